What follows belongs to an exercise in optimizing a design on an open flow for small area; a production flow would make more cautious choices. At most, simulation tests tie the RTL to the original design; equivalence was not proved. Runs are listed by start time; runs that overlapped did not see each other's results, and the first one shown may already differ from the original design. Some runs may be left out. An edit can pass the tests and still lose a function that they never use. No functional check of the RTL was part of run 2.

==> design/flow/design.v <==
`timescale 1ns / 1ps
module ALU(
        input [31:0] A,
        input [31:0] B,
        input [2:0] ALU_op,
        output reg [31:0] res,
        output wire zero
    );
    always @ (*) begin
        case(ALU_op)
            3'b000: res = A & B;
            3'b001: res = A | B;
            3'b010: res = A + B;
            3'b011: res = A ^ B;
            3'b100: res = ~(A | B);
            3'b101: res = A >> B;
            3'b110: res = A - B;
            3'b111: res = {31'b0, A < B};
        endcase
    end
    assign zero = (res == 0);
endmodule
module Pipeline_EX(
    input [31:0] rs1_data,
    input [31:0] rs2_data,
    input [31:0] Imm_data,
    input ALUSrc_B,
    input [2:0] ALU_Control,
    output [31:0] ALU_res
);
wire [31:0] alu_b_data = ALUSrc_B ? Imm_data : rs2_data;
ALU alu(
    .A(rs1_data),
    .B(alu_b_data),
    .ALU_op(ALU_Control),
    .res(ALU_res),
    .zero()
);
endmodule
module Pipeline_ID(
    input clk,
    input rst,
    input [31:0] inst,
    output [4:0] rs1_addr,
    output [4:0] rs2_addr,
    output [4:0] rd_addr,
    output [31:0] Imm_data,
    output reg ALUSrc_B,
    output reg [1:0] MemtoReg,
    output reg Branch,
    output reg Jump,
    output reg RegWrite,
    output reg MemRW,
    output reg [2:0] ALU_Control
);
    reg [1:0] ALU_op;
    wire [4:0] OPcode = inst[6:2];
    wire [2:0] Fun3 = inst[14:12];
    wire Fun7 = inst[30];
    reg [1:0] ImmSel;
    always @(*) begin
        case(OPcode)
            5'b01100: begin  
                ImmSel = 2'b00;
                ALUSrc_B = 0;
                MemtoReg = 0;
                Jump = 0;
                Branch = 0;
                RegWrite = 1;
                MemRW = 0;
                ALU_op = 2'b10;    
            end
            5'b00100: begin  
                ImmSel = 2'b00;
                ALUSrc_B = 1;
                MemtoReg = 0;
                Jump = 0;
                Branch = 0;
                RegWrite = 1;
                MemRW = 0;
                ALU_op = 2'b10; 
            end
            5'b00000: begin  
                ImmSel = 2'b00;
                ALUSrc_B = 1;
                MemtoReg = 1;
                Jump = 0;
                Branch = 0;
                RegWrite = 1;
                MemRW = 0;
                ALU_op = 2'b00;
            end
            5'b01000: begin  
                ImmSel = 2'b01;
                ALUSrc_B = 1;
                MemtoReg = 2'b00;
                Jump = 0;
                Branch = 0;
                RegWrite = 0;
                MemRW = 1;
                ALU_op = 2'b00; 
            end
            5'b11000: begin  
                ImmSel = 2'b10;
                ALUSrc_B = 0;
                MemtoReg = 2'b00;
                Jump = 0;
                Branch = 1;
                RegWrite = 0;
                MemRW = 0;
                ALU_op = 2'b01;
            end
            5'b11011: begin  
                ImmSel = 2'b11;
                ALUSrc_B = 1'b0;
                MemtoReg = 2'b10;
                Jump = 1;
                Branch = 0;
                RegWrite = 1;
                MemRW = 0;
                ALU_op = 2'b00;
            end
            default: begin
                ImmSel = 2'b00;
                ALUSrc_B = 1'b0;
                MemtoReg = 2'b00;
                Jump = 1'b0;
                Branch = 1'b0;
                RegWrite = 1'b0;
                MemRW = 1'b0;
                ALU_op = 2'b00;
            end
        endcase
    end 
    always @(*) begin
        case(ALU_op)
            2'b00: begin  
                ALU_Control = 3'b010;
            end
            2'b01: begin  
                ALU_Control = 3'b110;
            end
            default: begin  
                case(Fun3) 
                    3'b000: begin  
                        ALU_Control = {Fun7, 2'b10};
                    end
                    3'b010: begin
                        ALU_Control = 3'b111;
                    end
                    3'b100: begin
                        ALU_Control = 3'b011;
                    end
                    3'b101: begin
                        ALU_Control = 3'b101;
                    end
                    3'b110: begin
                        ALU_Control = 3'b001;
                    end
                    3'b111: begin
                        ALU_Control = 3'b000;
                    end
                    default: begin
                        ALU_Control = 3'b010;
                    end
                endcase 
            end
        endcase
    end
    assign Imm_data = ImmSel[1] ? (
        ImmSel[0] ? 
            {{12{inst[31]}}, inst[19:12], inst[20], inst[30:21], 1'b0} : 
            {{20{inst[31]}}, inst[7], inst[30:25], inst[11:8], 1'b0}
    ) : (
        ImmSel[0] ? {{21{inst[31]}}, inst[30:25], inst[11:7]} :
        {{21{inst[31]}}, inst[30:20]}
    );
    assign rs1_addr = inst[19:15];
    assign rs2_addr = inst[24:20];
    assign rd_addr = inst[11:7];
endmodule
module Pipeline_WB(
    input [31:0] ALU_res,
    input [31:0] Mem_res,
    input [31:0] PC,
    input [1:0] MemtoReg,
    output reg [31:0] wb_data
);
    always @ (*) begin
        case(MemtoReg)
        2'b00: begin
            wb_data = ALU_res;
        end
        2'b01: begin
            wb_data = Mem_res;
        end
        2'b10: begin
            wb_data = PC + 4;
        end
        2'b11: begin
            wb_data = PC + 4;
        end
        endcase
    end
endmodule
`timescale 1ns / 1ps
module regs(
    input clk, rst, RegWrite,
    input [4:0] Rs1_addr, Rs2_addr, Wt_addr,
    input [31:0] Wt_data,
    output [31:0] Rs1_data, Rs2_data
    );
    reg[31:0] register[1:31];
    integer i;
    wire Wt_en = (Wt_addr != 0) && (RegWrite == 1);
    assign Rs1_data = (Rs1_addr == 0) ? 0 : (Wt_en && Wt_addr == Rs1_addr) ? Wt_data : register[Rs1_addr];
    assign Rs2_data = (Rs2_addr == 0) ? 0 : (Wt_en && Wt_addr == Rs2_addr) ? Wt_data : register[Rs2_addr];
    always @ (posedge clk or posedge rst) begin
        if(rst == 1) 
            for(i = 1; i < 32; i=i+1) 
                register[i] <= 0;
        else if(Wt_en) 
            register[Wt_addr] <= Wt_data;
    end
endmodule
`timescale 1ns / 1ps
module Pipeline_CPU(
        input clk,
        input rst,
        input [31:0] Data_in,
        input [31:0] inst_in,
        output wire MemRW,
        output reg [31:0] PC_out,
        output [31:0] Addr_out,
        output [31:0] Data_out,
        output [31:0] PC_IF_debug,
        output [31:0] PC_ID_debug,
        output [31:0] PC_EX_debug,
        output [31:0] PC_MEM_debug,
        output [31:0] inst_IF_debug,
        output [31:0] inst_ID_debug,
        output MemRW_EX_debug,
        output MemRW_MEM_debug,
        output [31:0] wb_data_debug
    );
    reg [31:0] inst_IFID;
    reg [31:0] PC_IFID;
    reg [31:0] inst_IF;
    always @ (posedge clk or posedge rst) begin
        if(rst) begin
            PC_out <= 0; 
            inst_IF <= 0;
        end else begin
            PC_out <= PC_out + 4; 
            inst_IF <= inst_in;
        end
    end
    always @ (posedge clk or posedge rst) begin
        if(rst) begin
            inst_IFID <= 0;
            PC_IFID <= 0;
        end
        else begin
            inst_IFID <= inst_in;
            PC_IFID <= PC_out;
        end
    end
    reg [31:0] rs1_data_IDEX;
    reg [31:0] rs2_data_IDEX;
    reg [4:0] rd_addr_IDEX;
    reg [31:0] Imm_data_IDEX;
    reg ALUSrc_B_IDEX;
    reg [1:0] MemtoReg_IDEX;
    reg RegWrite_IDEX;
    reg MemRW_IDEX;
    reg [2:0] ALU_Control_IDEX;
    reg [31:0] PC_IDEX;
    wire [4:0] rs1_addr_IDEX_wire;
    wire [31:0] rs1_data_IDEX_wire;
    wire [4:0] rs2_addr_IDEX_wire;
    wire [31:0] rs2_data_IDEX_wire;
    wire [4:0] rd_addr_IDEX_wire;
    wire [31:0] Imm_data_IDEX_wire;
    wire ALUSrc_B_IDEX_wire;
    wire [1:0] MemtoReg_IDEX_wire;
    wire Branch_IDEX_wire;
    wire Jump_IDEX_wire;
    wire RegWrite_IDEX_wire;
    wire MemRW_IDEX_wire;
    wire [2:0] ALU_Control_IDEX_wire;
    Pipeline_ID ID(
        .clk(clk),
        .rst(rst),
        .inst(inst_IFID),
        .rs1_addr(rs1_addr_IDEX_wire),
        .rs2_addr(rs2_addr_IDEX_wire),
        .rd_addr(rd_addr_IDEX_wire),
        .Imm_data(Imm_data_IDEX_wire),
        .ALUSrc_B(ALUSrc_B_IDEX_wire),
        .MemtoReg(MemtoReg_IDEX_wire),
        .Branch(Branch_IDEX_wire),
        .Jump(Jump_IDEX_wire),
        .RegWrite(RegWrite_IDEX_wire),
        .MemRW(MemRW_IDEX_wire),
        .ALU_Control(ALU_Control_IDEX_wire)
    );
    always @ (posedge clk or posedge rst) begin
        if(rst) begin
            rs1_data_IDEX <= 0;
            rs2_data_IDEX <= 0;
            rd_addr_IDEX <= 0;
            Imm_data_IDEX <= 0;
            ALUSrc_B_IDEX <= 0;
            MemtoReg_IDEX <= 0;
            RegWrite_IDEX <= 0;
            MemRW_IDEX <= 0;
            ALU_Control_IDEX <= 0;
            PC_IDEX <= 0;
        end else begin
            rs1_data_IDEX <= rs1_data_IDEX_wire;
            rs2_data_IDEX <= rs2_data_IDEX_wire;
            rd_addr_IDEX <= rd_addr_IDEX_wire;
            Imm_data_IDEX <= Imm_data_IDEX_wire;
            ALUSrc_B_IDEX <= ALUSrc_B_IDEX_wire;
            MemtoReg_IDEX <= MemtoReg_IDEX_wire;
            RegWrite_IDEX <= RegWrite_IDEX_wire;
            MemRW_IDEX <= MemRW_IDEX_wire;
            ALU_Control_IDEX <= ALU_Control_IDEX_wire;
            PC_IDEX <= PC_IFID;
        end
    end
    reg [4:0] rd_addr_EXMEM;
    reg [1:0] MemtoReg_EXMEM;
    reg RegWrite_EXMEM;
    reg MemRW_EXMEM;
    reg [31:0] PC_EXMEM;
    reg [31:0] ALU_res_EXMEM;
    reg [31:0] rs2_data_EXMEM;
    wire [31:0] ALU_res_EXMEM_wire;
    Pipeline_EX EX(
        .rs1_data(rs1_data_IDEX),
        .rs2_data(rs2_data_IDEX),
        .Imm_data(Imm_data_IDEX),
        .ALUSrc_B(ALUSrc_B_IDEX),
        .ALU_Control(ALU_Control_IDEX),
        .ALU_res(ALU_res_EXMEM_wire)
    );
    always @ (posedge clk or posedge rst) begin
        if(rst) begin
            rd_addr_EXMEM <= 0;
            MemtoReg_EXMEM <= 0;
            RegWrite_EXMEM <= 0;
            MemRW_EXMEM <= 0;
            PC_EXMEM <= 0;
            ALU_res_EXMEM <= 0;
            rs2_data_EXMEM <= 0;
        end
        else begin
            rd_addr_EXMEM <= rd_addr_IDEX;
            MemtoReg_EXMEM <= MemtoReg_IDEX;
            RegWrite_EXMEM <= RegWrite_IDEX;
            MemRW_EXMEM <= MemRW_IDEX;
            PC_EXMEM <= PC_IDEX;
            ALU_res_EXMEM <= ALU_res_EXMEM_wire;
            rs2_data_EXMEM <= rs2_data_IDEX;
        end
    end
    assign Addr_out = ALU_res_EXMEM;
    assign Data_out = rs2_data_EXMEM;
    assign MemRW = MemRW_EXMEM;
    reg [4:0] rd_addr_MEMWB;
    reg [1:0] MemtoReg_MEMWB;
    reg RegWrite_MEMWB;
    reg [31:0] PC_MEMWB;
    reg [31:0] ALU_res_MEMWB;
    reg [31:0] Mem_res_MEMWB;
    always @ (posedge clk or posedge rst) begin
        if(rst) begin
            rd_addr_MEMWB <= 0;
            MemtoReg_MEMWB <= 0;
            RegWrite_MEMWB <= 0;
            PC_MEMWB <= 0;
            ALU_res_MEMWB <= 0;
            Mem_res_MEMWB <= 0;
        end
        else begin
            rd_addr_MEMWB <= rd_addr_EXMEM;
            MemtoReg_MEMWB <= MemtoReg_EXMEM;
            RegWrite_MEMWB <= RegWrite_EXMEM;
            PC_MEMWB <= PC_EXMEM;
            ALU_res_MEMWB <= ALU_res_EXMEM;
            Mem_res_MEMWB <= Data_in;
        end
    end
    wire [31:0] wb_data;
    Pipeline_WB WB(
        .ALU_res(ALU_res_MEMWB),
        .Mem_res(Mem_res_MEMWB),
        .PC(PC_MEMWB),
        .MemtoReg(MemtoReg_MEMWB),
        .wb_data(wb_data)
    );
    regs regfile(
        .clk(clk),
        .rst(rst),
        .RegWrite(RegWrite_MEMWB),
        .Rs1_addr(rs1_addr_IDEX_wire),
        .Rs2_addr(rs2_addr_IDEX_wire),
        .Wt_addr(rd_addr_MEMWB),
        .Wt_data(wb_data),
        .Rs1_data(rs1_data_IDEX_wire),
        .Rs2_data(rs2_data_IDEX_wire)
    );
    assign PC_IF_debug = PC_out;
    assign PC_ID_debug = PC_IFID;
    assign PC_EX_debug = PC_IDEX;
    assign PC_MEM_debug = PC_EXMEM;
    assign inst_IF_debug = inst_in;
    assign inst_ID_debug = inst_IFID;
    assign MemRW_EX_debug = MemRW_IDEX;
    assign MemRW_MEM_debug = MemRW_EXMEM;
    assign wb_data_debug = wb_data;
endmodule
==> design/flow/run.sh <==
#!/bin/bash
# synth_recipe.tcl (not shown) runs the flow's synth.tcl, then flattens the netlist and writes it again
# the make line also repeats each setting of config.mk as NAME=value (left out here)
make -C /OpenROAD-flow-scripts/flow DESIGN_CONFIG=/design/flow/config.mk WORK_HOME=/design/flow/orfs CLKGATE_MAP_FILE= SYNTH_SCRIPT=/design/flow/synth_recipe.tcl finish
==> design/flow/config.mk <==
export PLATFORM = sky130hd
export DESIGN_NAME = Pipeline_CPU
export DESIGN_NICKNAME = Pipeline_CPU
export VERILOG_FILES = /design/flow/design.v
export SDC_FILE = /design/flow/constraint.sdc
export NUM_CORES = 4
export LEC_CHECK = 0
export CAP_MARGIN = 20
export CORE_MARGIN = 2
export CORE_UTILIZATION = 25
export PLACE_DENSITY = 0.32
export SLEW_MARGIN = 20
==> design/flow/constraint.sdc <==
create_clock -name core_clock -period 8.0 [get_ports {clk}]
set_input_delay 1.6000 -clock core_clock [delete_from_list [all_inputs] [get_ports {clk}]]
set_output_delay 1.6000 -clock core_clock [all_outputs]
set_load 0.01 [all_outputs]
==> results of run 1 <==
==> worst paths after layout <==
kind	endpoint	slack, ns	cells after the start
worst max-delay path	wb_data_debug[26]	2.36	11
worst min-delay path	PC_IDEX[4]$_DFF_PP0_	0.33	0
worst max register to register	ALU_res_EXMEM[30]$_DFF_PP0_	3.03	12
worst min register to register	PC_IDEX[4]$_DFF_PP0_	0.33	0
max in group asynchronous	inst_IFID[15]$_DFF_PP0_	4.90	4
min in group asynchronous	regfile.register[16][14]$_DFFE_PP0P_	1.24	2
==> stage by stage <==
step | instances | area [um^2] | worst slack (ns)
finish | 10800 | 81700 | 2.36
global route | 10800 | 81700 | 2.04
CTS | 10800 | 81500 | 1.97
detailed placement | 10500 | 75500 | 2.93
global placement | 10500 | 75500 | 2.87
floorplan | 6985 | 67200 | -13.21
==> flip-flops by register name, summed over array words and instances (netlist names), 32 cells and up <==
| name | cells |
|---|---|
| regfile.register | 992 |
| inst_IFID | 32 |
| Mem_res_MEMWB | 32 |
| ALU_res_MEMWB | 32 |
| rs2_data_IDEX | 32 |
| rs1_data_IDEX | 32 |
| ALU_res_EXMEM | 32 |
| rs2_data_EXMEM | 32 |
==> cell type report <==
class | instances | area [um^2] | area share [%]
well taps | 3552 | 4440 | 5.44
multi-input cells | 4732 | 29100 | 35.6
diodes | 39 | 97.6 | 0.119
inverters | 141 | 533 | 0.653
repair buffers | 631 | 6000 | 7.34
clock inverters | 50 | 563 | 0.689
clock buffers | 271 | 5490 | 6.73
flip-flops and latches | 1417 | 35500 | 43.4
==> worst reg2reg max path: stages, from the launching register on <==
cell	delay, ns
dfrtp_2	0.52
mux2i_4	0.26
buf_4	0.41
clkinv_1	0.59
ha_1	0.46
o2111ai_1	0.46
a31o_2	0.25
a31oi_1	0.14
o31ai_2	0.69
o21ai_1	0.29
a31o_2	0.32
o311a_1	0.32
a31oi_1	0.18
==> Yosys cell counts (37+ instances only) <==
cell      number  area (um^2)
a22o_1       270         2360
clkbuf_1     495         1860
buf_2         89          445
o22ai_1       49          307
inv_1        133          499
xnor2_1       57          499
nand3_1       92          460
a222oi_1      65          651
a22oi_1      284         2130
a211oi_1      40          300
o21ai_0     1093         5470
nor2_1       263          987
a21oi_1      207         1040
ha_1          98         1230
buf_4         85          638
nand2_1     1181         4430
xor2_1        37          324
a221oi_1     322         2820
dfrtp_1     1417        35500
nor3_1        52          260
nand4_1      146          913
mux2i_1      107         1070
==> layer usage <==
layer / global-route usage, % / vias up / share of wire [%]
li1: - / 25700 / -
met1: 41.0 / 32400 / 42
met2: 48.8 / 3437 / 44
met3: 6.66 / 947 / 7.6
met4: 15.7 / 8 / 5.9
met5: 0 / - / 0.013
==> cell families after synthesis <==
group                      synth area share (%)
muxes                                      1.86
buffers and inverters                      5.37
AOI/OAI and AO/OA                          24.7
other                                   0.00558
xor gates and xnor gates                   1.23
and+or+nand+nor                            12.2
adders and majority gates                  1.89
DFF                                        52.8
==> results by group, run 1 <==
Status
  – Status: finished clean

Drt
  – DRT Pass-1 Iters: 11
  – DRT iter0 DRCs: 8282
  – Wire per inst: just over 40 um
  – DRC: 0
  – Vias per inst: 5.77
  – Final WL: 439000 um
  – DR vias: 62500
  – Antenna Violating Nets Remaining: 0

Place
  – Hpwl dp: 280000 um
  – GPL Wtd Cong: 0.940
  – PortBufs: about 380

Clock tree
  – Setup Fix Bufs, Post-CTS: 0
  – # hold bufs at CTS: 0
  – Later-pin clock latency in the skew report: roughly 0.9 ns
  – Clock buffer count from CTS: 186
  – CTS tree: done
  – Max Buffers Root-to-Sink: 4
  – Clock-pin slew on the worst setup and hold paths: 0.06 ns
  – Resize count post-CTS: 0
  – Htree depth: 4
  – CTS sink count: ~1400
  – Root Driver: clkbuf_16

Worst setup path
  – CP most frequent cell: nand2_1
  – Reg2reg start: ALUSrc_B_IDEX$_DFF_PP0_
  – Crit path max fanout: 34
  – Max stage delay cell, worst path: clkdlybuf4s50_1
  – WP buf/inv: 3
  – Critical Path Max Stage Delay: 0.49 ns
  – Critical Path Source: PC_MEMWB[2]$_DFF_PP0_
  – CP Capture Type: output port
  – CP required: 6.40 ns
  – Crit-path leading delay family: buffers and inverters
  – CP arrival: 4.04 ns
  – Crit path cell chain: ha_1 > and3_1 > and2_1 > nand2_1 > nor2_1 > nand2_1 > xor2_1 > a21o_1 > buf_4 > inv_1 > clkdlybuf4s50_1
  – Crit path kind: reg2out
  – Startpoint Class: flip-flop

Timing
  – Worst-margin pin slew: 1.33 ns
  – Fin. Hold Viols: 0
  – Post-layout minimum cycle time: 5.64 ns
  – Final Hold Slack: 0.326 ns
  – Final setup fails: 0
  – Final Skew: 0.0563 ns
  – Final Cycle Share: 70.5%
  – Slew Limit Fails: 0
  – Top achievable clock speed: 177 MHz
  – Unrepaired setup endpoints after global routing: no
  – Worst rel slew slack: 11.4%
  – Setup TNS: 0 ns

Cells and area
  – Layout cells sized above 1: 9.87%
  – Area delta synth->final: 21.6%
  – Most common cell after layout, fill and taps aside: dfrtp_1
  – Nets@finish: 7275
  – Layout Utilization: 30.5%
  – Fillers: 28000
  – Commonest cells after routing, fill and taps aside: dfrtp_1 (1411), nand2_1 (1160), o21ai_0 (1088)

Synthesis
  – Fraction of registers with async set/reset: between 90% and 100%
  – Ys Warns: 6
  – Post-synth EDFFs: 0
  – Register area share after synthesis: 52.8%
  – Synthesized instance count: between 6000 and 7000
  – Ys flop type: dfrtp_1
  – Register bit total from synthesis: 1417
  – Mapped Area: 0.0672 mm^2
  – Post-synth cell types: slightly above 90
  – Mean Syn Cell Area: 9.63 um^2

Floorplan
  – DIE WIDTH: 522 um
  – I/O pins: 389
  – Core ar.: 0.268 mm^2
  – Die height: 522 um
  – Row count: 190
  – Overall die area: 0.273 mm^2
  – Initial core utilization: between 20% and 30%

GRT
  – First-pass GRT wire length: slightly below 600000 um
  – Grt ovf: 0
  – Vias in the first global route: 60000
  – Pin count of the biggest net entering global routing: about 150
  – Initial antenna violation count: 45
  – GRT Total Usage: 31.3%

Min path
  – Hold crit path type: reg2reg
  – Hold path startpoint: PC_IFID[4]$_DFF_PP0_

Run
  – Max Cap Viol: 0
Power of run 1 is not shown: the default activity estimate is doubtful for this run.
==> run 2, diff against run 1 <==
==> design/flow/design.v (replaced) <==
module ALU(
        input [31:0] A,
        input [31:0] B,
        input [2:0] ALU_op,
        output [31:0] res
    );
    wire sub = (ALU_op == 3'b001) | (ALU_op == 3'b010);
    wire is_arith = (ALU_op == 3'b000) | (ALU_op == 3'b001) | (ALU_op == 3'b011);
    wire is_sltu = (ALU_op == 3'b010);
    wire use_p = (ALU_op == 3'b100) | (ALU_op == 3'b110);
    wire use_g = (ALU_op == 3'b111) | (ALU_op == 3'b110);
    wire is_srl = (ALU_op == 3'b101) & ~|B[31:5];
    wire [31:0] bx = B ^ {32{sub}};
    wire [31:0] p = A ^ bx;
    wire [31:0] g = A & bx;
    reg [31:0] G, P;
    integer l, i;
    always @(*) begin
        G = g;
        P = p;
        G[0] = g[0] | (p[0] & sub);
        for (l = 0; l < 5; l = l + 1)
            for (i = 0; i < 32; i = i + 1)
                if ((i + 1) % (2 << l) == 0) begin
                    G[i] = G[i] | (P[i] & G[i - (1 << l)]);
                    P[i] = P[i] & P[i - (1 << l)];
                end
        for (l = 3; l >= 0; l = l - 1)
            for (i = 0; i < 32; i = i + 1)
                if ((i + 1) % (2 << l) == (1 << l) && i >= (2 << l)) begin
                    G[i] = G[i] | (P[i] & G[i - (1 << l)]);
                    P[i] = P[i] & P[i - (1 << l)];
                end
    end
    wire [31:0] sum = p ^ {G[30:0], sub};
    wire [31:0] s1 = B[0] ? {1'b0, A[31:1]} : A;
    wire [31:0] s2 = B[1] ? {2'b0, s1[31:2]} : s1;
    wire [31:0] s3 = B[2] ? {4'b0, s2[31:4]} : s2;
    wire [31:0] s4 = B[3] ? {8'b0, s3[31:8]} : s3;
    wire [31:0] s5 = B[4] ? {16'b0, s4[31:16]} : s4;
    assign res = (sum & {32{is_arith}}) | (p & {32{use_p}}) | (g & {32{use_g}})
               | (s5 & {32{is_srl}}) | {31'b0, is_sltu & ~G[31]};
endmodule
module Pipeline_EX(
    input [31:0] rs1_data,
    input [31:0] rs2_data,
    input [31:0] Imm_data,
    input ALUSrc_B,
    input [2:0] ALU_op,
    output [31:0] ALU_res
);
wire [31:0] alu_b_data = ALUSrc_B ? Imm_data : rs2_data;
ALU alu(
    .A(rs1_data),
    .B(alu_b_data),
    .ALU_op(ALU_op),
    .res(ALU_res)
);
endmodule
module Pipeline_ID(
    input [31:0] inst,
    output reg [2:0] ALU_op,
    output reg ALUSrc_B,
    output reg ImmS,
    output reg RegWrite,
    output reg Load,
    output reg Jal,
    output reg MemRW
);
    wire [4:0] OPcode = inst[6:2];
    wire [2:0] Fun3 = inst[14:12];
    wire rd_nz = |inst[11:7];
    reg [2:0] rop;
    always @(*) begin
        case (Fun3)
            3'b000: rop = {2'b00, inst[30]};
            3'b001, 3'b011: rop = 3'b000;
            default: rop = Fun3;
        endcase
    end
    always @(*) begin
        ALU_op = 3'b000;
        ALUSrc_B = 0;
        ImmS = 0;
        RegWrite = 0;
        Load = 0;
        Jal = 0;
        MemRW = 0;
        case (OPcode)
            5'b01100: begin ALU_op = rop; RegWrite = rd_nz; end
            5'b00100: begin ALU_op = rop; ALUSrc_B = 1; RegWrite = rd_nz; end
            5'b00000: begin ALUSrc_B = 1; RegWrite = rd_nz; Load = 1; end
            5'b01000: begin ALUSrc_B = 1; ImmS = 1; MemRW = 1; end
            5'b11000: begin ALU_op = 3'b001; end
            5'b11011: begin RegWrite = rd_nz; Jal = 1; end
            default: ;
        endcase
    end
endmodule
module Pipeline_WB(
    input [31:0] ALU_res,
    input [31:0] Mem_res,
    input [31:0] PC4,
    input Load,
    input Jal,
    output [31:0] wb_next
);
    assign wb_next = Load ? Mem_res : Jal ? PC4 : ALU_res;
endmodule
module rf_nand2(input a, input b, output y);
    assign y = ~(a & b);
endmodule
module rf_o21ai(input a1, input a2, input b1, output y);
    assign y = ~((a1 | a2) & b1);
endmodule
module rf_aoi222(input a0, input b0, input a1, input b1, input a2, input b2, output y);
    assign y = ~((a0 & b0) | (a1 & b1) | (a2 & b2));
endmodule
module rf_nand11(input [10:0] a, output y);
    assign y = ~&a;
endmodule
module rf_rdbit(input [30:0] q, input [30:0] s, output y);
    wire [10:0] t;
    genvar g;
    generate
        for (g = 0; g < 10; g = g + 1) begin : a
            rf_aoi222 u(.a0(q[3*g]), .b0(s[3*g]), .a1(q[3*g+1]), .b1(s[3*g+1]),
                        .a2(q[3*g+2]), .b2(s[3*g+2]), .y(t[g]));
        end
    endgenerate
    rf_nand2 u_l(.a(q[30]), .b(s[30]), .y(t[10]));
    rf_nand11 u_o(.a(t), .y(y));
endmodule
module regs(
    input [31:0] Wt_data,
    input [30:0] wsel,           
    input [30:0] sel1, sel2,     
    input [32*31-1:0] q,         
    output [32*31-1:0] d,        
    output [31:0] Rs1_data, Rs2_data
    );
    wire [30:0] nwe = ~wsel;
    wire [31:0] nwd = ~Wt_data;
    wire [30:0] qcol [0:31];
    genvar i, j;
    generate
        for (i = 0; i < 31; i = i + 1) begin : r
            for (j = 0; j < 32; j = j + 1) begin : b
                wire n;
                rf_nand2 u_n(.a(nwe[i]), .b(q[32*i+j]), .y(n));
                rf_o21ai u_o(.a1(nwe[i]), .a2(nwd[j]), .b1(n), .y(d[32*i+j]));
                assign qcol[j][i] = q[32*i+j];
            end
        end
        for (j = 0; j < 32; j = j + 1) begin : c
            rf_rdbit u_r1(.q(qcol[j]), .s(sel1), .y(Rs1_data[j]));
            rf_rdbit u_r2(.q(qcol[j]), .s(sel2), .y(Rs2_data[j]));
        end
    endgenerate
endmodule
module Pipeline_CPU(
        input clk,
        input rst,
        input [31:0] Data_in,
        input [31:0] inst_in,
        output wire MemRW,
        output wire [31:0] PC_out,
        output [31:0] Addr_out,
        output [31:0] Data_out,
        output [31:0] PC_IF_debug,
        output [31:0] PC_ID_debug,
        output [31:0] PC_EX_debug,
        output [31:0] PC_MEM_debug,
        output [31:0] inst_IF_debug,
        output [31:0] inst_ID_debug,
        output MemRW_EX_debug,
        output MemRW_MEM_debug,
        output [31:0] wb_data_debug
    );
    reg [31:2] PC_IF;
    reg [31:0] inst_IFID;
    reg [31:2] PC_IFID;
    always @(posedge clk or posedge rst) begin
        if (rst) begin
            PC_IF <= 0;
            inst_IFID <= 0;
            PC_IFID <= 0;
        end else begin
            PC_IF <= PC_IF + 1'b1;
            inst_IFID <= inst_in;
            PC_IFID <= PC_IF;
        end
    end
    wire [2:0] alu_op_w;
    wire alusrc_w, imms_w, we_w, load_w, jal_w, store_w;
    Pipeline_ID ID(
        .inst(inst_IFID),
        .ALU_op(alu_op_w),
        .ALUSrc_B(alusrc_w),
        .ImmS(imms_w),
        .RegWrite(we_w),
        .Load(load_w),
        .Jal(jal_w),
        .MemRW(store_w)
    );
    reg [2:0] alu_op_IDEX;
    reg alusrc_IDEX, we_IDEX, load_IDEX, jal_IDEX, MemRW_IDEX;
    reg [31:2] PC_IDEX;
    reg imms_IDEX;
    reg [11:0] hi_IDEX;      
    reg [4:0] rs1_IDEX;
    reg [4:0] rd_IDEX;
    always @(posedge clk or posedge rst) begin
        if (rst) begin
            alu_op_IDEX <= 0;
            alusrc_IDEX <= 0;
            we_IDEX <= 0;
            load_IDEX <= 0;
            jal_IDEX <= 0;
            MemRW_IDEX <= 0;
            PC_IDEX <= 0;
        end else begin
            alu_op_IDEX <= alu_op_w;
            alusrc_IDEX <= alusrc_w;
            we_IDEX <= we_w;
            load_IDEX <= load_w;
            jal_IDEX <= jal_w;
            MemRW_IDEX <= store_w;
            PC_IDEX <= PC_IFID;
        end
    end
    always @(posedge clk) begin
        imms_IDEX <= imms_w;
        hi_IDEX <= inst_IFID[31:20];
        rs1_IDEX <= inst_IFID[19:15];
        rd_IDEX <= inst_IFID[11:7];
    end
    wire [31:0] rs1_data, rs2_data, alu_res;
    reg [31:0] wb_data;
    reg [4:0] rd_MEMWB;
    reg we_MEMWB;
    reg [32*31-1:0] rf_q;
    reg [31:1] rf_valid;
    wire [32*31-1:0] rf_d;
    wire [30:0] rf_wsel, rf_sel1, rf_sel2;
    genvar k;
    generate
        for (k = 1; k < 32; k = k + 1) begin : rsel
            assign rf_wsel[k-1] = we_MEMWB && (rd_MEMWB == k);
            assign rf_sel1[k-1] = rf_valid[k] && (rs1_IDEX == k);
            assign rf_sel2[k-1] = rf_valid[k] && (hi_IDEX[4:0] == k);
        end
    endgenerate
    always @(posedge clk)
        rf_q <= rf_d;
    always @(posedge clk or posedge rst) begin
        if (rst)
            rf_valid <= 0;
        else
            rf_valid <= rf_valid | rf_wsel;
    end
    regs regfile(
        .Wt_data(wb_data),
        .wsel(rf_wsel),
        .sel1(rf_sel1),
        .sel2(rf_sel2),
        .q(rf_q),
        .d(rf_d),
        .Rs1_data(rs1_data),
        .Rs2_data(rs2_data)
    );
    wire [31:0] imm = {{20{hi_IDEX[11]}}, hi_IDEX[11:5], imms_IDEX ? rd_IDEX : hi_IDEX[4:0]};
    Pipeline_EX EX(
        .rs1_data(rs1_data),
        .rs2_data(rs2_data),
        .Imm_data(imm),
        .ALUSrc_B(alusrc_IDEX),
        .ALU_op(alu_op_IDEX),
        .ALU_res(alu_res)
    );
    reg [31:0] ALU_res_EXMEM;
    reg [31:0] rs2_data_EXMEM;
    reg we_EXMEM, load_EXMEM, jal_EXMEM, MemRW_EXMEM;
    reg [31:2] PC_EXMEM;
    reg [4:0] rd_EXMEM;
    always @(posedge clk or posedge rst) begin
        if (rst) begin
            ALU_res_EXMEM <= 0;
            rs2_data_EXMEM <= 0;
            we_EXMEM <= 0;
            load_EXMEM <= 0;
            jal_EXMEM <= 0;
            MemRW_EXMEM <= 0;
            PC_EXMEM <= 0;
        end else begin
            ALU_res_EXMEM <= alu_res;
            rs2_data_EXMEM <= rs2_data;
            we_EXMEM <= we_IDEX;
            load_EXMEM <= load_IDEX;
            jal_EXMEM <= jal_IDEX;
            MemRW_EXMEM <= MemRW_IDEX;
            PC_EXMEM <= PC_IDEX;
        end
    end
    always @(posedge clk)
        rd_EXMEM <= rd_IDEX;
    assign Addr_out = ALU_res_EXMEM;
    assign Data_out = rs2_data_EXMEM;
    assign MemRW = MemRW_EXMEM;
    wire [31:0] wb_next;
    Pipeline_WB WB(
        .ALU_res(ALU_res_EXMEM),
        .Mem_res(Data_in),
        .PC4({PC_IDEX, 2'b00}),
        .Load(load_EXMEM),
        .Jal(jal_EXMEM),
        .wb_next(wb_next)
    );
    always @(posedge clk or posedge rst) begin
        if (rst) begin
            wb_data <= 0;
            we_MEMWB <= 0;
        end else begin
            wb_data <= wb_next;
            we_MEMWB <= we_EXMEM;
        end
    end
    always @(posedge clk)
        rd_MEMWB <= rd_EXMEM;
    assign PC_out = {PC_IF, 2'b00};
    assign PC_IF_debug = {PC_IF, 2'b00};
    assign PC_ID_debug = {PC_IFID, 2'b00};
    assign PC_EX_debug = {PC_IDEX, 2'b00};
    assign PC_MEM_debug = {PC_EXMEM, 2'b00};
    assign inst_IF_debug = inst_in;
    assign inst_ID_debug = inst_IFID;
    assign MemRW_EX_debug = MemRW_IDEX;
    assign MemRW_MEM_debug = MemRW_EXMEM;
    assign wb_data_debug = wb_data;
endmodule
--- a/design/flow/config.mk
+++ b/design/flow/config.mk
@@ -10,3 +10,4 @@
 export CORE_UTILIZATION = 25
 export PLACE_DENSITY = 0.32
 export SLEW_MARGIN = 20
+export SYNTH_HIERARCHICAL = 1
==> results by group, run 2 <==
Timing
  – Final Cycle Share: 88.3% (+18 points)
  – Fin. Hold Viols: 0 (unchanged)
  – Post-layout minimum cycle time: 7.07 ns (+1.43 ns)
  – Setup TNS: 0 ns (unchanged)
  – Worst-margin pin slew: 1.18 ns (-0.146 ns)
  – Unrepaired setup endpoints after global routing: no
  – Slew Limit Fails: 0 (unchanged)
  – Worst rel slew slack: 21.1% (+9.7 points)
  – Final Skew: 0.0203 ns (-0.0360 ns)
  – Top achievable clock speed: 142 MHz (-20%)
  – Final setup fails: 0 (unchanged)

Drt
  – DRC: 0 (unchanged)
  – DR vias: 48900 (-22%)
  – Antenna Violating Nets Remaining: 0 (unchanged)
  – Wire per inst: 31.6 um (-22%)
  – DRT iter0 DRCs: 7997 (-3.4%)
  – Vias per inst: 5.52 (-4.5%)
  – DRT Pass-1 Iters: 15 (+4)
  – Final WL: 280000 um (-36%)

Floorplan
  – Row count: 168 (-12%)
  – I/O pins: 389 (unchanged)
  – Initial core utilization: 25.1% (+0.053 points)
  – Die height: 463 um (-11%)
  – Core ar.: 0.210 mm^2 (-22%)
  – DIE WIDTH: 463 um (-11%)
  – Overall die area: 0.214 mm^2 (-21%)

Synthesis
  – Most frequent cells after synthesis: nand2_1 (1148), dfxtp_1 (1025), o21ai_1 (1021)
  – Mapped Area: 0.0527 mm^2 (-22%)
  – Cell accounting for the most synthesized area: dfxtp_1
  – Mean Syn Cell Area: 9.81 um^2 (+1.9%)
  – Post-synth EDFFs: 0 (unchanged)
  – Synthesized instance count: 5372 (-23%)
  – Post-synth cell types: 79 (-13%)
  – Top post-synthesis cells by area: dfxtp_1 (39%), dfrtp_1 (14%), a222oi_1 (12%), o21ai_1 (9.7%), nand2_1 (8.2%)
  – Register area share after synthesis: 52.8% (about the same)
  – Ys Warns: 10 (+4)
  – Top-count cell post-synth: nand2_1
  – Post-synth top area share: 38.9% (-14 points)
  – Fraction of registers with async set/reset: 22.2% (-78 points)
  – Register bit total from synthesis: 1317 (-7.1%)
  – Ys flop type: dfxtp_1

Cells and area
  – Layout cells sized above 1: 10.2% (+0.29 points)
  – Most common cell after layout, fill and taps aside: nand2_1
  – Nets@finish: 6044 (-17%)
  – Area delta synth->final: 24.4%
  – Largest reg by FF count: rf_q
  – Commonest cells after routing, fill and taps aside: nand2_1 (1148), dfxtp_1 (1025), o21ai_1 (1021)
  – Final instance area: 0.0656 mm^2 (-20%)
  – Fin cells: 8873 (-18%)
  – Max reg flops: 992 (unchanged)

Place
  – Cell Area, Placed: 0.0602 mm^2 (-20%)
  – # placed instances: 8572 (-18%)
  – PortBufs: 378 (unchanged)
  – GPL Wtd Cong: 0.862 (-8.3%)
  – Hpwl dp: 193000 um (-31%)

Worst setup path
  – Startpoint Class: flip-flop
  – CP required: 8.66 ns (+2.26 ns)
  – CP arrival: 7.72 ns (+3.68 ns)
  – CP Capture Type: flip-flop
  – Crit path kind: reg2reg
  – Crit path max fanout: 39 (+15%)

GRT
  – Initial antenna violation count: 32 (-29%)
  – First-pass GRT wire length: 386000 um (-33%)
  – GRT Total Usage: 25.3% (-6.1 points)
  – Pin count of the biggest net entering global routing: 70 (-54%)
  – Grt ovf: 0 (unchanged)
  – Vias in the first global route: 46400 (-23%)

Clock tree
  – Setup Fix Bufs, Post-CTS: 0 (unchanged)
  – Resize count post-CTS: 0 (unchanged)
  – Clock buffer count from CTS: 160 (-14%)
  – Root Driver: clkbuf_16
  – CTS tree: done
  – CTS sink count: 1317 (-7.1%)
  – Clock-pin slew on the worst setup and hold paths: 0.06 ns (about the same)
  – Htree depth: 4 (unchanged)
  – Later-pin clock latency in the skew report: 0.81 ns (-0.07 ns)
  – # hold bufs at CTS: 0 (unchanged)
  – Max Buffers Root-to-Sink: 3 (-1)

Min path
  – Hold crit path type: reg2reg

Status
  – Status: finished clean

Run
  – Max Cap Viol: 0 (unchanged)
## run 2: changes by cell type after synthesis, sizes merged, moves of 266 or more
| cell | change |
|---|---|
| dfxtp | +1025 |
| a22oi | -278 |
| a22o | -266 |
| a222oi | +577 |
| dfrtp | -1125 |
| a221oi | -307 |
| clkbuf | -473 |
## run 2: modules after synthesis, one instance, submodules excluded, excerpt
module	copies in the design	cell area (um^2)	flip-flops and latches
rf_nand11	64	23.8	0
rf_nand2	1056	3.75	0
ALU	1	4220	0
regs	1	236	0
rf_o21ai	992	5.00	0
Pipeline_EX	1	544	0
Pipeline_WB	1	714	0
Pipeline_CPU	1	30000	1317
rf_aoi222	640	10.0	0
Pipeline_ID	1	136	0
## run 2: metal layers
metal	part of all wire (%)	up-vias	global-route usage [%]
met1	44	24100	34.2
met3	7.0	375	4.58
met4	3.1	16	8.06
met5	0.042	-	0
met2	46	2139	40.6
li1	-	22300	-
## run 2: worst max-delay path, stage by stage, from the launching register on
cell	delay [ns]
dfxtp_1	0.41
nor2b_1	0.48
and2_1	0.35
and3_2	0.95
a222oi_1	0.26
nand4_1	0.33
or3_1	0.23
mux2_4	0.55
xor2_1	0.30
fa_1	0.29
a211oi_1	0.10
o21ai_0	0.46
o2111ai_1	0.29
a21oi_1	0.43
a21oi_1	0.18
o21ba_2	0.25
fa_1	0.40
a31o_2	0.22
a221oi_1	0.26
o31ai_1	0.11
## run 2: layout make-up
class	instances	area [um^2]
multi-input combinational	3835	23700
fill	21800	144000
inverter	95	360
antenna	15	37.5
sequential	1317	27800
clock inverter	42	512
clock buffer	244	4770
timing repair buffer	520	4860
tap	2805	3510
## run 2: kinds of logic (layout without fill, tap and decap cells)
logic type | after synthesis | in the layout | synth area share (%)
AOI/OAI and AO/OA | 1851 | 1851 | 24.4
and+or+nand+nor | 1719 | 1719 | 14.4
DFF | 1317 | 1317 | 52.8
buffers and inverters | 231 | 901 | 2.51
muxes | 136 | 136 | 3.31
xor gates and xnor gates | 68 | 68 | 1.13
adders and majority gates | 49 | 49 | 1.39
other | 1 | 27 | 0.00712
## run 2: metrics by stage
stage / hold WS [ns] / setup WS, ns / util (%)
floorplan: 0.310 / 2.33 / -
CTS: 0.326 / 1.14 / 31.3
global placement: 0.311 / 1.16 / 28.7
detailed placement: 0.312 / 1.16 / 28.7
finish: 0.325 / 0.935 / 31.3
global route: 0.330 / 0.627 / 31.3
## run 2: path summary, 6_finish.rpt
path	to	from	depth (start not counted)	slack, ns
min reg2reg	rd_MEMWB[0]$_DFF_P_	rd_EXMEM[0]$_DFF_P_	0	0.33
min in group asynchronous	inst_IFID[0]$_DFF_PP0_	rst	2	1.24
max	ALU_res_EXMEM[27]$_DFF_PP0_	hi_IDEX[2]$_DFF_P_	19	0.93
max in group asynchronous	PC_EXMEM[30]$_DFF_PP0_	rst	3	5.43
max reg2reg	ALU_res_EXMEM[27]$_DFF_PP0_	hi_IDEX[2]$_DFF_P_	19	0.93
min	rd_MEMWB[0]$_DFF_P_	rd_EXMEM[0]$_DFF_P_	0	0.33
Power of run 2 is not shown: the default activity estimate is doubtful for this run.
==> run 3, diff against run 2 <==
==> design/flow/design.v (replaced) <==
module rf_nand2(input a, input b, output y);
    assign y = ~(a & b);
endmodule
module rf_o21ai(input a1, input a2, input b1, output y);
    assign y = ~((a1 | a2) & b1);
endmodule
module rf_aoi222(input a0, input b0, input a1, input b1, input a2, input b2, output y);
    assign y = ~((a0 & b0) | (a1 & b1) | (a2 & b2));
endmodule
module rf_nand11(input [10:0] a, output y);
    assign y = ~&a;
endmodule
module rf_rdbit(input [30:0] q, input [30:0] s, output y);
    wire [10:0] t;
    genvar g;
    generate
        for (g = 0; g < 10; g = g + 1) begin : a
            rf_aoi222 u(.a0(q[3*g]), .b0(s[3*g]), .a1(q[3*g+1]), .b1(s[3*g+1]),
                        .a2(q[3*g+2]), .b2(s[3*g+2]), .y(t[g]));
        end
    endgenerate
    rf_nand2 u_l(.a(q[30]), .b(s[30]), .y(t[10]));
    rf_nand11 u_o(.a(t), .y(y));
endmodule
module regs(
    input [31:0] Wt_data,
    input [30:0] nwe,            
    input [30:0] sel1, sel2,     
    input [32*31-1:0] q,         
    output [32*31-1:0] d,        
    output [31:0] Rs1_data, Rs2_data
    );
    wire [31:0] nwd = ~Wt_data;
    wire [30:0] qcol [0:31];
    genvar i, j;
    generate
        for (i = 0; i < 31; i = i + 1) begin : r
            for (j = 0; j < 32; j = j + 1) begin : b
                wire n;
                rf_nand2 u_n(.a(nwe[i]), .b(q[32*i+j]), .y(n));
                rf_o21ai u_o(.a1(nwe[i]), .a2(nwd[j]), .b1(n), .y(d[32*i+j]));
                assign qcol[j][i] = q[32*i+j];
            end
        end
        for (j = 0; j < 32; j = j + 1) begin : c
            rf_rdbit u_r1(.q(qcol[j]), .s(sel1), .y(Rs1_data[j]));
            rf_rdbit u_r2(.q(qcol[j]), .s(sel2), .y(Rs2_data[j]));
        end
    endgenerate
endmodule
module Pipeline_CPU(
        input clk,
        input rst,
        input [31:0] Data_in,
        input [31:0] inst_in,
        output wire MemRW,
        output wire [31:0] PC_out,
        output [31:0] Addr_out,
        output [31:0] Data_out,
        output [31:0] PC_IF_debug,
        output [31:0] PC_ID_debug,
        output [31:0] PC_EX_debug,
        output [31:0] PC_MEM_debug,
        output [31:0] inst_IF_debug,
        output [31:0] inst_ID_debug,
        output MemRW_EX_debug,
        output MemRW_MEM_debug,
        output [31:0] wb_data_debug
    );
    reg [31:2] PC_IF;
    reg [31:0] inst_IFID;
    reg [2:0] v;
    always @(posedge clk or posedge rst) begin
        if (rst) begin
            PC_IF <= 0;
            inst_IFID <= 0;
            v <= 0;
        end else begin
            PC_IF <= PC_IF + 1'b1;
            inst_IFID <= inst_in;
            v <= {v[1:0], 1'b1};
        end
    end
    wire [1:0] a_id = {1'b0, v[0]};
    wire [1:0] a_ex = {v[1], v[0] & ~v[1]};
    wire [1:0] a_mem = {v[1], (v[0] & ~v[1]) | v[2]};
    wire [2:0] l_id = {1'b0, PC_IF[3:2]} - {1'b0, a_id};
    wire [2:0] l_ex = {1'b0, PC_IF[3:2]} - {1'b0, a_ex};
    wire [2:0] l_mem = {1'b0, PC_IF[3:2]} - {1'b0, a_mem};
    wire [31:4] z;       
    assign z[4] = 1'b1;
    genvar k;
    generate
        for (k = 5; k < 32; k = k + 1) begin : zc
            assign z[k] = z[k-1] & ~PC_IF[k-1];
        end
    endgenerate
    wire [31:2] PC_ID = {PC_IF[31:4] ^ (z & {28{l_id[2]}}), l_id[1:0]};
    wire [31:2] PC_EX = {PC_IF[31:4] ^ (z & {28{l_ex[2]}}), l_ex[1:0]};
    wire [31:2] PC_MEM = {PC_IF[31:4] ^ (z & {28{l_mem[2]}}), l_mem[1:0]};
    wire [4:0] opcode = inst_IFID[6:2];
    wire [2:0] funct3 = inst_IFID[14:12];
    wire rd_nz = |inst_IFID[11:7];
    reg [2:0] rop, alu_op_w;
    reg alusrc_w, imms_w, we_w, load_w, jal_w, store_w;
    always @(*) begin
        case (funct3)
            3'b000: rop = {2'b00, inst_IFID[30]};
            3'b001, 3'b011: rop = 3'b000;
            default: rop = funct3;
        endcase
        alu_op_w = 3'b000;
        alusrc_w = 0;
        imms_w = 0;
        we_w = 0;
        load_w = 0;
        jal_w = 0;
        store_w = 0;
        case (opcode)
            5'b01100: begin alu_op_w = rop; we_w = rd_nz; end
            5'b00100: begin alu_op_w = rop; alusrc_w = 1; we_w = rd_nz; end
            5'b00000: begin alusrc_w = 1; we_w = rd_nz; load_w = 1; end
            5'b01000: begin alusrc_w = 1; imms_w = 1; store_w = 1; end
            5'b11000: alu_op_w = 3'b001;
            5'b11011: begin we_w = rd_nz; jal_w = 1; end
            default: ;
        endcase
    end
    reg [2:0] alu_op_IDEX;
    reg alusrc_IDEX, we_IDEX, load_IDEX, jal_IDEX, MemRW_IDEX;
    reg imms_IDEX;
    reg [11:0] hi_IDEX;      
    reg [4:0] rs1_IDEX;
    reg [4:0] rd_IDEX;
    always @(posedge clk or posedge rst) begin
        if (rst) begin
            alu_op_IDEX <= 0;
            alusrc_IDEX <= 0;
            we_IDEX <= 0;
            load_IDEX <= 0;
            jal_IDEX <= 0;
            MemRW_IDEX <= 0;
        end else begin
            alu_op_IDEX <= alu_op_w;
            alusrc_IDEX <= alusrc_w;
            we_IDEX <= we_w;
            load_IDEX <= load_w;
            jal_IDEX <= jal_w;
            MemRW_IDEX <= store_w;
        end
    end
    always @(posedge clk) begin
        imms_IDEX <= imms_w;
        hi_IDEX <= inst_IFID[31:20];
        rs1_IDEX <= inst_IFID[19:15];
        rd_IDEX <= inst_IFID[11:7];
    end
    wire [31:0] rs1_data, rs2_data;
    reg [31:0] wb_data;
    reg [4:0] rd_MEMWB;
    reg we_MEMWB;
    reg [32*31-1:0] rf_q;
    reg [31:1] rf_valid;
    wire [32*31-1:0] rf_d;
    wire [30:0] rf_nwe, rf_sel1, rf_sel2;
    generate
        for (k = 1; k < 32; k = k + 1) begin : rsel
            assign rf_nwe[k-1] = ~(we_MEMWB && (rd_MEMWB == k));
            assign rf_sel1[k-1] = rf_valid[k] && (rs1_IDEX == k);
            assign rf_sel2[k-1] = rf_valid[k] && (hi_IDEX[4:0] == k);
        end
    endgenerate
    always @(posedge clk)
        rf_q <= rf_d;
    always @(posedge clk or posedge rst) begin
        if (rst)
            rf_valid <= 0;
        else
            rf_valid <= rf_valid | ~rf_nwe;
    end
    regs regfile(
        .Wt_data(wb_data),
        .nwe(rf_nwe),
        .sel1(rf_sel1),
        .sel2(rf_sel2),
        .q(rf_q),
        .d(rf_d),
        .Rs1_data(rs1_data),
        .Rs2_data(rs2_data)
    );
    wire [31:0] A = rs1_data;
    wire [31:0] imm = {{20{hi_IDEX[11]}}, hi_IDEX[11:5], imms_IDEX ? rd_IDEX : hi_IDEX[4:0]};
    wire [31:0] B = alusrc_IDEX ? imm : rs2_data;
    wire sub = (alu_op_IDEX == 3'b001) | (alu_op_IDEX == 3'b010);
    wire is_arith = (alu_op_IDEX == 3'b000) | (alu_op_IDEX == 3'b001) | (alu_op_IDEX == 3'b011);
    wire is_sltu = (alu_op_IDEX == 3'b010);
    wire use_p = (alu_op_IDEX == 3'b100) | (alu_op_IDEX == 3'b110);
    wire use_g = (alu_op_IDEX == 3'b111) | (alu_op_IDEX == 3'b110);
    wire is_srl = (alu_op_IDEX == 3'b101) & ~|B[31:5];
    wire [31:0] bx = B ^ {32{sub}};
    wire [31:0] p = A ^ bx;
    wire [31:0] g = A & bx;
    reg [31:0] G, P;
    integer l, i;
    always @(*) begin
        G = g;
        P = p;
        G[0] = g[0] | (p[0] & sub);
        for (l = 0; l < 5; l = l + 1)
            for (i = 0; i < 32; i = i + 1)
                if ((i + 1) % (2 << l) == 0) begin
                    G[i] = G[i] | (P[i] & G[i - (1 << l)]);
                    P[i] = P[i] & P[i - (1 << l)];
                end
        for (l = 3; l >= 0; l = l - 1)
            for (i = 0; i < 32; i = i + 1)
                if ((i + 1) % (2 << l) == (1 << l) && i >= (2 << l)) begin
                    G[i] = G[i] | (P[i] & G[i - (1 << l)]);
                    P[i] = P[i] & P[i - (1 << l)];
                end
    end
    wire [31:0] sum = p ^ {G[30:0], sub};
    wire [3:0] d1 = 4'b1 << B[1:0];
    wire [3:0] d2 = 4'b1 << B[3:2];
    wire [31:0] t1, t2;
    generate
        for (k = 0; k < 32; k = k + 1) begin : sh
            assign t1[k] = (A[k] & d1[0]) | ((k+1 < 32) ? A[(k+1)%32] & d1[1] : 1'b0)
                         | ((k+2 < 32) ? A[(k+2)%32] & d1[2] : 1'b0)
                         | ((k+3 < 32) ? A[(k+3)%32] & d1[3] : 1'b0);
            assign t2[k] = (t1[k] & d2[0]) | ((k+4 < 32) ? t1[(k+4)%32] & d2[1] : 1'b0)
                         | ((k+8 < 32) ? t1[(k+8)%32] & d2[2] : 1'b0)
                         | ((k+12 < 32) ? t1[(k+12)%32] & d2[3] : 1'b0);
        end
    endgenerate
    wire [31:0] s5 = B[4] ? {16'b0, t2[31:16]} : t2;
    wire [31:0] alu_res = (sum & {32{is_arith}}) | (p & {32{use_p}}) | (g & {32{use_g}})
                        | (s5 & {32{is_srl}}) | {31'b0, is_sltu & ~G[31]};
    reg [31:0] ALU_res_EXMEM;
    reg [31:0] rs2_data_EXMEM;
    reg we_EXMEM, load_EXMEM, jal_EXMEM, MemRW_EXMEM;
    reg [4:0] rd_EXMEM;
    always @(posedge clk or posedge rst) begin
        if (rst) begin
            ALU_res_EXMEM <= 0;
            rs2_data_EXMEM <= 0;
            we_EXMEM <= 0;
            load_EXMEM <= 0;
            jal_EXMEM <= 0;
            MemRW_EXMEM <= 0;
        end else begin
            ALU_res_EXMEM <= alu_res;
            rs2_data_EXMEM <= rs2_data;
            we_EXMEM <= we_IDEX;
            load_EXMEM <= load_IDEX;
            jal_EXMEM <= jal_IDEX;
            MemRW_EXMEM <= MemRW_IDEX;
        end
    end
    always @(posedge clk)
        rd_EXMEM <= rd_IDEX;
    wire s_mem = load_EXMEM;
    wire s_pc = ~load_EXMEM & jal_EXMEM;
    wire s_alu = ~load_EXMEM & ~jal_EXMEM;
    wire [31:0] wb_next = (Data_in & {32{s_mem}}) | ({PC_EX, 2'b00} & {32{s_pc}})
                        | (ALU_res_EXMEM & {32{s_alu}});
    always @(posedge clk or posedge rst) begin
        if (rst) begin
            wb_data <= 0;
            we_MEMWB <= 0;
        end else begin
            wb_data <= wb_next;
            we_MEMWB <= we_EXMEM;
        end
    end
    always @(posedge clk)
        rd_MEMWB <= rd_EXMEM;
    assign Addr_out = ALU_res_EXMEM;
    assign Data_out = rs2_data_EXMEM;
    assign MemRW = MemRW_EXMEM;
    assign PC_out = {PC_IF, 2'b00};
    assign PC_IF_debug = {PC_IF, 2'b00};
    assign PC_ID_debug = {PC_ID, 2'b00};
    assign PC_EX_debug = {PC_EX, 2'b00};
    assign PC_MEM_debug = {PC_MEM, 2'b00};
    assign inst_IF_debug = inst_in;
    assign inst_ID_debug = inst_IFID;
    assign MemRW_EX_debug = MemRW_IDEX;
    assign MemRW_MEM_debug = MemRW_EXMEM;
    assign wb_data_debug = wb_data;
endmodule
==> design/flow/flow/run.sh (new file) <==
#!/bin/bash
set -euo pipefail
bash standard.sh \
  'BUFFER_PORTS_ARGS=-buffer_cell sky130_fd_sc_hd__buf_1' \
  'CTS_ARGS=-sink_clustering_enable -repair_clock_nets -dont_use_dummy_load -buf_list {sky130_fd_sc_hd__clkbuf_8} -sink_clustering_size 16 -sink_clustering_max_diameter 60' \
  finish > flow_make.log 2>&1
==> design/flow/standard.sh (new file) <==
#!/bin/bash
# synth_recipe.tcl (not shown) runs the flow's synth.tcl, then flattens the netlist and writes it again
# the make line also repeats each setting of config.mk as NAME=value (left out here)
make -C /OpenROAD-flow-scripts/flow DESIGN_CONFIG=/design/flow/config.mk WORK_HOME=/design/flow/orfs CLKGATE_MAP_FILE= SYNTH_SCRIPT=/design/flow/synth_recipe.tcl "${@:-finish}"
--- a/design/flow/config.mk
+++ b/design/flow/config.mk
@@ -7,7 +7,10 @@
 export LEC_CHECK = 0
 export CAP_MARGIN = 20
 export CORE_MARGIN = 2
-export CORE_UTILIZATION = 25
-export PLACE_DENSITY = 0.32
+export CORE_UTILIZATION = 45
+export CTS_BUF_LIST = sky130_fd_sc_hd__clkbuf_8
+export CTS_CLUSTER_DIAMETER = 60
+export CTS_CLUSTER_SIZE = 16
+export PLACE_DENSITY = 0.55
 export SLEW_MARGIN = 20
 export SYNTH_HIERARCHICAL = 1
removed: design/flow/run.sh
==> results by group, run 3 <==
Status
  – Status: finished clean

Drt
  – Wire per inst: 30.0 um (-4.9%)
  – Antenna Violating Nets Remaining: 0 (unchanged)
  – Vias per inst: 6.63 (+20%)
  – DRT iter0 DRCs: 9861 (+23%)
  – DR vias: 49600 (+1.3%)
  – DRC: 0 (unchanged)
  – DRT Pass-1 Iters: 20 (+5)
  – Final WL: 225000 um (-20%)

Clock tree
  – Resize count post-CTS: 0 (unchanged)
  – Setup Fix Bufs, Post-CTS: 0 (unchanged)
  – Htree depth: 3 (-1)
  – Max Buffers Root-to-Sink: 3 (unchanged)
  – CTS sink count: 1230 (-6.6%)
  – Root Driver: clkbuf_8
  – CTS tree: done
  – Clock-pin slew on the worst setup and hold paths: 0.10 ns (+0.04 ns)
  – Clock buffer count from CTS: 108 (-33%)
  – Later-pin clock latency in the skew report: 0.87 ns (+0.06 ns)
  – # hold bufs at CTS: 0 (unchanged)

Cells and area
  – Commonest cells after routing, fill and taps aside: nand2_1 (1188), dfxtp_1 (1025), o21ai_1 (1010)
  – Layout cells sized above 1: 5.83% (-4.3 points)
  – Fillers: 11100 (-49%)
  – Area delta synth->final: 9.62%
  – Nets@finish: 6076 (+0.53%)
  – Most common cell after layout, fill and taps aside: nand2_1
  – Largest reg by FF count: rf_q
  – Max reg flops: 992 (unchanged)

Synthesis
  – Post-synth cell types: 77 (-2.5%)
  – Top-count cell post-synth: nand2_1
  – Mean Syn Cell Area: 9.35 um^2 (-4.7%)
  – Post-synth top area share: 39.8% (+0.90 points)
  – Mapped Area: 0.0515 mm^2 (-2.3%)
  – Synthesized instance count: 5509 (+2.6%)
  – Register bit total from synthesis: 1230 (-6.6%)
  – Cell accounting for the most synthesized area: dfxtp_1
  – Ys flop type: dfxtp_1
  – Top post-synthesis cells by area: dfxtp_1 (40%), a222oi_1 (12%), dfrtp_1 (10%), o21ai_1 (9.8%), nand2_1 (8.9%)
  – Post-synth EDFFs: 0 (unchanged)
  – Most frequent cells after synthesis: nand2_1 (1219), dfxtp_1 (1025), o21ai_1 (1009)
  – Ys Warns: 8 (-2)
  – Fraction of registers with async set/reset: 16.7% (-5.5 points)
  – Register area share after synthesis: 49.8% (-3.0 points)

Timing
  – Final setup fails: 0 (unchanged)
  – Final Cycle Share: 85.7% (-2.6 points)
  – Post-layout minimum cycle time: 6.86 ns (-0.208 ns)
  – Setup TNS: 0 ns (unchanged)
  – Top achievable clock speed: 146 MHz (+3.0%)
  – Worst rel slew slack: 10.1% (-11 points)
  – Final Skew: 0.142 ns (+0.122 ns)
  – Worst-margin pin slew: 1.33 ns (+0.151 ns)
  – Fin. Hold Viols: 0 (unchanged)
  – Slew Limit Fails: 0 (unchanged)
  – Unrepaired setup endpoints after global routing: no

GRT
  – Initial antenna violation count: 16 (-50%)
  – GRT Total Usage: 36.8% (+12 points)
  – Vias in the first global route: 44500 (-4.0%)
  – Pin count of the biggest net entering global routing: 73 (+4.3%)
  – Grt ovf: 0 (unchanged)
  – First-pass GRT wire length: 317000 um (-18%)

Worst setup path
  – CP required: 8.64 ns (-0.02 ns)
  – CP most frequent cell: o21ai_0
  – Startpoint Class: flip-flop
  – Crit path max fanout: 32 (-18%)
  – Crit path cell chain: nor2b_1 > nor2b_1 > and3_2 > a222oi_1 > nand4_1 > or3_1 > nor2_1 > a21oi_1 > xor2_1 > ha_1 > o21ai_0 > o21ai_0 > nor3b_1 > o21ai_0 > nor4_1 > a211oi_1 > o21a_1 > fa_1 > xnor2_1 > a21oi_1 > o22ai_1
  – Critical path depth: 21 (+2)
  – Max stage delay cell, worst path: and3_2
  – WP buf/inv: 0 (unchanged)
  – CP arrival: 7.50 ns (-0.22 ns)
  – Crit-path leading delay family: simple AND/OR/NAND/NOR gates
  – Crit path kind: reg2reg
  – Critical Path Max Stage Delay: 0.93 ns (-0.02 ns)
  – CP Capture Type: flip-flop
  – Worst r2r path cells: 21 (+2)

Min path
  – Hold crit path type: reg2reg
  – Hold path cells: 0 (unchanged)

Place
  – Hpwl dp: 149000 um (-23%)
  – GPL Wtd Cong: 1.03 (+19%)
  – PortBufs: 378 (unchanged)

Floorplan
  – I/O pins: 389 (unchanged)
  – Die height: 342 um (-26%)
  – DIE WIDTH: 342 um (-26%)
  – Core ar.: 0.114 mm^2 (-46%)
  – Overall die area: 0.117 mm^2 (-45%)
  – Row count: 124 (-26%)
  – Initial core utilization: 45.2% (+20 points)

Run
  – Max Cap Viol: 0 (unchanged)
[run 3: metal layers]
layer  wire length, um  vias to the layer above  GRT usage [%]  part of all wire, %
li1                  -                    22300              -                    -
met1             92900                    23500           50.7                   41
met2             95400                     3183           54.7                   42
met3             24000                      510           7.68                   11
met4             12200                       10           18.3                  5.5
met5                66                        -              0                0.029
[run 3: through the flow]
step / util (%) / hold slack (ns) / instance area [um^2] / setup WS (ns) / cells
after global routing: 49.6 / 0.321 / 56400 / 0.855 / 7466
after CTS: 49.5 / 0.328 / 56400 / 1.48 / 7461
after global placement: 48.2 / 0.311 / 54900 / 1.54 / 7350
after detailed placement: 48.2 / 0.313 / 54900 / 1.56 / 7353
after floorplan: - / 0.310 / 51500 / 0.804 / 5518
final: 49.6 / 0.315 / 56500 / 1.14 / 7476
[run 3: final timing paths]
path,from,end,slack [ns]
worst max-delay path,hi_IDEX[1]$_DFF_P_,ALU_res_EXMEM[25]$_DFF_PP0_,1.14
worst min-delay path,inst_IFID[27]$_DFF_PP0_,hi_IDEX[7]$_DFF_P_,0.32
worst max register to register,hi_IDEX[1]$_DFF_P_,ALU_res_EXMEM[25]$_DFF_PP0_,1.14
worst min register to register,inst_IFID[27]$_DFF_PP0_,hi_IDEX[7]$_DFF_P_,0.32
max in group asynchronous,rst,wb_data[0]$_DFF_PP0_,5.64
min in group asynchronous,rst,wb_data[15]$_DFF_PP0_,0.88
[run 3: logic make-up after synthesis]
family | count (synthesis) | synth area share [%]
simple gates | 1823 | 15.9
other cells | 2 | 0.0146
compound gates | 1893 | 25.4
xor+xnor | 130 | 2.21
fa+ha+maj | 58 | 1.67
flops | 1230 | 49.8
buf+inv | 250 | 2.52
mux | 123 | 2.44
[run 3: Yosys stat by module, one instance, submodules excluded, a selection]
module	cell area, um^2	cells
rf_nand2	3.75	1
Pipeline_CPU	34500	2533
regs	120	32
rf_aoi222	10.0	1
rf_nand11	23.8	4
rf_o21ai	5.00	1
[run 3: layout make-up]
cell class              instances  area [um^2]  area share, %
well taps                    1512         1890           3.35
repair buffers                494         2320           4.12
multi-input cells            4038        24800           43.9
inverters                      80          308          0.545
clock buffers                 108         1490           2.63
flip-flops and latches       1230        25700           45.4
diodes                         14         35.0         0.0620
[run 3: worst register-to-register path: cells and delay by family (launching register included)]
kind	cells	cell delay [ns]
AND/OR/NAND/NOR	8	3.13
AO/OA/AOI/OAI	9	2.06
XOR/XNOR	2	0.32
flip-flops	1	0.43
adder cells (fa/ha/maj)	2	0.73
Power of run 3 is not shown: the default activity estimate is doubtful for this run.
==> run 4, diff against run 3 <==
==> design/flow/run.sh (new file) <==
#!/bin/bash
# synth_recipe.tcl (not shown) runs the flow's synth.tcl, then flattens the netlist and writes it again
# the make line also repeats each setting of config.mk as NAME=value (left out here)
make -C /OpenROAD-flow-scripts/flow DESIGN_CONFIG=/design/flow/config.mk WORK_HOME=/design/flow/orfs CLKGATE_MAP_FILE= SYNTH_SCRIPT=/design/flow/synth_recipe.tcl finish
removed: design/flow/flow/run.sh
removed: design/flow/standard.sh
==> results by group, run 4 <==
Status
  – Status: finished clean

Drt
  – DRT Pass-1 Iters: 14 (-30%)
  – Antenna Violating Nets Remaining: 0 (unchanged)
  – DRC: 0 (unchanged)
  – DR vias: 49700 (+0.22%)
  – Vias per inst: 6.55 (-1.2%)
  – Final WL: 230000 um (+2.4%)
  – Wire per inst: 30.3 um (+0.88%)
  – DRT iter0 DRCs: 10600 (+7.3%)

Clock tree
  – Setup Fix Bufs, Post-CTS: 0 (unchanged)
  – Clock buffer count from CTS: 109 (+0.93%)
  – Clock-pin slew on the worst setup and hold paths: 0.10 ns (about the same)
  – Later-pin clock latency in the skew report: 0.85 ns (-0.02 ns)
  – Root Driver: clkbuf_8
  – CTS tree: done
  – CTS sink count: 1230 (unchanged)
  – Max Buffers Root-to-Sink: 3 (unchanged)
  – Resize count post-CTS: 0 (unchanged)
  – Htree depth: 3 (unchanged)
  – # hold bufs at CTS: 0 (unchanged)

Worst setup path
  – Startpoint Class: flip-flop
  – Crit path kind: reg2reg
  – CP Capture Type: flip-flop
  – Reg2reg start: hi_IDEX[4]$_DFF_P_
  – FF-to-FF End: ALU_res_EXMEM[25]$_DFF_PP0_
  – Worst r2r path cells: 22 (+4.8%)
  – CP arrival: 7.87 ns (+0.37 ns)
  – Reg2Reg Setup Slack: 0.79 ns (-0.35 ns)
  – CP required: 8.67 ns (+0.03 ns)
  – Critical Path Source: hi_IDEX[4]$_DFF_P_
  – Crit path max fanout: 19 (-41%)

Synthesis
  – Post-synth top area share: 39.8% (unchanged)
  – Fraction of registers with async set/reset: 16.7% (unchanged)
  – Ys Warns: 8 (unchanged)
  – Post-synth EDFFs: 0 (unchanged)
  – Register area share after synthesis: 49.8% (unchanged)
  – Top-count cell post-synth: nand2_1
  – Synthesized instance count: 5509 (unchanged)
  – Top post-synthesis cells by area: dfxtp_1 (40%), a222oi_1 (12%), dfrtp_1 (10%), o21ai_1 (9.8%), nand2_1 (8.9%)
  – Mean Syn Cell Area: 9.35 um^2 (unchanged)
  – Ys flop type: dfxtp_1
  – Mapped Area: 0.0515 mm^2 (unchanged)
  – Cell accounting for the most synthesized area: dfxtp_1
  – Post-synth cell types: 77 (unchanged)
  – Most frequent cells after synthesis: nand2_1 (1219), dfxtp_1 (1025), o21ai_1 (1009)
  – Register bit total from synthesis: 1230 (unchanged)

Min path
  – Hold path startpoint: rd_EXMEM[3]$_DFF_P_
  – Hold EP: rd_MEMWB[3]$_DFF_P_
  – Hold path cells: 0 (unchanged)
  – Hold crit path type: reg2reg

Cells and area
  – Area delta synth->final: 16.2%
  – Commonest cells after routing, fill and taps aside: nand2_1 (1188), dfxtp_1 (1025), o21ai_1 (1011)
  – Fillers: 10800 (-3.0%)
  – Layout cells sized above 1: 6.95% (+1.1 points)
  – Most common cell after layout, fill and taps aside: nand2_1
  – Max reg flops: 992 (unchanged)
  – Largest reg by FF count: rf_q
  – Nets@finish: 6096 (+0.33%)

Timing
  – Worst-margin pin slew: 1.20 ns (-0.132 ns)
  – Post-layout minimum cycle time: 7.21 ns (+0.348 ns)
  – Final Cycle Share: 90.1% (+4.3 points)
  – Final Skew: 0.0617 ns (-0.0806 ns)
  – Slew Limit Fails: 0 (unchanged)
  – Top achievable clock speed: 139 MHz (-4.8%)
  – Setup TNS: 0 ns (unchanged)
  – Fin. Hold Viols: 0 (unchanged)
  – Final setup fails: 0 (unchanged)
  – Worst rel slew slack: 19.8% (+9.7 points)
  – Unrepaired setup endpoints after global routing: no

GRT
  – Vias in the first global route: 44700 (+0.29%)
  – GRT Total Usage: 37.8% (+0.99 points)
  – First-pass GRT wire length: 325000 um (+2.3%)
  – Grt ovf: 0 (unchanged)
  – Pin count of the biggest net entering global routing: 113 (+55%)
  – Initial antenna violation count: 22 (+6)

Run
  – Max Cap Viol: 0 (unchanged)

Floorplan
  – Die height: 342 um (unchanged)
  – DIE WIDTH: 342 um (unchanged)
  – Row count: 124 (unchanged)
  – I/O pins: 389 (unchanged)
  – Overall die area: 0.117 mm^2 (unchanged)
  – Core ar.: 0.114 mm^2 (unchanged)
  – Initial core utilization: 45.2% (unchanged)

Place
  – PortBufs: 378 (unchanged)
  – Hpwl dp: 154000 um (+3.3%)
  – GPL Wtd Cong: 1.00 (-2.8%)
==> run 4: cell counts after synthesis <==
No cell type changed its count.
==> run 4: critical path: stages (launching register included) <==
cell,delay [ns]
dfxtp_1,0.42
nor2b_1,0.52
and2_1,0.29
and3_1,0.83
buf_4,0.49
a222oi_1,0.18
nand4_1,0.23
or3_1,0.15
nor2_1,0.04
a21oi_1,0.59
xor2_1,0.17
ha_1,0.35
o21ai_0,0.10
o21ai_0,0.19
nor3b_1,0.58
o21ai_0,0.34
nor4_1,0.40
a211oi_1,0.15
o21a_1,0.22
fa_1,0.39
xnor2_1,0.14
a21oi_1,0.15
o22ai_1,0.09
==> run 4: metal layers <==
| metal | vias up | share of wire (%) | GRT usage (%) |
|---|---|---|---|
| li1 | 22500 | - | - |
| met1 | 23500 | 41 | 52.7 |
| met2 | 3140 | 43 | 56.2 |
| met3 | 535 | 11 | 7.55 |
| met4 | 12 | 5.3 | 17.6 |
| met5 | - | 0.034 | 0 |
==> run 4: worst max path at each step <==
stage                                        to  slack (ns)
floorplan            ALU_res_EXMEM[0]$_DFF_PP0_        0.80
global placement    ALU_res_EXMEM[31]$_DFF_PP0_        1.38
detailed placement  ALU_res_EXMEM[25]$_DFF_PP0_        1.31
CTS                 ALU_res_EXMEM[25]$_DFF_PP0_        1.22
global route        ALU_res_EXMEM[25]$_DFF_PP0_        0.44
finish              ALU_res_EXMEM[25]$_DFF_PP0_        0.79
==> run 4: final cells by class <==
type | count | area, um^2 | area share, %
Antenna cell | 16 | 40.0 | 0.0669
Clock buffer | 117 | 1610 | 2.69
Clock inverter | 80 | 790 | 1.32
Inverter | 80 | 308 | 0.514
Multi-Input combinational cell | 4038 | 24700 | 41.3
Sequential cell | 1230 | 25700 | 42.9
Tap cell | 1512 | 1890 | 3.16
Timing Repair Buffer | 513 | 4820 | 8.05
==> run 4: stage by stage <==
stage                     worst slack (ns)  utilization, %  area (um^2)  instances  hold WS (ns)
after global routing                 0.442            52.5        59800       7574         0.344
after floorplan                      0.804               -        51500       5518         0.310
final                                0.795            52.6        59900       7586         0.335
after detailed placement              1.31            50.4        57400       7373         0.315
after CTS                             1.22            52.5        59800       7570         0.340
after global placement                1.38            50.4        57400       7372         0.312
==> run 4: cells by family (layout without fill, tap and decap cells) <==
| logic type | after synthesis | count (layout) | synth area share (%) |
|---|---|---|---|
| muxes | 123 | 123 | 2.44 |
| DFF | 1230 | 1230 | 49.8 |
| buffers and inverters | 250 | 790 | 2.52 |
| xor gates and xnor gates | 130 | 130 | 2.21 |
| AOI/OAI and AO/OA | 1893 | 1893 | 25.4 |
| and+or+nand+nor | 1823 | 1823 | 15.9 |
| adders and majority gates | 58 | 58 | 1.67 |
| other | 2 | 27 | 0.0146 |
==> run 4: Yosys stat by module, one instance, submodules excluded, excerpt <==
module	cells	flops+latches
rf_o21ai	1	0
rf_nand2	1	0
regs	32	0
rf_nand11	4	0
Pipeline_CPU	2533	1230
rf_aoi222	1	0
Power of run 4 is not shown: the default activity estimate is doubtful for this run.
==> run 5, diff against run 4 <==
==> design/flow/flow/run.sh (new file) <==
#!/bin/bash
set -euo pipefail
bash standard.sh \
  'BUFFER_PORTS_ARGS=-buffer_cell sky130_fd_sc_hd__buf_1' \
  'CTS_ARGS=-sink_clustering_enable -repair_clock_nets -dont_use_dummy_load -buf_list {sky130_fd_sc_hd__clkbuf_8} -sink_clustering_size 16 -sink_clustering_max_diameter 80' \
  finish > flow_make.log 2>&1
==> design/flow/standard.sh (new file) <==
#!/bin/bash
# synth_recipe.tcl (not shown) runs the flow's synth.tcl, then flattens the netlist and writes it again
# the make line also repeats each setting of config.mk as NAME=value (left out here)
make -C /OpenROAD-flow-scripts/flow DESIGN_CONFIG=/design/flow/config.mk WORK_HOME=/design/flow/orfs CLKGATE_MAP_FILE= SYNTH_SCRIPT=/design/flow/synth_recipe.tcl "${@:-finish}"
--- a/design/flow/config.mk
+++ b/design/flow/config.mk
@@ -9,7 +9,7 @@
 export CORE_MARGIN = 2
 export CORE_UTILIZATION = 45
 export CTS_BUF_LIST = sky130_fd_sc_hd__clkbuf_8
-export CTS_CLUSTER_DIAMETER = 60
+export CTS_CLUSTER_DIAMETER = 80
 export CTS_CLUSTER_SIZE = 16
 export PLACE_DENSITY = 0.55
 export SLEW_MARGIN = 20
removed: design/flow/run.sh
==> results by group, run 5 <==
Status
  – Status: finished clean

Cells and area
  – Largest reg by FF count: rf_q
  – Max reg flops: 992 (unchanged)
  – Area delta synth->final: 9.10%
  – Fillers: 11100 (+3.2%)
  – Most common cell after layout, fill and taps aside: nand2_1
  – Commonest cells after routing, fill and taps aside: nand2_1 (1188), dfxtp_1 (1025), o21ai_1 (1010)
  – Nets@finish: 6057 (-0.64%)
  – Layout cells sized above 1: 5.53% (-1.4 points)

Worst setup path
  – CP most frequent cell: o21ai_0
  – Crit path max fanout: 32 (+13)
  – WP buf/inv: 0 (-1)
  – CP Capture Type: flip-flop
  – CP arrival: 7.58 ns (-0.29 ns)
  – Startpoint Class: flip-flop
  – Max stage delay cell, worst path: and3_2
  – CP required: 8.59 ns (-0.08 ns)
  – Critical Path Max Stage Delay: 1.01 ns (+0.18 ns)
  – Crit path kind: reg2reg
  – Crit path cell chain: nor2b_1 > nor2b_1 > and3_2 > a222oi_1 > nand4_1 > or3_1 > nor2_1 > a21oi_1 > xor2_1 > ha_1 > o21ai_0 > o21ai_0 > nor3b_1 > o21ai_0 > nor4_1 > a211oi_1 > o21a_1 > fa_1 > xnor2_1 > a21oi_1 > o22ai_1
  – Crit-path leading delay family: simple AND/OR/NAND/NOR gates

Floorplan
  – Initial core utilization: 45.2% (unchanged)
  – DIE WIDTH: 342 um (unchanged)
  – Die height: 342 um (unchanged)
  – Row count: 124 (unchanged)
  – Overall die area: 0.117 mm^2 (unchanged)
  – I/O pins: 389 (unchanged)
  – Core ar.: 0.114 mm^2 (unchanged)

Clock tree
  – Clock-pin slew on the worst setup and hold paths: 0.11 ns (about the same)
  – Later-pin clock latency in the skew report: 0.83 ns (-0.02 ns)
  – Htree depth: 3 (unchanged)
  – CTS sink count: 1230 (unchanged)
  – Resize count post-CTS: 0 (unchanged)
  – Max Buffers Root-to-Sink: 3 (unchanged)
  – # hold bufs at CTS: 0 (unchanged)
  – CTS tree: done
  – Clock buffer count from CTS: 88 (-19%)
  – Setup Fix Bufs, Post-CTS: 0 (unchanged)
  – Root Driver: clkbuf_8

Synthesis
  – Ys Warns: 8 (unchanged)
  – Fraction of registers with async set/reset: 16.7% (unchanged)
  – Top-count cell post-synth: nand2_1
  – Cell accounting for the most synthesized area: dfxtp_1
  – Post-synth cell types: 77 (unchanged)
  – Register area share after synthesis: 49.8% (unchanged)
  – Top post-synthesis cells by area: dfxtp_1 (40%), a222oi_1 (12%), dfrtp_1 (10%), o21ai_1 (9.8%), nand2_1 (8.9%)
  – Synthesized instance count: 5509 (unchanged)
  – Ys flop type: dfxtp_1
  – Mean Syn Cell Area: 9.35 um^2 (unchanged)
  – Post-synth top area share: 39.8% (unchanged)
  – Mapped Area: 0.0515 mm^2 (unchanged)
  – Register bit total from synthesis: 1230 (unchanged)
  – Post-synth EDFFs: 0 (unchanged)
  – Most frequent cells after synthesis: nand2_1 (1219), dfxtp_1 (1025), o21ai_1 (1009)

Drt
  – DRT iter0 DRCs: 9919 (-6.2%)
  – Wire per inst: 30.1 um (-0.56%)
  – DR vias: 49300 (-0.76%)
  – Final WL: 225000 um (-2.3%)
  – DRT Pass-1 Iters: 14 (unchanged)
  – DRC: 0 (unchanged)
  – Antenna Violating Nets Remaining: 0 (unchanged)
  – Vias per inst: 6.61 (+1.0%)

GRT
  – Pin count of the biggest net entering global routing: 73 (-35%)
  – Met2 track demand over resource: 54.8% (-1.4 points)
  – Met3 Usage GRT: 7.72% (+0.17 points)
  – Grt met1 use: 50.7% (-2.0 points)
  – Initial antenna violation count: 21 (-4.5%)
  – Vias in the first global route: 44300 (-0.76%)
  – Grt ovf: 0 (unchanged)
  – GR peak layer: met2
  – GRT Total Usage: 36.9% (-0.93 points)
  – First-pass GRT wire length: 318000 um (-2.1%)

Run
  – Max Cap Viol: 0 (unchanged)

Timing
  – Top achievable clock speed: 143 MHz (+3.0%)
  – Worst-margin pin slew: 1.35 ns (+0.149 ns)
  – Setup TNS: 0 ns (unchanged)
  – Worst rel slew slack: 8.91% (-11 points)
  – Slew Limit Fails: 0 (unchanged)
  – Unrepaired setup endpoints after global routing: no
  – Post-layout minimum cycle time: 6.99 ns (-0.212 ns)
  – Final Cycle Share: 87.4% (-2.6 points)
  – Fin. Hold Viols: 0 (unchanged)
  – Final Skew: 0.128 ns (+0.0660 ns)
  – Final setup fails: 0 (unchanged)

Place
  – Hpwl dp: 149000 um (-3.2%)
  – GPL Wtd Cong: 1.03 (+2.9%)
  – PortBufs: 378 (unchanged)

Min path
  – Hold crit path type: reg2reg
[run 5: cell counts after synthesis]
No cell type changed its count.
[run 5: cell families after synthesis]
family	after synthesis	synth area share [%]
xor gates and xnor gates	130	2.21
AOI/OAI and AO/OA	1893	25.4
adders and majority gates	58	1.67
buffers and inverters	250	2.52
other	2	0.0146
muxes	123	2.44
DFF	1230	49.8
and+or+nand+nor	1823	15.9
[run 5: worst paths after layout]
kind / start / to / slack [ns] / cells past startpoint
max: hi_IDEX[1]$_DFF_P_ / ALU_res_EXMEM[25]$_DFF_PP0_ / 1.01 / 21
min in group asynchronous: rst / wb_data[15]$_DFF_PP0_ / 0.89 / 2
min: inst_IFID[27]$_DFF_PP0_ / hi_IDEX[7]$_DFF_P_ / 0.29 / 0
max reg2reg: hi_IDEX[1]$_DFF_P_ / ALU_res_EXMEM[25]$_DFF_PP0_ / 1.01 / 21
max in group asynchronous: rst / inst_IFID[0]$_DFF_PP0_ / 5.59 / 3
min reg2reg: inst_IFID[27]$_DFF_PP0_ / hi_IDEX[7]$_DFF_P_ / 0.29 / 0
[run 5: cell type report]
type / instances / area [um^2] / share of cell area [%]
Tap cell: 1512 / 1890 / 3.37
Inverter: 80 / 308 / 0.548
Clock buffer: 88 / 1210 / 2.16
Multi-Input combinational cell: 4038 / 24800 / 44.1
Sequential cell: 1230 / 25700 / 45.6
Timing Repair Buffer: 495 / 2340 / 4.16
Antenna cell: 10 / 25.0 / 0.0445
[run 5: per-stage QoR]
step	hold slack (ns)	setup slack [ns]	cells	cell area, um^2	util, %
floorplan	0.310	0.804	5518	51500	-
global placement	0.311	1.54	7350	54900	48.2
detailed placement	0.313	1.56	7353	54900	48.2
CTS	0.292	1.40	7441	56100	49.3
global route	0.315	0.739	7445	56200	49.3
finish	0.294	1.01	7453	56200	49.3
[run 5: per-layer routing]
layer,part of all wire (%),up-vias
li1,-,22300
met1,42,23500
met2,42,2991
met3,10,488
met4,5.5,20
met5,0.054,-
[run 5: per-module statistics from Yosys (local to each module, per instance), excerpt]
module,times used,cells inside,flops+latches
rf_o21ai,992,1,0
rf_aoi222,640,1,0
Pipeline_CPU,1,2533,1230
regs,1,32,0
rf_nand11,64,4,0
rf_nand2,1056,1,0
Power of run 5 is not shown: the default activity estimate is doubtful for this run.
==> run 6, diff against run 5 <==
--- a/design/flow/design.v
+++ b/design/flow/design.v
@@ -3,6 +3,9 @@
 endmodule
 module rf_o21ai(input a1, input a2, input b1, output y);
     assign y = ~((a1 | a2) & b1);
+endmodule
+module rf_nor2(input a, input b, output y);
+    assign y = ~(a | b);
 endmodule
 module rf_aoi222(input a0, input b0, input a1, input b1, input a2, input b2, output y);
     assign y = ~((a0 & b0) | (a1 & b1) | (a2 & b2));
@@ -23,14 +26,14 @@
     rf_nand11 u_o(.a(t), .y(y));
 endmodule
 module regs(
-    input [31:0] Wt_data,
+    input [31:0] Wt_data_n,      
     input [30:0] nwe,            
     input [30:0] sel1, sel2,     
     input [32*31-1:0] q,         
     output [32*31-1:0] d,        
     output [31:0] Rs1_data, Rs2_data
     );
-    wire [31:0] nwd = ~Wt_data;
+    wire [31:0] nwd = Wt_data_n;
     wire [30:0] qcol [0:31];
     genvar i, j;
     generate
@@ -156,7 +159,8 @@
         rd_IDEX <= inst_IFID[11:7];
     end
     wire [31:0] rs1_data, rs2_data;
-    reg [31:0] wb_data;
+    reg [31:0] wb_n;
+    wire [31:0] wb_data;
     reg [4:0] rd_MEMWB;
     reg we_MEMWB;
     reg [32*31-1:0] rf_q;
@@ -179,7 +183,7 @@
             rf_valid <= rf_valid | ~rf_nwe;
     end
     regs regfile(
-        .Wt_data(wb_data),
+        .Wt_data_n(wb_n),
         .nwe(rf_nwe),
         .sel1(rf_sel1),
         .sel2(rf_sel2),
@@ -236,20 +240,26 @@
     wire [31:0] s5 = B[4] ? {16'b0, t2[31:16]} : t2;
     wire [31:0] alu_res = (sum & {32{is_arith}}) | (p & {32{use_p}}) | (g & {32{use_g}})
                         | (s5 & {32{is_srl}}) | {31'b0, is_sltu & ~G[31]};
-    reg [31:0] ALU_res_EXMEM;
+    reg [31:0] alu_n_EXMEM;
+    wire [31:0] ALU_res_EXMEM;
+    wire nv0 = ~v[0];
+    generate
+        for (k = 0; k < 32; k = k + 1) begin : og
+            rf_nor2 u_a(.a(alu_n_EXMEM[k]), .b(nv0), .y(ALU_res_EXMEM[k]));
+            rf_nor2 u_w(.a(wb_n[k]), .b(nv0), .y(wb_data[k]));
+        end
+    endgenerate
     reg [31:0] rs2_data_EXMEM;
     reg we_EXMEM, load_EXMEM, jal_EXMEM, MemRW_EXMEM;
     reg [4:0] rd_EXMEM;
     always @(posedge clk or posedge rst) begin
         if (rst) begin
-            ALU_res_EXMEM <= 0;
             rs2_data_EXMEM <= 0;
             we_EXMEM <= 0;
             load_EXMEM <= 0;
             jal_EXMEM <= 0;
             MemRW_EXMEM <= 0;
         end else begin
-            ALU_res_EXMEM <= alu_res;
             rs2_data_EXMEM <= rs2_data;
             we_EXMEM <= we_IDEX;
             load_EXMEM <= load_IDEX;
@@ -257,8 +267,10 @@
             MemRW_EXMEM <= MemRW_IDEX;
         end
     end
-    always @(posedge clk)
+    always @(posedge clk) begin
+        alu_n_EXMEM <= ~alu_res;
         rd_EXMEM <= rd_IDEX;
+    end
     wire s_mem = load_EXMEM;
     wire s_pc = ~load_EXMEM & jal_EXMEM;
     wire s_alu = ~load_EXMEM & ~jal_EXMEM;
@@ -266,15 +278,15 @@
                         | (ALU_res_EXMEM & {32{s_alu}});
     always @(posedge clk or posedge rst) begin
         if (rst) begin
-            wb_data <= 0;
             we_MEMWB <= 0;
         end else begin
-            wb_data <= wb_next;
             we_MEMWB <= we_EXMEM;
         end
     end
-    always @(posedge clk)
+    always @(posedge clk) begin
+        wb_n <= ~wb_next;
         rd_MEMWB <= rd_EXMEM;
+    end
     assign Addr_out = ALU_res_EXMEM;
     assign Data_out = rs2_data_EXMEM;
     assign MemRW = MemRW_EXMEM;
==> results by group, run 6 <==
Floorplan
  – Row count: 123 (-0.81%)
  – Initial core utilization: 45.5% (+0.27 points)
  – I/O pins: 389 (unchanged)
  – Die height: 342 um (-0.11%)
  – Core ar.: 0.113 mm^2 (-0.81%)
  – DIE WIDTH: 342 um (-0.11%)
  – Overall die area: 0.117 mm^2 (-0.22%)

Timing
  – Setup TNS: 0 ns (unchanged)
  – Slew Limit Fails: 0 (unchanged)
  – Final Cycle Share: 86.5% (-0.90 points)
  – Final Skew: 0.0619 ns (-0.0658 ns)
  – Fin. Hold Viols: 0 (unchanged)
  – Worst rel slew slack: 11.8% (+2.9 points)
  – Unrepaired setup endpoints after global routing: no
  – Top achievable clock speed: 144 MHz (+1.0%)
  – Post-layout minimum cycle time: 6.92 ns (-0.0721 ns)
  – Final Hold Slack: 0.336 ns (+0.0417 ns)
  – Final setup fails: 0 (unchanged)
  – Worst-margin pin slew: 1.32 ns (-0.0295 ns)

Clock tree
  – Root Driver: clkbuf_8
  – Setup Fix Bufs, Post-CTS: 0 (unchanged)
  – Resize count post-CTS: 0 (unchanged)
  – Htree depth: 3 (unchanged)
  – Clock buffer count from CTS: 89 (+1.1%)
  – Later-pin clock latency in the skew report: 0.82 ns (about the same)
  – CTS sink count: 1230 (unchanged)
  – # hold bufs at CTS: 0 (unchanged)
  – CTS tree: done
  – Clock-pin slew on the worst setup and hold paths: 0.10 ns (about the same)
  – Max Buffers Root-to-Sink: 3 (unchanged)

Cells and area
  – Commonest cells after routing, fill and taps aside: nand2_1 (1203), dfxtp_1 (1089), o21ai_1 (999)
  – Layout cells sized above 1: 5.54% (+0.012 points)
  – Area of the multi-input gates: 0.0251 mm^2 (+1.2%)
  – FF/Latch Area: 0.0253 mm^2 (-1.3%)
  – Max reg flops: 992 (unchanged)
  – Fillers: 11100 (-0.14%)
  – Area delta synth->final: 9.67%
  – Layout Utilization: 49.9% (+0.55 points)
  – Most common cell after layout, fill and taps aside: nand2_1
  – Largest reg by FF count: rf_q
  – Nets@finish: 6207 (+2.5%)

Synthesis
  – Ys Warns: 8 (unchanged)
  – Top post-synthesis cells by area: dfxtp_1 (42%), a222oi_1 (12%), o21ai_1 (9.7%), nand2_1 (9.0%), dfrtp_1 (6.9%)
  – Post-synth EDFFs: 0 (unchanged)
  – Top-count cell post-synth: nand2_1
  – Post-synth cell types: 73 (-5.2%)
  – Register area share after synthesis: 49.3% (-0.51 points)
  – Synthesized instance count: 5614 (+1.9%)
  – Ys flop type: dfxtp_1
  – Register bit total from synthesis: 1230 (unchanged)
  – Most frequent cells after synthesis: nand2_1 (1234), dfxtp_1 (1089), o21ai_1 (999)
  – Post-synth top area share: 42.4% (+2.6 points)
  – Fraction of registers with async set/reset: 11.5% (-5.2 points)
  – Mean Syn Cell Area: 9.15 um^2 (-2.1%)
  – Mapped Area: 0.0514 mm^2 (-0.22%)
  – Cell accounting for the most synthesized area: dfxtp_1

Place
  – Hpwl dp: 154000 um (+3.5%)
  – PortBufs: 378 (unchanged)
  – GPL Wtd Cong: 1.00 (-2.4%)

Drt
  – DRT iter0 DRCs: 9969 (+0.50%)
  – Vias per inst: 6.66 (+0.73%)
  – DR vias: 50600 (+2.6%)
  – Final WL: 234000 um (+4.1%)
  – DRT Pass-1 Iters: 13 (-1)
  – Wire per inst: 30.8 um (+2.2%)
  – DRC: 0 (unchanged)
  – Antenna Violating Nets Remaining: 0 (unchanged)

GRT
  – Initial antenna violation count: 13 (-38%)
  – First-pass GRT wire length: 329000 um (+3.6%)
  – Pin count of the biggest net entering global routing: 66 (-9.6%)
  – Grt ovf: 0 (unchanged)
  – Vias in the first global route: 45800 (+3.3%)
  – GRT Total Usage: 38.4% (+1.5 points)

Worst setup path
  – Reg2reg start: hi_IDEX[1]$_DFF_P_
  – Critical Path Max Stage Delay: 0.96 ns (-0.05 ns)
  – Worst r2r path cells: 21 (unchanged)
  – Reg2Reg Setup Slack: 1.08 ns (+0.07 ns)
  – WP buf/inv: 1 (+1)
  – Max stage delay cell, worst path: and3_1
  – CP required: 8.70 ns (+0.11 ns)
  – CP Capture Type: flip-flop
  – Crit path to: alu_n_EXMEM[24]$_DFF_P_
  – Startpoint Class: flip-flop
  – Critical path depth: 21 (unchanged)
  – CP arrival: 7.62 ns (+0.04 ns)
  – Critical Path Source: hi_IDEX[1]$_DFF_P_
  – Crit path cell chain: and2_1 > nor2b_1 > and3_1 > buf_4 > a222oi_1 > nand4_1 > or3_1 > mux2i_1 > xnor2_1 > ha_1 > and3_1 > a221o_1 > a211o_1 > o21ai_1 > o21ai_0 > a21o_1 > a21oi_1 > fa_1 > nor3_1 > a21oi_1 > o21a_1
  – FF-to-FF End: alu_n_EXMEM[24]$_DFF_P_
  – Crit-path leading delay family: simple AND/OR/NAND/NOR gates
  – Crit path kind: reg2reg
  – Crit path max fanout: 17 (-47%)

Run
  – Max Cap Viol: 0 (unchanged)

Status
  – Status: finished clean

Min path
  – Hold crit path type: reg2reg
run 6: cell types whose count changed after synthesis, moves of 9 or more:
| cell | change |
|---|---|
| mux2i_1 | -13 |
| nand2_1 | +15 |
| o21ai_0 | -16 |
| a221oi_1 | -9 |
| o21a_1 | +11 |
| o21ai_1 | -10 |
| inv_1 | -26 |
| a21oi_1 | +47 |
| xor2_1 | -13 |
| dfxtp_1 | +64 |
| nor3_1 | +25 |
| dfrtp_1 | -64 |
| nor2_1 | +90 |
| o22ai_1 | -13 |
run 6: how the worst min path moves through the flow:
stage,startpoint,endpoint,slack (ns),cells past startpoint
after CTS,rd_EXMEM[0]$_DFF_P_,rd_MEMWB[0]$_DFF_P_,0.34,0
after floorplan,rd_EXMEM[0]$_DFF_P_,rd_MEMWB[0]$_DFF_P_,0.31,0
after detailed placement,rd_EXMEM[0]$_DFF_P_,rd_MEMWB[0]$_DFF_P_,0.31,0
after global routing,rd_EXMEM[0]$_DFF_P_,rd_MEMWB[0]$_DFF_P_,0.34,0
final,rd_EXMEM[1]$_DFF_P_,rd_MEMWB[1]$_DFF_P_,0.34,0
after global placement,rd_EXMEM[0]$_DFF_P_,rd_MEMWB[0]$_DFF_P_,0.31,0
run 6: kinds of logic (layout without fill, tap and decap cells):
| family | after synthesis | count (layout) | synth area share (%) |
|---|---|---|---|
| and+or+nand+nor | 1951 | 1951 | 16.8 |
| AOI/OAI and AO/OA | 1920 | 1920 | 25.8 |
| DFF | 1230 | 1230 | 49.3 |
| buffers and inverters | 223 | 681 | 2.22 |
| xor gates and xnor gates | 120 | 120 | 2.05 |
| muxes | 110 | 110 | 2.16 |
| adders and majority gates | 58 | 58 | 1.67 |
| other | 2 | 21 | 0.0146 |
run 6: layout make-up:
cell class	count	share of cell area (%)
Antenna cell	10	0.0444
Clock buffer	89	2.17
Inverter	53	0.362
Multi-Input combinational cell	4170	44.5
Sequential cell	1230	44.9
Tap cell	1500	3.33
Timing Repair Buffer	539	4.66
run 6: per-layer routing:
metal  GRT usage (%)  share of wire [%]  vias up
met5               0              0.012        -
met4            23.2                6.6        6
met3            8.82                 11      618
met2            56.7                 42     3184
met1            51.1                 40    24000
li1                -                  -    22700
run 6: Yosys stat by module (local to each module, per instance), excerpt:
module / cells inside / flip-flops and latches
Pipeline_CPU: 2606 / 1230
rf_nand11: 4 / 0
rf_aoi222: 1 / 0
rf_o21ai: 1 / 0
rf_nand2: 1 / 0
rf_nor2: 1 / 0
run 6: worst reg2reg max path, cell delays in order (launching register included):
cell and delay [ns]:
dfxtp_1 0.42, and2_1 0.28, nor2b_1 0.30, and3_1 0.97, buf_4 0.44, a222oi_1 0.19
nand4_1 0.35, or3_1 0.27, mux2i_1 0.11, xnor2_1 0.28, ha_1 0.32, and3_1 0.19
a221o_1 0.37, a211o_1 0.29, o21ai_1 0.55, o21ai_0 0.27, a21o_1 0.22, a21oi_1 0.19
fa_1 0.44, nor3_1 0.17, a21oi_1 0.06, o21a_1 0.14
run 6: through the flow:
stage	cells	instance area, um^2	worst slack, ns
floorplan	5623	51400	2.47
global placement	7492	55100	1.42
detailed placement	7492	55100	1.45
CTS	7581	56300	1.36
global route	7585	56300	0.852
finish	7591	56400	1.08
Power of run 6 is not shown: the default activity estimate is doubtful for this run.

==> re-timing with driven ports <==
How much do the figures lean on ideal ports? The routed layouts below were timed once more, with nothing changed but the port constraints. Step 1 assumes that a clkbuf_16 drives the clock port and a buf_2 every other input. Step 2, shift: input delay + t, output delay - t, t = (earliest + latest rising clock arrival at the registers) / 2. This alone moves slack from input paths to output paths. a / b / c = ideal ports / drivers / drivers and shift; a / b = the first two.
run	shift t [ns]	slack for setup (ns)	latest minus earliest clock arrival (ns)	worst register clock-pin slew, ns	worst data-port slew with drivers (ns)
run 1	0.955	2.363 / 2.264 / 3.035	0.059 / 0.059	0.07 / 0.07	0.12
run 2	0.883	0.935 / 0.935 / 0.935	0.023 / 0.022	0.07 / 0.07	0.10
run 3	0.882	1.143 / 1.143 / 1.143	0.143 / 0.142	0.11 / 0.11	0.09
run 4	0.889	0.795 / 0.795 / 0.795	0.074 / 0.075	0.11 / 0.11	0.11
run 5	0.844	1.007 / 1.007 / 1.007	0.134 / 0.134	0.11 / 0.11	0.08
run 6	0.867	1.079 / 1.079 / 1.079	0.068 / 0.068	0.11 / 0.11	0.13
After both steps setup and hold are still met in every run listed.
